Background: an optimization exercise with open tools, aiming at small area, a short achievable clock period and few clock cycles. Do not read the settings as production practice. In this exercise RTL edits were held to simulation tests only and were not proved equivalent to the original. The runs stand in the order in which they began. Some may have run side by side, so a run need not build on the results above it, and the first need not be the original design. Not every run is shown, and edits may drop behaviour that the tests do not exercise.

`design/flow/design.v`:
```
module Registrador (
    input  wire        Clk,
    input  wire        Reset,
    input  wire        Load,
    input  wire [31:0] Entrada,
    output reg  [31:0] Saida
);
always @(posedge Clk) begin
    if (Reset)
        Saida <= 32'd0;
    else if (Load)
        Saida <= Entrada;
end
endmodule
module Instr_Reg (
    input  wire        Clk,
    input  wire        Reset,
    input  wire        Load_ir,
    input  wire [31:0] Entrada,
    output reg  [5:0]  Instr31_26,
    output reg  [4:0]  Instr25_21,
    output reg  [4:0]  Instr20_16,
    output reg  [15:0] Instr15_0
);
always @(posedge Clk) begin
    if (Reset) begin
        Instr31_26 <= 6'd0;
        Instr25_21 <= 5'd0;
        Instr20_16 <= 5'd0;
        Instr15_0  <= 16'd0;
    end
    else if (Load_ir) begin
        Instr31_26 <= Entrada[31:26];
        Instr25_21 <= Entrada[25:21];
        Instr20_16 <= Entrada[20:16];
        Instr15_0  <= Entrada[15:0];
    end
end
endmodule
module Banco_reg (
    input  wire        Clk,
    input  wire        Reset,
    input  wire        RegWrite,
    input  wire [4:0]  ReadReg1,
    input  wire [4:0]  ReadReg2,
    input  wire [4:0]  WriteReg,
    input  wire [31:0] WriteData,
    output wire [31:0] ReadData1,
    output wire [31:0] ReadData2
);
reg [31:0] Cluster [0:31];
integer i;
assign ReadData1 = Cluster[ReadReg1];
assign ReadData2 = Cluster[ReadReg2];
always @(posedge Clk) begin
    if (Reset) begin
        for (i = 0; i < 32; i = i + 1)
            Cluster[i] <= 32'd0;
    end
    else if (RegWrite)
        Cluster[WriteReg] <= WriteData;
end
endmodule
module RegDesloc (
    input  wire        Clk,
    input  wire        Reset,
    input  wire [2:0]  Shift,
    input  wire [4:0]  N,
    input  wire [31:0] Entrada,
    output wire [31:0] Saida
);
reg [31:0] temp;
reg [4:0]  n_shift;
assign Saida = temp;
always @(posedge Clk) begin
    if (Reset)
        temp <= 32'd0;
    else begin
        case (Shift)
            3'b001: begin
                temp    <= Entrada;
                n_shift <= N;
            end
            3'b010: temp <= temp << n_shift;
            3'b011: temp <= temp >> n_shift;
            3'b100: temp <= $signed(temp) >>> n_shift;
            3'b101: temp <= (temp >> n_shift) | (temp << (6'd32 - {1'b0, n_shift}));
            3'b110: temp <= (temp << n_shift) | (temp >> (6'd32 - {1'b0, n_shift}));
            default: temp <= temp;
        endcase
    end
end
endmodule
module Ula32 (
    input  wire [31:0] A,
    input  wire [31:0] B,
    input  wire [2:0]  Seletor,
    output wire [31:0] S,
    output wire        Overflow,
    output wire        Negativo,
    output wire        z,
    output wire        Igual,
    output wire        Maior,
    output wire        Menor
);
wire [31:0] novo_B;
wire [31:0] carry_temp;
wire [31:0] soma_temp;
reg  [31:0] s_temp;
wire        overflow_temp;
wire        igual_temp;
assign novo_B = (Seletor == 3'b001) ? B :
                (Seletor == 3'b100) ? 32'd1 :
                                      ~B;
assign soma_temp[0]  = A[0] ^ novo_B[0] ^ Seletor[1];
assign carry_temp[0] = (Seletor[1] & (A[0] | novo_B[0])) | (A[0] & novo_B[0]);
genvar k;
generate
    for (k = 1; k < 32; k = k + 1) begin : g_carry
        assign soma_temp[k]  = A[k] ^ novo_B[k] ^ carry_temp[k-1];
        assign carry_temp[k] = (carry_temp[k-1] & (A[k] | novo_B[k])) | (A[k] & novo_B[k]);
    end
endgenerate
always @(*) begin
    case (Seletor)
        3'b000:  s_temp = A;
        3'b001:  s_temp = soma_temp;
        3'b010:  s_temp = soma_temp;
        3'b011:  s_temp = A & B;
        3'b110:  s_temp = A ^ B;
        3'b101:  s_temp = ~A;
        3'b100:  s_temp = soma_temp;
        default: s_temp = 32'd0;
    endcase
end
assign S             = s_temp;
assign Negativo      = s_temp[31];
assign z             = (s_temp == 32'd0);
assign overflow_temp = carry_temp[31] ^ carry_temp[30];
assign Overflow      = overflow_temp;
assign igual_temp    = (soma_temp == 32'd0) ? ~overflow_temp : 1'b0;
assign Igual         = igual_temp;
assign Maior         = ((~soma_temp[31] & ~overflow_temp) | (overflow_temp & ~A[31])) & ~igual_temp;
assign Menor         = (soma_temp[31] & ~overflow_temp) | (overflow_temp & A[31]);
endmodule
module Control_Unit (
    output reg        PCWrite,
    output reg  [2:0] PCSource,
    output reg        MemWrRd,
    output reg  [2:0] MemAdrsSrc,
    output reg  [1:0] WDControl,
    output reg        IRWrite,
    output reg        MDWrite,
    output reg  [1:0] MDControl,
    output reg  [1:0] WriteIn,
    output reg  [2:0] WriteDataSrc,
    output reg        RegWrite,
    output reg        ABWrite,
    output reg  [2:0] ALUControl,
    output reg  [1:0] ALUSrcA,
    output reg  [1:0] ALUSrcB,
    output reg        ALUOutWrite,
    output reg        EPCWrite,
    output reg  [2:0] ShiftControl,
    output reg        ShiftEntry,
    output reg        DivMultTempWrite,
    output reg        DivMultEntry,
    output reg  [1:0] Div,
    output reg  [1:0] Mult,
    output reg        DivorMult,
    output reg        WriteHi,
    output reg        WriteLo,
    input  wire       Clock,
    input  wire       Reset,
    input  wire       MulttoControl,
    input  wire [1:0] DivtoControl,
    input  wire [5:0] Funct,
    input  wire [5:0] Opcode,
    input  wire       Z,
    input  wire       N,
    input  wire       O,
    input  wire       ET,
    input  wire       GT,
    input  wire       LT
);
    parameter RESET1 = 7'd0;
    parameter RESET2 = 7'd1;
    parameter BUSCA1 = 7'd2;
    parameter BUSCA2 = 7'd3;
    parameter INSTRUCAOWRITE = 7'd4;
    parameter LEITURA1 = 7'd5;
    parameter LEITURA2 = 7'd6;
    parameter ESCREVE1 = 7'd7;
    parameter ESCREVE2 = 7'd8;
    parameter AND = 7'd9;
    parameter ADD = 7'd10;
    parameter SUB = 7'd11;
    parameter ADDIS = 7'd12;
    parameter JR = 7'd13;
    parameter J = 7'd14;
    parameter JAL1 = 7'd15;
    parameter JAL2 = 7'd16;
    parameter MFHI = 7'd17;
    parameter MFLO = 7'd18;
    parameter SLT = 7'd19;
    parameter BREAK = 7'd20;
    parameter RTE = 7'd21;
    parameter LUI = 7'd22;
    parameter SLTI = 7'd23;
    parameter BRANCHS = 7'd24;
    parameter DESVIO = 7'd25;
    parameter OFFSOMARS = 7'd26;
    parameter MEMTOMDR1 = 7'd27;
    parameter MEMTOMDR2 = 7'd28;
    parameter ADDM = 7'd29;
    parameter LB = 7'd30;
    parameter LH = 7'd31;
    parameter LW = 7'd32;
    parameter SB = 7'd33;
    parameter SH = 7'd34;
    parameter SW = 7'd35;
    parameter SHIFTSHAMT = 7'd36;
    parameter SHIFTREG = 7'd37;
    parameter SHIFTDIREITA = 7'd38;
    parameter SHIFTARITMETICO = 7'd39;
    parameter SHIFTESQUERDA = 7'd40;
    parameter SHIFTRESULT = 7'd41;
    parameter OVERFLOW = 7'd42;
    parameter OVERFLOW2 = 7'd43;
    parameter OVERFLOW3 = 7'd44;
    parameter OVERFLOW4 = 7'd45;
    parameter INEXISTENTE = 7'd46;
    parameter INEXISTENTE2 = 7'd47;
    parameter INEXISTENTE3 = 7'd48;
    parameter INEXISTENTE4 = 7'd49;
    parameter MULT1 = 7'd50;
    parameter MULT2 = 7'd51;
    parameter MULT3 = 7'd52;
    parameter DIV1 = 7'd53;
    parameter DIV2 = 7'd54;
    parameter DIV3 = 7'd55;
    parameter DIVM1 = 7'd56;
    parameter DIVM2 = 7'd57;
    parameter DIVM3 = 7'd58;
    parameter DIVM4 = 7'd59;
    parameter DIVM5 = 7'd60;
    parameter DIVZERO = 7'd61;
    parameter DIVZERO2 = 7'd62;
    parameter DIVZERO3 = 7'd63;
    parameter DIVZERO4 = 7'd64;
    reg [6:0] State;
    reg [1:0] Counter;
    always @(posedge Clock) begin
        if (Reset) begin
            State <= RESET1;
            Counter <= 2'b00;
            PCWrite <= 0;
            PCSource <= 3'b000;
            MemWrRd <= 0;
            MemAdrsSrc <= 3'b000;
            WDControl <= 2'b00;
            IRWrite <= 0;
            MDWrite <= 0;
            MDControl <= 2'b00;
            WriteIn <= 2'b00;
            WriteDataSrc <= 3'b000;
            RegWrite <= 0;
            ABWrite <= 0;
            ALUControl <= 3'b000;
            ALUSrcA <= 2'b00;
            ALUSrcB <= 2'b00;
            ALUOutWrite <= 0;
            EPCWrite <= 0;
            ShiftControl <= 3'b000;
            ShiftEntry <= 0;
            DivMultTempWrite <= 0;
            DivMultEntry <= 0;
            Div <= 2'b00;
            Mult <= 2'b00;
            DivorMult <= 0;
            WriteHi <= 0;
            WriteLo <= 0;
        end
        else if (State == RESET1) begin
            State <= RESET2;
            Counter <= 2'b00;
            PCWrite <= 0;
            PCSource <= 3'b000;
            MemWrRd <= 0;
            MemAdrsSrc <= 3'b000;
            WDControl <= 2'b00;
            IRWrite <= 0;
            MDWrite <= 0;
            MDControl <= 2'b00;
            WriteIn <= 2'b00;
            WriteDataSrc <= 3'b000;
            RegWrite <= 0;
            ABWrite <= 0;
            ALUControl <= 3'b000;
            ALUSrcA <= 2'b00;
            ALUSrcB <= 2'b00;
            ALUOutWrite <= 0;
            EPCWrite <= 0;
            ShiftControl <= 3'b000;
            ShiftEntry <= 0;
            DivMultTempWrite <= 0;
            DivMultEntry <= 0;
            Div <= 2'b00;
            Mult <= 2'b00;
            DivorMult <= 0;
            WriteHi <= 0;
            WriteLo <= 0;
        end
        else if (State == RESET2) begin
            WriteIn <= 2'b10;
            WriteDataSrc <= 3'b110;
            RegWrite <= 1;
            State <= BUSCA1;
        end
        else if (State == BUSCA1) begin
            PCWrite <= 1;
            PCSource <= 3'b001;
            MemWrRd <= 0;
            MemAdrsSrc <= 3'b000;
            WDControl <= 2'b00;
            IRWrite <= 0;
            MDWrite <= 0;
            MDControl <= 2'b00;
            WriteIn <= 2'b00;
            WriteDataSrc <= 3'b000;
            RegWrite <= 0;
            ABWrite <= 0;
            ALUControl <= 3'b001;
            ALUSrcA <= 2'b00;
            ALUSrcB <= 2'b01;
            ALUOutWrite <= 0;
            EPCWrite <= 0;
            ShiftControl <= 3'b000;
            ShiftEntry <= 0;
            DivMultTempWrite <= 0;
            DivMultEntry <= 0;
            Div <= 2'b00;
            Mult <= 2'b00;
            DivorMult <= 0;
            WriteHi <= 0;
            WriteLo <= 0;
            Counter <= 2'b00;
            State <= BUSCA2;
        end
        else if (State == BUSCA2) begin
            PCWrite <= 0;
            PCSource <= 3'b000;
            MemWrRd <= 0;
            MemAdrsSrc <= 3'b000;
            ALUControl <= 3'b000;
            ALUSrcA <= 2'b00;
            ALUSrcB <= 2'b00;
            State <= INSTRUCAOWRITE;
        end
        else if (State == INSTRUCAOWRITE) begin
            MemWrRd <= 0;
            MemAdrsSrc <= 3'b000;
            IRWrite <= 1;
            State <= LEITURA1;
        end
        else if (State == LEITURA1) begin
            IRWrite <= 0;
            ABWrite <= 1;
            ALUControl <= 3'b001;
            ALUSrcA <= 2'b00;
            ALUSrcB <= 2'b11;
            ALUOutWrite <= 1;
            State <= LEITURA2;
        end
        else if (State == LEITURA2) begin
            ABWrite <= 0;
            ALUControl <= 3'b000;
            ALUSrcA <= 2'b00;
            ALUSrcB <= 2'b00;
            ALUOutWrite <= 0;
            Counter <= 2'b00;
            if (Opcode == 6'h0) begin
                if (Funct == 6'h0 || Funct == 6'h2 ||
                    Funct == 6'h3)
                    State <= SHIFTSHAMT;
                else if (Funct == 6'h4 || Funct == 6'h7)
                    State <= SHIFTREG;
                else if (Funct == 6'h5)
                    State <= DIVM1;
                else if (Funct == 6'h8)
                    State <= JR;
                else if (Funct == 6'hd)
                    State <= BREAK;
                else if (Funct == 6'h10)
                    State <= MFHI;
                else if (Funct == 6'h12)
                    State <= MFLO;
                else if (Funct == 6'h13)
                    State <= RTE;
                else if (Funct == 6'h18)
                    State <= MULT1;
                else if (Funct == 6'h1a)
                    State <= DIV1; 
                else if (Funct == 6'h20)
                    State <= ADD;
                else if (Funct == 6'h22)
                    State <= SUB;
                else if (Funct == 6'h24)
                    State <= AND;
                else if (Funct == 6'h2a)
                    State <= SLT;
                else 
                    State <= INEXISTENTE;
            end
            else if (Opcode == 6'h2)
                State <= J;
            else if (Opcode == 6'h3)
                State <= JAL1;
            else if (Opcode == 6'h4 || Opcode == 6'h5 ||
                     Opcode == 6'h6 || Opcode == 6'h7)
                State <= BRANCHS;
            else if (Opcode == 6'h8 || Opcode == 6'h9)
                State <= ADDIS;
            else if (Opcode == 6'ha)
                State <= SLTI;
            else if (Opcode == 6'hf)
                    State <= LUI;
            else if (Opcode == 6'h1  || Opcode == 6'h20 ||
                     Opcode == 6'h21 || Opcode == 6'h23 ||
                     Opcode == 6'h28 || Opcode == 6'h29 ||
                     Opcode == 6'h2b)
                State <= OFFSOMARS;
            else
                State <= INEXISTENTE;
        end
        else if (State == ESCREVE1) begin
            WriteIn <= 2'b01;
            WriteDataSrc <= 3'b000;
            RegWrite <= 1;
            ALUControl <= 3'b000;
            ALUSrcA <= 2'b00;
            ALUSrcB <= 2'b00;
            ALUOutWrite <= 0;
            Counter <= 2'b00;
            State <= BUSCA1;
        end
        else if (State == ESCREVE2) begin
            WriteIn <= 2'b00;
            WriteDataSrc <= 3'b000;
            RegWrite <= 1;
            ALUControl <= 3'b000;
            ALUSrcA <= 2'b00;
            ALUSrcB <= 2'b00;
            ALUOutWrite <= 0;
            Counter <= 2'b00;
            State <= BUSCA1;
        end
        else if (State == AND) begin
            ALUControl <= 3'b011;
            ALUSrcA <= 2'b01;
            ALUSrcB <= 2'b00;
            ALUOutWrite <= 1;
            State <= ESCREVE1;
        end
        else if (State == ADD) begin
            ALUControl <= 3'b001;
            ALUSrcA <= 2'b01;
            ALUSrcB <= 2'b00;
            ALUOutWrite <= 1;
            if (Counter == 2'b01) begin 
                if (O == 1)
                    State <= OVERFLOW;
                else
                    State <= ESCREVE1;
            end
            else
                Counter <= Counter + 1;
        end
        else if (State == SUB) begin
            ALUControl <= 3'b010;
            ALUSrcA <= 2'b01;
            ALUSrcB <= 2'b00;
            ALUOutWrite <= 1;
            if (Counter == 2'b01) begin 
                if (O == 1)
                    State <= OVERFLOW;
                else
                    State <= ESCREVE1;
            end
            else
                Counter <= Counter + 1;
        end
        else if (State == ADDIS) begin
            ALUControl <= 3'b001;
            ALUSrcA <= 2'b01;
            ALUSrcB <= 2'b10;
            ALUOutWrite <= 1;
            if (Counter == 2'b01) begin 
                if (Opcode == 6'h8 && O == 1)
                    State <= OVERFLOW;
                else
                    State <= ESCREVE2;
            end
            else
                Counter <= Counter + 1;
        end
        else if (State == JR) begin
            PCWrite <= 1;
            PCSource <= 3'b001;
            ALUControl <= 3'b000;
            ALUSrcA <= 2'b01;
            State <= BUSCA1;
        end
        else if (State == J) begin
            PCWrite <= 1;
            PCSource <= 3'b000;
            State <= BUSCA1;
        end
        else if (State == JAL1) begin
            ALUControl <= 3'b000;
            ALUSrcA <= 2'b00;
            ALUOutWrite <= 1;
            State <= JAL2;
        end
        else if (State == JAL2) begin
            PCWrite <= 1;
            PCSource <= 3'b000;
            WriteIn <= 2'b11;
            WriteDataSrc <= 3'b000;
            RegWrite <= 1;
            ALUControl <= 3'b000;
            ALUSrcA <= 2'b00;
            ALUOutWrite <= 0;
            State <= BUSCA1;
        end
        else if (State == MFHI) begin
            WriteIn <= 2'b01;
            WriteDataSrc <= 3'b100;
            RegWrite <= 1;
            State <= BUSCA1;
        end
        else if (State == MFLO) begin
            WriteIn <= 2'b01;
            WriteDataSrc <= 3'b011;
            RegWrite <= 1;
            State <= BUSCA1;
        end
        else if (State == SLT) begin
            WriteIn <= 2'b01;
            WriteDataSrc <= 3'b111;
            RegWrite <= 1;
            ALUControl <= 3'b111;
            ALUSrcA <= 2'b01;
            ALUSrcB <= 2'b00;
            State <= BUSCA1;
        end
        else if (State == BREAK) begin
            PCWrite <= 1;
            PCSource <= 3'b001;
            ALUControl <= 3'b010;
            ALUSrcA <= 2'b00;
            ALUSrcB <= 2'b01;
            State <= BUSCA1;
        end
        else if (State == RTE) begin
            PCWrite <= 1;
            PCSource <= 3'b010;
            State <= BUSCA1;
        end
        else if (State == LUI) begin
            WriteIn <= 2'b00;
            WriteDataSrc <= 3'b010;
            RegWrite <= 1;
            State <= BUSCA1;
        end
        else if (State == SLTI) begin
            WriteIn <= 2'b00;
            WriteDataSrc <= 3'b111;
            RegWrite <= 1;
            ALUControl <= 3'b111; 
            ALUSrcA <= 2'b01;
            ALUSrcB <= 2'b10;
            State <= BUSCA1;
        end
        else if (State == BRANCHS) begin
            ALUControl <= 3'b111;
            ALUSrcA <= 2'b01;
            ALUSrcB <= 2'b00;
            if (Counter == 2'b01) begin 
                if ((Opcode == 6'h4 && ET == 0) ||
                    (Opcode == 6'h5 && ET == 1) ||
                    (Opcode == 6'h6 && GT == 1) ||
                    (Opcode == 6'h7 && GT == 0))
                    State <= BUSCA1;
                else if ((Opcode == 6'h4 && ET == 1) ||
                    (Opcode == 6'h5 && ET == 0) ||
                    (Opcode == 6'h6 && (ET == 1 || LT == 1)) ||
                    (Opcode == 6'h7 && GT == 1))
                    State <= DESVIO;
            end
            else
                Counter <= Counter + 1;
        end
        else if (State == DESVIO) begin
            PCWrite <= 1;
            PCSource <= 3'b011;
            ALUControl <= 3'b000;
            ALUSrcA <= 2'b00;
            ALUSrcB <= 2'b00;
            Counter <= 2'b00;
            State <= BUSCA1;
        end
        else if (State == OFFSOMARS) begin
            ALUControl <= 3'b001;
            ALUSrcA <= 2'b01;
            ALUSrcB <= 2'b10;
            ALUOutWrite <= 1;
            State <= MEMTOMDR1;
        end
        else if (State == MEMTOMDR1) begin
            MemWrRd <= 0;
            MemAdrsSrc <= 3'b001;
            ALUControl <= 3'b000;
            ALUSrcA <= 2'b00;
            ALUSrcB <= 2'b00;
            ALUOutWrite <= 0;
            if (Counter == 2'b00) begin
                Counter <= Counter + 1;
            end
            else if (Counter == 2'b01) begin
                Counter <= 2'b00;
                State <= MEMTOMDR2;
            end
        end
        else if (State == MEMTOMDR2) begin
            MemWrRd <= 0;
            MemAdrsSrc <= 3'b001;
            MDWrite <= 1;
            Counter <= 2'b00;
            if (Opcode == 6'h1)
                State <= ADDM;
            else if (Opcode == 6'h20)
                State <= LB;
            else if (Opcode == 6'h21)
                State <= LH;
            else if (Opcode == 6'h23)
                State <= LW;
            else if (Opcode == 6'h28)
                State <= SB;
            else if (Opcode == 6'h29)
                State <= SH;
            else if (Opcode == 6'h2b)
                State <= SW;
        end
        else if (State == ADDM) begin
            ALUControl <= 3'b001;
            ALUSrcA <= 2'b10;
            ALUSrcB <= 2'b00;
            ALUOutWrite <= 1;
            MemWrRd <= 0;
            MemAdrsSrc <= 3'b000;
            MDWrite <= 0;
            if (Counter == 2'b01) begin 
                if (O == 1)
                    State <= OVERFLOW;
                else
                    State <= ESCREVE2;
            end
            else
                Counter <= Counter + 1;
        end
        else if (State == LB) begin
            MDControl <= 2'b10;
            WriteIn <= 2'b00;
            WriteDataSrc <= 3'b001;
            RegWrite <= 1;
            MemWrRd <= 0;
            MemAdrsSrc <= 3'b000;
            MDWrite <= 0;
            State <= BUSCA1;
        end
        else if (State == LH) begin
            MDControl <= 2'b01;
            WriteIn <= 2'b00;
            WriteDataSrc <= 3'b001;
            RegWrite <= 1;
            MemWrRd <= 0;
            MemAdrsSrc <= 3'b000;
            MDWrite <= 0;
            State <= BUSCA1;
        end
        else if (State == LW) begin
            MDControl <= 2'b00;
            WriteIn <= 2'b00;
            WriteDataSrc <= 3'b001;
            RegWrite <= 1;
            MemWrRd <= 0;
            MemAdrsSrc <= 3'b000;
            MDWrite <= 0;
            State <= BUSCA1;
        end
        else if (State == SB) begin
            MemWrRd <= 1;
            MemAdrsSrc <= 3'b001;
            WDControl <= 2'b10;
            State <= BUSCA1;
        end
        else if (State == SH) begin
            MemWrRd <= 1;
            MemAdrsSrc <= 3'b001;
            WDControl <= 2'b01;
            State <= BUSCA1;
        end
        else if (State == SW) begin
            MemWrRd <= 1;
            MemAdrsSrc <= 3'b001;
            WDControl <= 2'b00;
            State <= BUSCA1;
        end
        else if (State == SHIFTSHAMT) begin
            ShiftControl <= 3'b001;
            ShiftEntry <= 0;
            if (Funct == 6'h2)
                State <= SHIFTDIREITA;
            else if (Funct == 6'h3)
                State <= SHIFTARITMETICO;
            else if (Funct == 6'h0)
                State <= SHIFTESQUERDA;
        end
        else if (State == SHIFTREG) begin
            ShiftControl <= 3'b001;
            ShiftEntry <= 1;
            if (Funct == 6'h4)
                State <= SHIFTESQUERDA;
            else if (Funct == 6'h7)
                State <= SHIFTARITMETICO;
        end
        else if (State == SHIFTDIREITA) begin
            ShiftControl <= 3'b011;
            ShiftEntry <= 0;
            State <= SHIFTRESULT;
        end
        else if (State == SHIFTARITMETICO) begin
            ShiftControl <= 3'b100;
            ShiftEntry <= 0;
            State <= SHIFTRESULT;
        end
        else if (State == SHIFTESQUERDA) begin
            ShiftControl <= 3'b010;
            ShiftEntry <= 0;
            State <= SHIFTRESULT;
        end
        else if (State == SHIFTRESULT) begin
            WriteIn <= 2'b01;
            WriteDataSrc <= 3'b101;
            RegWrite <= 1;
            ShiftControl <= 3'b000;
            State <= BUSCA1;
        end
        else if (State == OVERFLOW) begin
            ALUControl <= 3'b010;
            ALUSrcA <= 2'b00;
            ALUSrcB <= 2'b01;
            EPCWrite <= 1;
            MemWrRd <= 0;
            MemAdrsSrc <= 3'b011;
            ALUOutWrite <= 0;
            State <= OVERFLOW2;
        end
        else if (State == OVERFLOW2) begin
            MemWrRd <= 0;
            MemAdrsSrc <= 3'b011;
            ALUControl <= 3'b000;
            ALUSrcA <= 2'b00;
            ALUSrcB <= 2'b00;
            EPCWrite <= 0;
            State <= OVERFLOW3;
        end
        else if (State == OVERFLOW3) begin
            MemWrRd <= 0;
            MemAdrsSrc <= 3'b011;
            MDWrite <= 1;
            State <= OVERFLOW4;
        end
        else if (State == OVERFLOW4) begin
            PCWrite <= 1;
            PCSource <= 3'b100;
            MDControl <= 2'b10;
            MemWrRd <= 0;
            MemAdrsSrc <= 3'b000;
            MDWrite <= 0;
            State <= BUSCA1;
        end
        else if (State == INEXISTENTE) begin
            ALUControl <= 3'b010;
            ALUSrcA <= 2'b00;
            ALUSrcB <= 2'b01;
            EPCWrite <= 1;
            MemWrRd <= 0;
            MemAdrsSrc <= 3'b010;
            ALUOutWrite <= 0;
            State <= INEXISTENTE2;
        end
        else if (State == INEXISTENTE2) begin
            MemWrRd <= 0;
            MemAdrsSrc <= 3'b010;
            ALUControl <= 3'b000;
            ALUSrcA <= 2'b00;
            ALUSrcB <= 2'b00;
            EPCWrite <= 0;
            State <= INEXISTENTE3;
        end
        else if (State == INEXISTENTE3) begin
            MemWrRd <= 0;
            MemAdrsSrc <= 3'b010;
            MDWrite <= 1;
            State <= INEXISTENTE4;
        end
        else if (State == INEXISTENTE4) begin
            PCWrite <= 1;
            PCSource <= 3'b100;
            MDControl <= 2'b10;
            MemWrRd <= 0;
            MemAdrsSrc <= 3'b000;
            MDWrite <= 0;
            State <= BUSCA1;
        end
        else if (State == MULT1) begin
            DivMultEntry <= 0;
            Mult <= 2'b01;
            State <= MULT2;
        end
        else if (State == MULT2) begin
            Mult <= 2'b10;
            DivMultEntry <= 0;
            if (MulttoControl == 1)
                State <= MULT3;
        end
        else if (State == MULT3) begin
            DivorMult <= 1;
            WriteHi <= 1;
            WriteLo <= 1;
            Mult <= 2'b00;
            State <= BUSCA1;
        end
        else if (State == DIV1) begin
            DivMultEntry <= 0;
            Div <= 2'b01;
            State <= DIV2;
        end
        else if (State == DIV2) begin
            Div <= 2'b10;
            DivMultEntry <= 0;
            if (DivtoControl == 2'b01)
                State <= DIV3;
            else if (DivtoControl == 2'b10)
                State <= DIVZERO;
        end
        else if (State == DIV3) begin
            DivorMult <= 0;
            WriteHi <= 1;
            WriteLo <= 1;
            Div <= 2'b00;
            State <= BUSCA1;
        end
        else if (State == DIVM1) begin
            MemAdrsSrc <= 3'b110;
            MemWrRd <= 0;
            if (Counter == 2'b01) begin 
                State <= DIVM2;
            end
            else begin
                Counter <= Counter + 1;
            end
        end
        else if (State == DIVM2) begin
            MemAdrsSrc <= 3'b101;
            MemWrRd <= 0;
            MDWrite <= 1;
            Counter <= 2'b00;
            State <= DIVM3;
        end
        else if (State == DIVM3) begin
            MemAdrsSrc <= 3'b101;
            MemWrRd <= 0;
            DivMultTempWrite <= 1;
            MDWrite <= 0;
            State <= DIVM4;
        end
        else if (State == DIVM4) begin
            MemAdrsSrc <= 3'b101;
            MemWrRd <= 0;
            MDWrite <= 1;
            DivMultTempWrite <= 0;
            State <= DIVM5;
        end
        else if (State == DIVM5) begin
            DivMultEntry <= 1;
            Div <= 2'b01;
            MemAdrsSrc <= 3'b000;
            MemWrRd <= 0;
            MDWrite <= 0;
            State <= DIV2;
        end
        else if (State == DIVZERO) begin
            ALUControl <= 3'b010;
            ALUSrcA <= 2'b00;
            ALUSrcB <= 2'b01;
            EPCWrite <= 1;
            MemWrRd <= 0;
            MemAdrsSrc <= 3'b100;
            Div <= 2'b00;
            State <= DIVZERO2;  
        end
        else if (State == DIVZERO2) begin
            MemWrRd <= 0;
            MemAdrsSrc <= 3'b100;
            ALUControl <= 3'b000;
            ALUSrcA <= 2'b00;
            ALUSrcB <= 2'b00;
            EPCWrite <= 0;
            State <= DIVZERO3;  
        end
        else if (State == DIVZERO3) begin
            MemWrRd <= 0;
            MemAdrsSrc <= 3'b100;
            MDWrite <= 1;
            State <= DIVZERO4;  
        end
        else if (State == DIVZERO4) begin
            PCWrite <= 1;
            PCSource <= 3'b100;
            MDControl <= 2'b10;
            MemWrRd <= 0;
            MemAdrsSrc <= 3'b000;
            MDWrite <= 0;
            State <= BUSCA1;  
        end
    end
endmodule
module Div(
    output reg [31:0] Hi,
    output reg [31:0] Lo,
    output reg [1:0]  DivtoControl,
    input wire        Clock,
    input wire        Reset,
    input wire [1:0]  State,
    input wire [31:0] Dividend,
    input wire [31:0] Divider
);
reg [63:0] Resto;
reg [31:0] Divider_reg;
reg [5:0] Counter;
reg Dividend_Sinal;
reg Divider_Sinal;
reg [31:0] Temp;
reg [1:0]  c_DivtoControl;
reg [63:0] c_Resto;
reg [31:0] c_Divider_reg;
reg [5:0]  c_Counter;
reg        c_Dividend_Sinal;
reg        c_Divider_Sinal;
always @(posedge Clock) begin
    c_DivtoControl = DivtoControl;
    c_Resto = Resto;
    c_Divider_reg = Divider_reg;
    c_Counter = Counter;
    c_Dividend_Sinal = Dividend_Sinal;
    c_Divider_Sinal = Divider_Sinal;
    if (Reset) begin
        c_Resto = 64'd0;
        c_Divider_reg = 32'd0;
        c_Counter = 6'd0;
        c_DivtoControl = 2'b00;
        c_Dividend_Sinal = 0;
        c_Divider_Sinal = 0;
    end
    else if (State == 2'b00) begin
        c_Counter = 6'd0;
        c_DivtoControl = 2'b00;
        c_Dividend_Sinal = 0;
        c_Divider_Sinal = 0;
    end
    else if (State == 2'b01) begin
        if (Dividend[31] == 1) begin
            c_Resto = {32'd0, ((~Dividend) + 32'd1)};
            c_Dividend_Sinal = 1;
        end
        else begin
            c_Resto = {32'd0, Dividend};
            c_Dividend_Sinal = 0;
        end
        if (Divider[31] == 1) begin
            c_Divider_reg = (~Divider) + 1;
            c_Divider_Sinal = 1;
        end
        else begin
            c_Divider_reg = Divider;
            c_Divider_Sinal = 0;
        end
        if (c_Divider_reg == 0)
            c_DivtoControl = 2'b10;
    end
    else if (State == 2'b10) begin
        if (c_Counter <= 32) begin
            Temp = c_Resto[63:32] - c_Divider_reg;
            if (Temp[31] == 1) begin
                c_Resto[63:32] = c_Resto[63:32];
                c_Resto = {c_Resto[62:0], 1'b0};
            end
            else begin
                c_Resto[63:32] = Temp;
                c_Resto = {c_Resto[62:0], 1'b1};
            end
            c_Counter = c_Counter + 1;
        end
        if (c_Counter >= 33) begin
            if (c_DivtoControl != 2'b01) begin
                if (c_Dividend_Sinal == c_Divider_Sinal) begin
                    c_Resto[31:0] = c_Resto[31:0];
                end
                else begin
                    c_Resto[31:0] = (~c_Resto[31:0]) + 1;
                end
                if (c_Resto[63:32] != 0) begin
                    c_Resto[63:32] = {1'b0, c_Resto[63:33]};
                    if (c_Dividend_Sinal == 0)
                        c_Resto[63:32] = c_Resto[63:32];
                    else 
                        c_Resto[63:32] = (~c_Resto[63:32]) + 1;
                end
            end
            c_DivtoControl = 2'b01;
        end
    end
    DivtoControl <= c_DivtoControl;
    Resto <= c_Resto;
    Divider_reg <= c_Divider_reg;
    Counter <= c_Counter;
    Dividend_Sinal <= c_Dividend_Sinal;
    Divider_Sinal <= c_Divider_Sinal;
end
always @(*) begin
        Hi = Resto[63:32];
        Lo = Resto[31:0];
    end
endmodule
module Extend_1to32 (
    output wire [31:0] O,
    input  wire        I
);
assign O = {31'd0, I};
endmodule
module MD_Control (
    output wire [31:0] O,
    input  wire [31:0] I,
    input  wire [1:0]  Selector
);
    assign O = (Selector == 2'b00) ?                I:  
               (Selector == 2'b01) ? {16'd0, I[15:0]}:  
               (Selector == 2'b10) ?  {24'd0, I[7:0]}:  
                                                32'bx;
endmodule
module MUX_2to1 (
    output wire [31:0] O,
    input  wire [31:0] I0,
    input  wire [31:0] I1,
    input  wire        Select
);
assign O = (Select == 1'b0) ? I0: I1;
endmodule
module MUX_ALUSrcA (
    output wire [31:0] O,
    input  wire [31:0] I0,
    input  wire [31:0] I1,
    input  wire [31:0] I2,
    input  wire [1:0]  Select
);
assign O = (Select == 2'b00) ? I0:  
           (Select == 2'b01) ? I1:  
           (Select == 2'b10) ? I2:  
                            32'bx;
endmodule
module MUX_ALUSrcB (
    output wire [31:0] O,
    input  wire [31:0] I0,
    input  wire [31:0] I2,
    input  wire [31:0] I3,
    input  wire [1:0]  Select
);
assign O = (Select == 2'b00) ? I0:     
           (Select == 2'b01) ? 32'd4:  
           (Select == 2'b10) ? I2:     
                               I3;     
endmodule
module MUX_MemAdrsSrc (
    output wire [31:0] O,
    input  wire [31:0] I0,
    input  wire [31:0] I1,
    input  wire [31:0] I5,
    input  wire [31:0] I6,
    input  wire [2:0]  Select
);
assign O = (Select == 3'b000) ? I0:       
           (Select == 3'b001) ? I1:       
           (Select == 3'b010) ? 32'd253:  
           (Select == 3'b011) ? 32'd254:  
           (Select == 3'b100) ? 32'd255:  
           (Select == 3'b101) ? I5:       
           (Select == 3'b110) ? I6:       
                             32'bx;
endmodule
module MUX_PCSource (
    output wire [31:0] O,
    input  wire [31:0] I0,
    input  wire [31:0] I1,
    input  wire [31:0] I2,
    input  wire [31:0] I3,
    input  wire [31:0] I4,
    input  wire [2:0]  Select
);
assign O = (Select == 3'b000) ? I0:  
           (Select == 3'b001) ? I1:  
           (Select == 3'b010) ? I2:  
           (Select == 3'b011) ? I3:  
           (Select == 3'b100) ? I4:  
                             32'bx;
endmodule
module MUX_ShiftNumber (
    output wire [4:0] O,
    input  wire [4:0] I0,
    input  wire [4:0] I1,
    input  wire       Select
);
assign O = (Select == 1'b0) ? I0:  
                              I1;  
endmodule
module MUX_WriteDataSrc (
    output wire [31:0] O,
    input  wire [31:0] I0,
    input  wire [31:0] I1,
    input  wire [31:0] I2,
    input  wire [31:0] I3,
    input  wire [31:0] I4,
    input  wire [31:0] I5,
    input  wire [31:0] I7,
    input  wire [2:0]  Select
);
assign O = (Select == 3'b000) ? I0:        
           (Select == 3'b001) ? I1:       
           (Select == 3'b010) ? I2:       
           (Select == 3'b011) ? I3:       
           (Select == 3'b100) ? I4:       
           (Select == 3'b101) ? I5:       
           (Select == 3'b110) ? 32'd227:  
                                I7;       
endmodule
module MUX_WriteIn (
    output wire [4:0] O,
    input  wire [4:0] I0,
    input  wire [15:0] I1,
    input  wire [1:0] Select
);
assign O = (Select == 2'b00) ? I0:     
           (Select == 2'b01) ? I1[15:11]:     
           (Select == 2'b10) ? 5'd29:  
                               5'd31;  
endmodule
module Mult (
    output reg  [31:0] Hi,
    output reg  [31:0] Lo,
    output reg         MulttoControl,
    input  wire        Clock,
    input  wire        Reset,
    input  wire [1:0]  State,
    input  wire [31:0] Multiplying,
    input  wire [31:0] Multiplier
);
    reg [5:0]  Counter;
    reg [31:0] Multiplying_reg;
    reg [63:0] Product;
    reg        Operation;
    reg        Product_signal;
    reg        c_MulttoControl;
    reg [5:0]  c_Counter;
    reg [31:0] c_Multiplying_reg;
    reg [63:0] c_Product;
    reg        c_Operation;
    reg        c_Product_signal;
always @(posedge Clock) begin
    c_MulttoControl = MulttoControl;
    c_Counter = Counter;
    c_Multiplying_reg = Multiplying_reg;
    c_Product = Product;
    c_Operation = Operation;
    c_Product_signal = Product_signal;
    if (Reset) begin
        c_MulttoControl = 0;
        c_Counter = 6'd0;
        c_Multiplying_reg = 32'd0;
        c_Product = 64'd0;
    end
    else if (State == 2'b00) begin
        c_MulttoControl = 0;
        c_Counter = 6'd0;
    end
    else if (State == 2'b01) begin
        c_Multiplying_reg = Multiplying;
        c_MulttoControl = 0;
        c_Counter = 6'd0;
        if (Multiplying[31] == Multiplier[31])
            c_Product_signal = 0;
        else
            c_Product_signal = 1;
        if (Multiplier[31] == 0) begin
            c_Operation = 0;
            c_Product = {32'd0, Multiplier};
        end
        else begin 
            c_Operation = 1;
            c_Product = {32'd0, ((~Multiplier) + 32'd1)};
        end
    end
    else if (State == 2'b10) begin
        if (c_Counter <= 31) begin
            if (c_Product[0] == 1) begin
                if (c_Operation == 0)
                    c_Product[63:32] = c_Product[63:32] + c_Multiplying_reg;
                else 
                    c_Product[63:32] = c_Product[63:32] - c_Multiplying_reg;
            end
            if (c_Product[63:32] == 0)
                c_Product = {1'b0, c_Product[63:1]};
            else
                c_Product = {c_Product_signal, c_Product[63:1]};
            c_Counter = c_Counter + 1;
        end
        if (c_Counter >= 32) begin
            c_MulttoControl = 1;
        end
    end
    MulttoControl <= c_MulttoControl;
    Counter <= c_Counter;
    Multiplying_reg <= c_Multiplying_reg;
    Product <= c_Product;
    Operation <= c_Operation;
    Product_signal <= c_Product_signal;
end
always @(*) begin
    Hi = Product[63:32];
    Lo = Product[31:0];
end
endmodule
module ShiftLeft16 (
    output wire [31:0] O,
    input  wire [15:0] I
);
assign O = {I[15:0], 16'd0};
endmodule
module ShiftLeft2_32bits (
    output wire [31:0] O,
    input  wire [31:0] I
);
assign O = I << 2;
endmodule
module ShiftLeft_26to28 (
    output wire [27:0] O,
    input  wire [25:0] I
);
assign O = {I[25:0], 2'b00};
endmodule
module SignExtend_16to32 (
    output wire [31:0] O,
    input  wire [15:0] I
);
assign O = (I[15] == 1) ? {16'b1111111111111111, I[15:0]}:
                          {16'b0000000000000000, I[15:0]};
endmodule
module WD_Control (
    output wire [31:0] O,
    input  wire [31:0] I,
    input  wire [31:0] Data,
    input  wire [1:0]  Selector
);
    assign O = (Selector == 2'b00) ?                      I:  
               (Selector == 2'b01) ? {Data[31:16], I[15:0]}:  
               (Selector == 2'b10) ?   {Data[31:8], I[7:0]}:  
                                                      32'bx;
endmodule
module CPU (
    input  wire        clock,
    input  wire        reset,
    output wire [31:0] mem_addr,
    output wire        mem_wr,
    output wire [31:0] mem_wdata,
    input  wire [31:0] mem_rdata
);
    wire Z;
    wire N;
    wire O;
    wire ET;
    wire GT;
    wire LT;
    wire PCWrite;
    wire MemWrRd;
    wire IRWrite;
    wire RegWrite;
    wire ABWrite;
    wire MDWrite;
    wire ShiftEntry;
    wire DivMultTempWrite;
    wire DivMultEntry;
    wire DivorMult;
    wire WriteHi;
    wire WriteLo;
    wire [1:0] ALUSrcA;
    wire [1:0] ALUSrcB;
    wire [1:0] WriteIn;
    wire [1:0] MDControl;
    wire [1:0] WDControl;
    wire [1:0] Div;
    wire [1:0] Mult;
    wire [2:0] PCSource;
    wire [2:0] MemAdrsSrc;
    wire [2:0] ALUControl;
    wire [2:0] WriteDataSrc;
    wire [2:0] ShiftControl;
    wire MulttoControl;
    wire [1:0] DivtoControl;
    wire ALUOutWrite;
    wire EPCWrite;
    wire [31:0] M_PCSource_out;
    wire [31:0] JumpAdrs;
    wire [31:0] ALU;
    wire [31:0] EPC;
    wire [31:0] ALU_out;
    wire [31:0] MDControl_out;
    wire [31:0] MuxMem_out;
    wire [31:0] PC_out;
    wire [31:0] A;
    wire [31:0] B;
    wire [31:0] WDControl_out;
    wire [31:0] MemData_out;
    wire [31:0] MemDataReg_out;
    wire [5:0] Opcode;
    wire [4:0] Instr25_21;
    wire [4:0] Instr20_16;
    wire [15:0] Instr15_0;
    wire [4:0] M_WriteIn_out;
    wire [31:0] SL16_out;
    wire [31:0] Extd_1to32_out;
    wire [31:0] ShiftReg_out;
    wire [31:0] M_WriteData_out;
    wire [31:0] BReg_to_A;
    wire [31:0] BReg_to_B;
    wire [31:0] MuxA_out;
    wire [31:0] MuxB_out;
    wire [31:0] Extend_16to32_out;
    wire [31:0] SL2_out;
    wire [25:0] Instrucoes_25to0;
    wire [27:0] Shift_26to28_out;
    wire [4:0] MUX_Shift_N_out;
    wire [31:0] MUX_Shift_Entry_out;
    wire [31:0] DivMultTempReg_out;
    wire [31:0] MUX_DivMult_Entry1_out;
    wire [31:0] MUX_DivMult_Entry2_out;
    wire [31:0] Div_out_hi;
    wire [31:0] Div_out_lo;
    wire [31:0] Mult_out_hi;
    wire [31:0] Mult_out_lo;
    wire [31:0] MUX_DivMult_Out1_out;
    wire [31:0] MUX_DivMult_Out2_out;
    wire [31:0] Hi;
    wire [31:0] Lo;
    assign Instrucoes_25to0 = {Instr25_21, Instr20_16, Instr15_0};
    assign JumpAdrs = {PC_out[31:28], Shift_26to28_out};
    MUX_PCSource M_PCSource_(
        M_PCSource_out,
        JumpAdrs,
        ALU,
        EPC,
        ALU_out,
        MDControl_out,
        PCSource
    );
    Registrador PC_(
        clock,
        reset,
        PCWrite,
        M_PCSource_out,
        PC_out
    );
    MUX_MemAdrsSrc MuxMem_ (
        MuxMem_out,
        PC_out,
        ALU_out,
        A,
        B,
        MemAdrsSrc
    );
    assign mem_addr    = MuxMem_out;
    assign mem_wr      = MemWrRd;
    assign mem_wdata   = WDControl_out;
    assign MemData_out = mem_rdata;
    Instr_Reg IR_(
        clock,
        reset,
        IRWrite,
        MemData_out,
        Opcode,
        Instr25_21,
        Instr20_16,
        Instr15_0
    );
    MUX_WriteIn M_WriteIn_(
        M_WriteIn_out,
        Instr20_16,
        Instr15_0,
        WriteIn
    );
    ShiftLeft16 SL16_(
        SL16_out,
        Instr15_0
    );
    Extend_1to32 Extd_1to32_(
        Extd_1to32_out,
        LT
    );
    MUX_WriteDataSrc M_WriteData_(
        M_WriteData_out,
        ALU_out,
        MDControl_out,
        SL16_out,
        Lo,
        Hi,
        ShiftReg_out,
        Extd_1to32_out,
        WriteDataSrc
    );
    Banco_reg BReg_(
        clock,
        reset,
        RegWrite,
        Instr25_21,
        Instr20_16,
        M_WriteIn_out,
        M_WriteData_out,
        BReg_to_A,
        BReg_to_B
    );
    Registrador A_(
        clock,
        reset,
        ABWrite,
        BReg_to_A,
        A
    );
    Registrador B_(
        clock,
        reset,
        ABWrite,
        BReg_to_B,
        B
    );
    MUX_ALUSrcA MuxA_(
        MuxA_out,
        PC_out,
        A,
        MemDataReg_out,
        ALUSrcA
    );
    SignExtend_16to32 Extend_16to32_(
        Extend_16to32_out,
        Instr15_0
    );
    ShiftLeft2_32bits SL2_(
        SL2_out,
        Extend_16to32_out
    );
    MUX_ALUSrcB MuxB_(
        MuxB_out,
        B,
        Extend_16to32_out,
        SL2_out,
        ALUSrcB
    );
    Ula32 ALU_(
        MuxA_out,
        MuxB_out,
        ALUControl,
        ALU,
        O,
        N,
        Z,
        ET,
        GT,
        LT
    );
    Registrador EPC_(
        clock,
        reset,
        EPCWrite,
        ALU,
        EPC
    );
    Registrador ALU_out_(
        clock,
        reset,
        ALUOutWrite,
        ALU,
        ALU_out
    );
    ShiftLeft_26to28 Shift_26to28_(
        Shift_26to28_out,
        Instrucoes_25to0
    );
    Registrador MemDataReg_(
        clock,
        reset,
        MDWrite,
        MemData_out,
        MemDataReg_out
    );
    MD_Control MemDataControl_(
        MDControl_out,
        MemDataReg_out,
        MDControl
    );
    WD_Control WriteDataControl_(
        WDControl_out,
        B,
        MemDataReg_out,
        WDControl
    );
    MUX_ShiftNumber MUX_Shift_N_(
        MUX_Shift_N_out,
        Instr15_0[10:6],
        B[4:0],
        ShiftEntry
    );
    MUX_2to1 MUX_Shift_Entry_(
        MUX_Shift_Entry_out,
        B,
        A,
        ShiftEntry
    );
    RegDesloc ShiftReg_(
        clock,
        reset,
        ShiftControl,
        MUX_Shift_N_out,
        MUX_Shift_Entry_out,
        ShiftReg_out
    );
    Registrador DivMultTempReg_(
        clock,
        reset,
        DivMultTempWrite,
        MemDataReg_out,
        DivMultTempReg_out
    );
    MUX_2to1 MUX_DivMult_Entry1_(
        MUX_DivMult_Entry1_out,
        A,
        MemDataReg_out,
        DivMultEntry
    );
    MUX_2to1 MUX_DivMult_Entry2_(
        MUX_DivMult_Entry2_out,
        B,
        DivMultTempReg_out,
        DivMultEntry
    );
    Mult Mult_(
        Mult_out_hi,
        Mult_out_lo,
        MulttoControl,
        clock,
        reset,
        Mult,
        MUX_DivMult_Entry1_out,
        MUX_DivMult_Entry2_out
    );
    Div Div_(
        Div_out_hi,
        Div_out_lo,
        DivtoControl,
        clock,
        reset,
        Div,
        MUX_DivMult_Entry1_out,
        MUX_DivMult_Entry2_out
    );
    MUX_2to1 MUX_DivMult_Out1_(
        MUX_DivMult_Out1_out,
        Div_out_hi,
        Mult_out_hi,
        DivorMult
    );
    MUX_2to1 MUX_DivMult_Out2_(
        MUX_DivMult_Out2_out,
        Div_out_lo,
        Mult_out_lo,
        DivorMult
    );
    Registrador Hi_(
        clock,
        reset,
        WriteHi,
        MUX_DivMult_Out1_out,
        Hi
    );
    Registrador Lo_(
        clock,
        reset,
        WriteLo,
        MUX_DivMult_Out2_out,
        Lo
    );
    Control_Unit Control_(
        PCWrite,
        PCSource,
        MemWrRd,
        MemAdrsSrc,
        WDControl,
        IRWrite,
        MDWrite,
        MDControl,
        WriteIn,
        WriteDataSrc,
        RegWrite,
        ABWrite,
        ALUControl,
        ALUSrcA,
        ALUSrcB,
        ALUOutWrite,
        EPCWrite,
        ShiftControl,
        ShiftEntry,
        DivMultTempWrite,
        DivMultEntry,
        Div,
        Mult,
        DivorMult,
        WriteHi,
        WriteLo,
        clock,
        reset,
        MulttoControl,
        DivtoControl,
        Instr15_0[5:0],
        Opcode,
        Z,
        N,
        O,
        ET,
        GT,
        LT
    );
endmodule
```
`design/flow/run.sh`:
```
#!/bin/bash
# synth_recipe.tcl (not shown) runs the flow's synth.tcl, then flattens the netlist and writes it again
# the make line also repeats each setting of config.mk as NAME=value (left out here)
make -C /OpenROAD-flow-scripts/flow DESIGN_CONFIG=/design/flow/config.mk WORK_HOME=/design/flow/orfs CLKGATE_MAP_FILE= SYNTH_SCRIPT=/design/flow/synth_recipe.tcl finish
```
`design/flow/config.mk`:
```
export PLATFORM = sky130hd
export DESIGN_NAME = CPU
export DESIGN_NICKNAME = CPU
export VERILOG_FILES = /design/flow/design.v
export SDC_FILE = /design/flow/constraint.sdc
export NUM_CORES = 4
export LEC_CHECK = 0
export CAP_MARGIN = 20
export CORE_MARGIN = 2
export CORE_UTILIZATION = 30
export SLEW_MARGIN = 20
```
`design/flow/constraint.sdc`:
```
create_clock -name core_clock -period 17.0 [get_ports {clock}]
set_input_delay 3.4000 -clock core_clock [delete_from_list [all_inputs] [get_ports {clock}]]
set_output_delay 3.4000 -clock core_clock [all_outputs]
set_load 0.01 [all_outputs]
```
==> results of run 1 <==
## stage by stage
stage | area, µm² | util (%) | setup WS, ps | cells | hold WS [ps]
floorplan | 103000 | - | 1170 | 10200 | 441
global placement | 109000 | 31.9 | 937 | 14100 | 445
detailed placement | 109000 | 31.9 | 937 | 14100 | 450
CTS | 115000 | 33.6 | 912 | 14500 | 460
global route | 115000 | 33.6 | 112 | 14500 | 503
finish | 115000 | 33.6 | 754 | 14500 | 456
## final cells by class
class / count / area [µm²] / area share (%)
clock inverters: 87 / 881 / 0.767
repair buffers: 441 / 3710 / 3.23
clock buffers: 235 / 4920 / 4.28
inverters: 121 / 454 / 0.395
multi-input cells: 7382 / 55900 / 48.7
well taps: 4557 / 5700 / 4.96
diodes: 7 / 17.5 / 0.0152
flip-flops and latches: 1643 / 43300 / 37.7
## final timing paths
path,startpoint,end,slack [ps],depth (start not counted)
max,Control_.ALUControl[0],Control_.State[1],750,54
min,Control_.MemWrRd,Control_.MemWrRd,460,2
min reg2reg,Control_.MemWrRd,Control_.MemWrRd,460,2
max reg2reg,Control_.ALUControl[0],Control_.State[1],750,54
## cell usage after synthesis, drive strengths merged (117+ instances only)
cell       n
nand3    133
xnor2    120
edfxtp  1031
a211oi   361
nor2    2191
mux2i    619
a21oi    479
dfxtp    612
mux4     683
nand2    583
o21ai    473
clkbuf   840
nor3     168
a22oi    117
buf      173
## per-layer routing
layer	routed length [µm]	up-vias	part of all wire [%]
li1	-	37000	-
met1	164000	43100	38
met2	189000	5815	44
met3	50000	1101	12
met4	30400	8	7.0
met5	58	-	0.013
## kinds of logic after synthesis
group / count (synthesis) / share of synthesized area, %
compound gates: 2113 / 13.4
simple gates: 3518 / 14.5
xor+xnor: 188 / 1.61
buf+inv: 1134 / 4.23
mux: 1413 / 22.2
flops: 1643 / 42.0
fa+ha+maj: 150 / 2.08
## critical path: cells and delay by family, from the launching register on
kind            cells  cell delay [ps]
fa+ha+maj          32            12250
simple gates        9             1420
compound gates      4             1050
buf+inv             7              700
flops               1              330
xor+xnor            1              200
mux                 1              190
==> flow_summary.json, run 1 <==
{
  "fin_skew_ps": 104,
  "synthArstFlopShare_pct": 0,
  "hold_violations": 0,
  "cts_sinks": 1643,
  "tns_ps": 0,
  "status": "finished clean",
  "largest_reg_flops": 1024,
  "path_max_fanout": 17,
  "ys_types": 98,
  "largestRegisters": "BReg_.Cluster x1024, Div_.Resto x64, Mult_.Product x64",
  "syn_inst": 10200,
  "wl_per_cell_um": 29.9,
  "grt_pass1_vias": 80100,
  "yosys.area.top_type": "edfxtp_1",
  "port-buffer-count": 98,
  "place.gp.congestion": 1.02,
  "grt_pass1_wl_um": 610000,
  "n_fill_cell": 34500,
  "root_buffer": "clkbuf_16",
  "slowest_delay_ps": 510,
  "num_io_pins": 99,
  "period_share_pct": 95.6,
  "initial_core_util_pct": 30.1,
  "synth.avg_cell_area_um2": 10.1,
  "rsz0062_at_grt": "no",
  "grt_max_degree": 143,
  "worstMarginPinSlew_ps": 1320,
  "antenna_found_initial": 18,
  "period_needed_ps": 16250,
  "ys_seq_area_share_pct": 42.0,
  "drtIter0Drc": 13000,
  "cts-resized-gates": 0,
  "grt_use_met2_pct": 36.3,
  "syn_area_um2": 103000,
  "overflow": 0,
  "vias": 87000,
  "setup_viol": 0,
  "path_class": "register to register",
  "drc": 0,
  "grt-busiest-layer": "met2",
  "globalRouteMet1Util_pct": 31.8,
  "cts_tree": "done",
  "cts_setup_buffers": 0,
  "slew_headroom_pct": 11.2,
  "core_um2": 342000,
  "dp_hpwl_um": 292000,
  "clock_latency_ps": 910,
  "final_cell_mix": "nor2_1, edfxtp_1, mux4_2",
  "grt.total_usage_pct": 24.1,
  "fmax_ghz": 0.0616,
  "firstDrtPassIters": 6,
  "cts_hold_buf": 0,
  "start_kind": "register",
  "area_growth_pct": 11.6,
  "wirelength_um": 433000,
  "h-tree-depth": 4,
  "max_cap_violations": 0,
  "numCtsBuffers": 182,
  "cp-end-kind": "register",
  "synth_top_cell_area_share_pct": 30.1,
  "ys_seq_elements": 1643,
  "regMostFlops": "BReg_.Cluster",
  "mostFrequentLayoutCell": "nor2_1",
  "ys.flop_type": "edfxtp_1",
  "die_x_um": 590,
  "grt_use_met3_pct": 5.25,
  "dieArea_um2": 348000,
  "die_h_um": 590,
  "num_rows": 215,
  "synth_warnings": 8,
  "fin_nets": 9955,
  "clk_path_buf_depth": 4,
  "synth_nets": 10300,
  "path_common_cell": "fa_1",
  "worstPathArrival_ps": 17040,
  "drv_slew": 0,
  "hold_class": "register to register",
  "viasPerCell": 6.01,
  "ant_nets": 0,
  "critPathSlowestCell": "fa_1",
  "layout-drive-gt1-share_pct": 16.2,
  "synth_edf_count": 1031,
  "synth_area_leaders": "edfxtp_1, mux4_2, dfxtp_1",
  "critPathRequiredTime_ps": 17800,
  "path_clk_slew_ps": 70
}
Testbench counts, summed over its fixed seeds: cycles 153,464.
Power of run 1 is not shown: the default activity estimate is doubtful for this run.
==> run 2, diff against run 1 <==
==> design/flow/design.v (replaced) <==
module CPU (
    input  wire        clock,
    input  wire        reset,
    output wire [31:0] mem_addr,
    output wire        mem_wr,
    output wire [31:0] mem_wdata,
    input  wire [31:0] mem_rdata
);
    localparam K_NONE = 2'd0, K_FETCH = 2'd1, K_DATA = 2'd2;
    reg [31:0] ba, bwd;
    reg        bw;
    reg [1:0]  k0, k1, k2;      
    assign mem_addr  = ba;
    assign mem_wr    = bw;
    assign mem_wdata = bwd;
    wire arr_fetch = (k2 == K_FETCH);
    wire arr_data  = (k2 == K_DATA);
    reg [31:0] fpc;             
    reg [31:0] ir, bufr;
    reg        irv, bufv;
    reg [31:0] pc;              
    localparam S_RUN  = 3'd0, S_MEM = 3'd1, S_ADDM = 3'd2, S_DM1 = 3'd3,
               S_DM2  = 3'd4, S_DM3 = 3'd5, S_MD   = 3'd6, S_TRAP = 3'd7;
    reg [2:0]  est;
    reg [3:0]  cnt;
    reg        is_div, fix, sq, sr, prev;
    reg [31:0] hi, lo, md, epc;
    reg [1:0]  hx;              
    wire [5:0]  op  = ir[31:26];
    wire [4:0]  rs  = ir[25:21];
    wire [4:0]  rt  = ir[20:16];
    wire [4:0]  rd  = ir[15:11];
    wire [4:0]  sha = ir[10:6];
    wire [5:0]  fn  = ir[5:0];
    wire [15:0] imm = ir[15:0];
    wire [31:0] simm = {{16{imm[15]}}, imm};
    wire isR     = (op == 6'h00);
    wire i_sll   = isR & (fn == 6'h00);
    wire i_srl   = isR & (fn == 6'h02);
    wire i_sra   = isR & (fn == 6'h03);
    wire i_sllv  = isR & (fn == 6'h04);
    wire i_divm  = isR & (fn == 6'h05);
    wire i_srav  = isR & (fn == 6'h07);
    wire i_jr    = isR & (fn == 6'h08);
    wire i_brk   = isR & (fn == 6'h0d);
    wire i_mfhi  = isR & (fn == 6'h10);
    wire i_mflo  = isR & (fn == 6'h12);
    wire i_rte   = isR & (fn == 6'h13);
    wire i_mult  = isR & (fn == 6'h18);
    wire i_div   = isR & (fn == 6'h1a);
    wire i_add   = isR & (fn == 6'h20);
    wire i_sub   = isR & (fn == 6'h22);
    wire i_and   = isR & (fn == 6'h24);
    wire i_slt   = isR & (fn == 6'h2a);
    wire i_addm  = (op == 6'h01);
    wire i_j     = (op == 6'h02);
    wire i_jal   = (op == 6'h03);
    wire i_beq   = (op == 6'h04);
    wire i_bne   = (op == 6'h05);
    wire i_ble   = (op == 6'h06);
    wire i_bgt   = (op == 6'h07);
    wire i_addi  = (op == 6'h08);
    wire i_addiu = (op == 6'h09);
    wire i_slti  = (op == 6'h0a);
    wire i_lui   = (op == 6'h0f);
    wire i_lb    = (op == 6'h20);
    wire i_lh    = (op == 6'h21);
    wire i_lw    = (op == 6'h23);
    wire i_sb    = (op == 6'h28);
    wire i_sh    = (op == 6'h29);
    wire i_sw    = (op == 6'h2b);
    wire i_shift  = i_sll | i_srl | i_sra | i_sllv | i_srav;
    wire i_branch = i_beq | i_bne | i_ble | i_bgt;
    wire i_load   = i_lb | i_lh | i_lw;
    wire i_rmw    = i_sb | i_sh;
    wire r_valid  = i_shift | i_divm | i_jr | i_brk | i_mfhi | i_mflo | i_rte |
                    i_mult | i_div | i_add | i_sub | i_and | i_slt;
    wire i_undef  = ~(r_valid | i_addm | i_j | i_jal | i_branch | i_addi |
                      i_addiu | i_slti | i_lui | i_load | i_rmw | i_sw);
    wire [31:0] rf [0:31];
    reg         wen;
    reg  [4:0]  wa;
    reg  [31:0] wd;
    genvar gi;
    generate
        for (gi = 0; gi < 32; gi = gi + 1) begin : g_rf
            reg [31:0] q;
            wire we_i = reset | (wen & (wa == gi));
            wire [31:0] d_i = reset ? ((gi == 29) ? 32'd227 : 32'd0) : wd;
            always @(posedge clock)
                if (we_i) q <= d_i;
            assign rf[gi] = q;
        end
    endgenerate
    wire [31:0] rsv = rf[rs];
    wire [31:0] rtv = rf[rt];
    wire        in_addm = (est == S_ADDM);
    wire [31:0] opa  = in_addm ? md : rsv;
    wire [31:0] opb  = (isR | i_branch | in_addm) ? rtv : simm;
    wire        dosub = i_sub | i_slt | i_slti | i_branch;
    wire [31:0] bb   = dosub ? ~opb : opb;
    wire [31:0] sum  = opa + bb + {31'd0, dosub};
    wire        ovf  = (opa[31] == bb[31]) & (sum[31] != opa[31]);
    wire        lt   = (opa[31] ^ opb[31]) ? opa[31] : sum[31];
    wire        eq   = (rsv == rtv);
    function [31:0] rev32(input [31:0] x);
        integer k;
        begin
            for (k = 0; k < 32; k = k + 1) rev32[k] = x[31 - k];
        end
    endfunction
    wire        sh_var  = i_sllv | i_srav;
    wire        sh_left = i_sll | i_sllv;
    wire        sh_ar   = i_sra | i_srav;
    wire [31:0] sh_in   = sh_var ? rsv : rtv;
    wire [4:0]  sh_amt  = sh_var ? rtv[4:0] : sha;
    wire [31:0] sh_x    = sh_left ? rev32(sh_in) : sh_in;
    wire [32:0] sh_y    = $signed({sh_ar & sh_x[31], sh_x}) >>> sh_amt;
    wire [31:0] shres   = sh_left ? rev32(sh_y[31:0]) : sh_y[31:0];
    wire [31:0] pc4  = pc + 32'd4;
    wire [31:0] btgt = pc4 + {simm[29:0], 2'b00};
    wire        taken = (i_beq & eq) | (i_bne & ~eq) | (i_ble & (lt | eq)) |
                        (i_bgt & ~(lt | eq));
    wire [31:0] ldata = i_lb ? {24'd0, mem_rdata[7:0]} :
                        i_lh ? {16'd0, mem_rdata[15:0]} : mem_rdata;
    wire [11:0] smc_d   = sum[11:0] - pc4[11:0];
    wire        smc_hit = (smc_d < 12'd16) | (smc_d > 12'd4092);
    wire [2:0]  bd = {lo[1:0], prev};
    wire [33:0] mde = {{2{md[31]}}, md};
    reg  [33:0] badd;
    always @(*) begin
        case (bd)
            3'b001, 3'b010: badd = mde;
            3'b011:         badd = mde << 1;
            3'b100:         badd = ~(mde << 1);
            3'b101, 3'b110: badd = ~mde;
            default:        badd = 34'd0;
        endcase
    end
    wire        bneg = bd[2] & ~(bd[1] & bd[0]);
    wire [33:0] macc = {hx, hi} + badd + {33'd0, bneg};
    wire [31:0] t1  = {hi[30:0], lo[31]};
    wire [32:0] d1  = {1'b0, t1} - {1'b0, md};
    wire        q1  = ~d1[32];
    wire [31:0] r1  = q1 ? d1[31:0] : t1;
    wire [31:0] t2  = {r1[30:0], lo[30]};
    wire [32:0] d2  = {1'b0, t2} - {1'b0, md};
    wire        q2  = ~d2[32];
    wire [31:0] r2  = q2 ? d2[31:0] : t2;
    wire [31:0] dv_a = (est == S_DM3) ? md : rsv;
    wire [31:0] dv_b = (est == S_DM3) ? mem_rdata : rtv;
    wire [31:0] abs_a = dv_a[31] ? (~dv_a + 32'd1) : dv_a;
    wire [31:0] abs_b = dv_b[31] ? (~dv_b + 32'd1) : dv_b;
    wire        b_zero = (dv_b == 32'd0);
    reg         pop;            
    reg         redir;          
    reg  [31:0] rtgt;
    reg         ereq;           
    reg         ereq_wr;
    reg  [31:0] ereq_a, ereq_d;
    reg  [2:0]  est_n;
    reg         trap;
    reg  [31:0] tvec;
    reg         md_start, dv_start, md_step, md_fix, md_cap;
    reg         epc_we;
    always @(*) begin
        pop = 1'b0; redir = 1'b0; rtgt = pc4;
        ereq = 1'b0; ereq_wr = 1'b0; ereq_a = sum; ereq_d = rtv;
        est_n = est; trap = 1'b0; tvec = 32'd253;
        wen = 1'b0; wa = isR ? rd : rt; wd = sum;
        md_start = 1'b0; dv_start = 1'b0; md_step = 1'b0; md_fix = 1'b0;
        md_cap = 1'b0; epc_we = 1'b0;
        if (irv) begin
            case (est)
            S_RUN: begin
                if (i_undef) begin
                    trap = 1'b1; tvec = 32'd253;
                end else if (i_add | i_sub | i_addi) begin
                    if (ovf) begin trap = 1'b1; tvec = 32'd254; end
                    else begin wen = 1'b1; pop = 1'b1; end
                end else if (i_addiu) begin
                    wen = 1'b1; pop = 1'b1;
                end else if (i_and) begin
                    wd = rsv & rtv; wen = 1'b1; pop = 1'b1;
                end else if (i_slt | i_slti) begin
                    wd = {31'd0, lt}; wen = 1'b1; pop = 1'b1;
                end else if (i_shift) begin
                    wd = shres; wen = 1'b1; pop = 1'b1;
                end else if (i_lui) begin
                    wd = {imm, 16'd0}; wen = 1'b1; pop = 1'b1;
                end else if (i_mfhi) begin
                    wd = hi; wen = 1'b1; pop = 1'b1;
                end else if (i_mflo) begin
                    wd = lo; wen = 1'b1; pop = 1'b1;
                end else if (i_j) begin
                    redir = 1'b1; rtgt = {pc4[31:28], ir[25:0], 2'b00};
                end else if (i_jal) begin
                    redir = 1'b1; rtgt = {pc4[31:28], ir[25:0], 2'b00};
                    wd = pc4; wa = 5'd31; wen = 1'b1;
                end else if (i_jr) begin
                    redir = 1'b1; rtgt = rsv;
                end else if (i_rte) begin
                    redir = 1'b1; rtgt = epc;
                end else if (i_brk) begin
                    redir = 1'b1; rtgt = pc;
                end else if (i_branch) begin
                    if (taken) begin redir = 1'b1; rtgt = btgt; end
                    else pop = 1'b1;
                end else if (i_sw) begin
                    ereq = 1'b1; ereq_wr = 1'b1; ereq_a = sum; ereq_d = rtv;
                    if (smc_hit) redir = 1'b1; else pop = 1'b1;
                end else if (i_load | i_rmw | i_addm) begin
                    ereq = 1'b1; ereq_a = sum; est_n = S_MEM;
                end else if (i_divm) begin
                    ereq = 1'b1; ereq_a = rsv; est_n = S_DM1;
                end else if (i_mult) begin
                    md_start = 1'b1; est_n = S_MD;
                end else if (i_div) begin
                    if (b_zero) begin trap = 1'b1; tvec = 32'd255; end
                    else begin dv_start = 1'b1; est_n = S_MD; end
                end
            end
            S_MEM: begin
                if (arr_data) begin
                    if (i_load) begin
                        wd = ldata; wen = 1'b1; pop = 1'b1; est_n = S_RUN;
                    end else if (i_addm) begin
                        md_cap = 1'b1; est_n = S_ADDM;
                    end else begin
                        ereq = 1'b1; ereq_wr = 1'b1; ereq_a = sum;
                        ereq_d = i_sb ? {mem_rdata[31:8], rtv[7:0]}
                                      : {mem_rdata[31:16], rtv[15:0]};
                        if (smc_hit) redir = 1'b1; else pop = 1'b1;
                        est_n = S_RUN;
                    end
                end
            end
            S_ADDM: begin
                if (ovf) begin trap = 1'b1; tvec = 32'd254; end
                else begin wa = rt; wen = 1'b1; pop = 1'b1; est_n = S_RUN; end
            end
            S_DM1: begin
                ereq = 1'b1; ereq_a = rtv; est_n = S_DM2;
            end
            S_DM2: begin
                if (arr_data) begin md_cap = 1'b1; est_n = S_DM3; end
            end
            S_DM3: begin
                if (arr_data) begin
                    if (b_zero) begin trap = 1'b1; tvec = 32'd255; end
                    else begin dv_start = 1'b1; est_n = S_MD; end
                end
            end
            S_MD: begin
                if (fix) begin
                    md_fix = 1'b1; pop = 1'b1; est_n = S_RUN;
                end else begin
                    md_step = 1'b1;
                    if (cnt == 4'd15 && !is_div) begin pop = 1'b1; est_n = S_RUN; end
                end
            end
            S_TRAP: begin
                if (arr_data) begin
                    redir = 1'b1; rtgt = {24'd0, mem_rdata[7:0]}; est_n = S_RUN;
                end
            end
            endcase
        end
        if (trap) begin
            ereq = 1'b1; ereq_a = tvec; epc_we = 1'b1; est_n = S_TRAP;
            wen = 1'b0; pop = 1'b0;
        end
        if (redir) pop = 1'b0;
    end
    wire        drop     = arr_fetch & irv & bufv & ~pop & ~redir;
    wire        accept   = arr_fetch & ~redir & ~drop;
    wire        flushf   = redir | drop;         
    wire [31:0] fnext    = redir ? rtgt : (drop ? pc + 32'd8 : fpc);
    always @(posedge clock) begin
        if (reset) begin
            ba <= 32'd0; bw <= 1'b0; bwd <= 32'd0;
            k0 <= K_FETCH; k1 <= K_NONE; k2 <= K_NONE;
            fpc <= 32'd4;
            irv <= 1'b0; bufv <= 1'b0; pc <= 32'd0;
            est <= S_RUN; cnt <= 4'd0;
            is_div <= 1'b0; fix <= 1'b0; sq <= 1'b0; sr <= 1'b0; prev <= 1'b0;
            hi <= 32'd0; lo <= 32'd0; hx <= 2'd0; md <= 32'd0; epc <= 32'd0;
        end else begin
            k2 <= (flushf && k1 == K_FETCH) ? K_NONE : k1;
            k1 <= (flushf && k0 == K_FETCH) ? K_NONE : k0;
            if (ereq) begin
                ba <= ereq_a; bw <= ereq_wr; bwd <= ereq_d;
                k0 <= ereq_wr ? K_NONE : K_DATA;
                fpc <= fnext;
            end else begin
                ba <= fnext; bw <= 1'b0;
                k0 <= K_FETCH;
                fpc <= fnext + 32'd4;
            end
            if (redir) begin
                irv <= 1'b0; bufv <= 1'b0; pc <= rtgt;
            end else begin
                if (pop) pc <= pc4;
                if (pop | ~irv) begin
                    if (bufv) begin
                        ir <= bufr;
                        if (accept) bufr <= mem_rdata;
                        else bufv <= 1'b0;
                    end else begin
                        irv <= accept;
                        if (accept) ir <= mem_rdata;
                    end
                end else if (accept) begin
                    bufr <= mem_rdata; bufv <= 1'b1;
                end
            end
            est <= est_n;
            if (epc_we) epc <= pc;
            if (md_cap) md <= mem_rdata;
            if (md_start) begin
                hi <= 32'd0; hx <= 2'd0; lo <= rtv; md <= rsv; prev <= 1'b0;
                cnt <= 4'd0; is_div <= 1'b0; fix <= 1'b0;
            end
            if (dv_start) begin
                hi <= 32'd0; lo <= abs_a; md <= abs_b;
                sq <= dv_a[31] ^ dv_b[31]; sr <= dv_a[31];
                cnt <= 4'd0; is_div <= 1'b1; fix <= 1'b0;
            end
            if (md_step) begin
                cnt <= cnt + 4'd1;
                if (is_div) begin
                    hi <= r2; lo <= {lo[29:0], q1, q2};
                    if (cnt == 4'd15) fix <= 1'b1;
                end else begin
                    {hx, hi} <= {macc[33], macc[33], macc[33:2]};
                    lo <= {macc[1:0], lo[31:2]};
                    prev <= lo[1];
                end
            end
            if (md_fix) begin
                fix <= 1'b0;
                if (sr) hi <= ~hi + 32'd1;
                if (sq) lo <= ~lo + 32'd1;
            end
        end
    end
endmodule
==> run 2 against run 1 <==
Still clean; register-to-register slack improved by 3900 ps; count of clock-buffer cells in the layout decreased by 38; worst hold slack improved by 0.86 ps; critical endpoint is now fpc[30]; highest routed layer unchanged.
==> flow_summary.json, run 2 <==
{
  "status": "finished clean",
  "ys_seq_area_share_pct": 45.6,
  "cts_tree": "done",
  "path_common_cell": "o21ai_0",
  "root_buffer": "clkbuf_16",
  "cts_hold_buf": 0,
  "antenna_found_initial": 73,
  "fin_skew_ps": 109,
  "fmax_ghz": 0.0808,
  "wirelength_um": 542000,
  "port-buffer-count": 98,
  "critPathSlowestCell": "edfxtp_1",
  "firstDrtPassIters": 11,
  "period_share_pct": 72.8,
  "clk_path_buf_depth": 4,
  "cts-resized-gates": 0,
  "drtIter0Drc": 18300,
  "period_needed_ps": 12380,
  "numCtsBuffers": 164,
  "synth_top_cell_area_share_pct": 38.9,
  "worstPathArrival_ps": 13080,
  "yosys.area.top_type": "edfxtp_1",
  "synth_most_common_cell": "edfxtp_1",
  "layout-drive-gt1-share_pct": 11.6,
  "initial_core_util_pct": 30.1,
  "synth_nets": 8910,
  "path_class": "register to register",
  "syn_area_um2": 83900,
  "h-tree-depth": 4,
  "grt_max_degree": 74,
  "viasPerCell": 6.98,
  "path_clk_slew_ps": 60,
  "num_io_pins": 99,
  "wl_per_cell_um": 43.0,
  "synthArstFlopShare_pct": 0,
  "setup_viol": 0,
  "mostFrequentLayoutCell": "edfxtp_1",
  "cp-end-kind": "register",
  "core_um2": 279000,
  "yosys-top-cells-count": "edfxtp_1, nor2_1, nand2_1",
  "start_kind": "register",
  "worstMarginPinSlew_ps": 1290,
  "ys_seq_elements": 1367,
  "largest_reg_flops": 1024,
  "ys.flop_type": "edfxtp_1",
  "cts_sinks": 1367,
  "tns_ps": 0,
  "num_rows": 194,
  "ys_types": 108,
  "synth_area_leaders": "edfxtp_1, dfxtp_1, a22oi_1",
  "final_cell_mix": "edfxtp_1, nand2_1, nor2_1",
  "dieArea_um2": 284000,
  "hold_class": "register to register",
  "fin_nets": 8950,
  "die_x_um": 533,
  "crit_family": "simple AND/OR/NAND/NOR gates",
  "drv_slew": 0,
  "synth_warnings": 1,
  "reg2reg_slack_ps": 4620,
  "rsz0062_at_grt": "no",
  "synth.avg_cell_area_um2": 9.69,
  "grt_pass1_wl_um": 712000,
  "path_buf_inv": 4,
  "drc": 0,
  "path_max_fanout": 23,
  "clock_latency_ps": 910,
  "syn_inst": 8658,
  "hold_violations": 0,
  "max_cap_violations": 0,
  "grt.total_usage_pct": 36.4,
  "cts_setup_buffers": 0,
  "slowest_delay_ps": 770,
  "die_h_um": 533,
  "regMostFlops": "g_rf.q",
  "grt_pass1_vias": 78900,
  "vias": 88200,
  "overflow": 0,
  "place.gp.congestion": 1.07,
  "dp_hpwl_um": 361000,
  "area_growth_pct": 15.2,
  "critPathRequiredTime_ps": 17700,
  "slew_headroom_pct": 14.2,
  "ant_nets": 0,
  "synth_edf_count": 1088
}
## run 2: final cells by class
class                           instances  area, µm²
Clock buffer                          197       4270
Multi-Input combinational cell       6472      43500
Sequential cell                      1367      38300
Tap cell                             3724       4660
Timing Repair Buffer                  535       4270
Inverter                              158        593
Antenna cell                           83        208
Clock inverter                         87        907
Fill cell                           27900     182000
## run 2: path summary, 6_finish.rpt
| kind | end | start | depth (start not counted) |
|---|---|---|---|
| max | fpc[30] | ir[23] | 37 |
| min | k2[0] | k1[0] | 1 |
| max reg2reg | fpc[30] | ir[23] | 37 |
| min reg2reg | k2[0] | k1[0] | 1 |
## run 2: per-stage QoR
| step | std cells | area [µm²] | setup WS (ps) | utilization, % | hold WS (ps) |
|---|---|---|---|---|---|
| global route | 12600 | 96500 | 4470 | 34.6 | 474 |
| CTS | 12500 | 96300 | 5130 | 34.5 | 460 |
| floorplan | 8658 | 83900 | 7370 | - | 439 |
| detailed placement | 12300 | 91200 | 5250 | 32.7 | 446 |
| global placement | 12300 | 91100 | 5130 | 32.7 | 446 |
| finish | 12600 | 96600 | 4620 | 34.7 | 457 |
## run 2: logic make-up (layout without fill, tap and decap cells)
family / after synthesis / in the layout / share of synthesized area (%)
other: 0 / 83 / 0
flip-flops: 1367 / 1367 / 45.6
AND/OR/NAND/NOR: 2707 / 2707 / 15.2
adder cells (fa/ha/maj): 223 / 223 / 3.37
AO/OA/AOI/OAI: 2785 / 2785 / 23.4
XOR/XNOR: 365 / 365 / 3.81
multiplexers: 392 / 392 / 4.80
buffers and inverters: 819 / 977 / 3.82
## run 2: routing by layer
| layer | track usage [%] | share of wire, % | up-vias |
|---|---|---|---|
| li1 | - | - | 33700 |
| met1 | 45.8 | 36 | 42800 |
| met2 | 49.4 | 39 | 9190 |
| met3 | 15.2 | 16 | 2434 |
| met4 | 26.2 | 8.9 | 42 |
| met5 | 0.472 | 0.088 | - |
Testbench counts for the RTL of run 2, summed over its fixed seeds: cycles 41,782.
Power of run 2 is not shown: the default activity estimate is doubtful for this run.
==> run 3, diff against run 2 <==
--- a/design/flow/design.v
+++ b/design/flow/design.v
@@ -16,6 +16,8 @@
     wire arr_fetch = (k2 == K_FETCH);
     wire arr_data  = (k2 == K_DATA);
-    reg [31:0] fpc;             
+    reg [31:0] fa;              
+    reg        fa_inc;
     reg [31:0] ir, bufr;
+    reg [31:0] rs_oh, rt_oh;    
     reg        irv, bufv;
     reg [31:0] pc;              
@@ -23,6 +25,9 @@
                S_DM2  = 3'd4, S_DM3 = 3'd5, S_MD   = 3'd6, S_TRAP = 3'd7;
     reg [2:0]  est;
-    reg [3:0]  cnt;
+    reg [4:0]  cnt;
     reg        is_div, fix, sq, sr, prev;
+    reg        ldp;             
+    reg [4:0]  ld_rt;
+    reg [1:0]  ld_k;            
     reg [31:0] hi, lo, md, epc;
     reg [1:0]  hx;              
@@ -93,6 +98,13 @@
         end
     endgenerate
-    wire [31:0] rsv = rf[rs];
-    wire [31:0] rtv = rf[rt];
+    reg [31:0] rsv, rtv;
+    integer ri;
+    always @(*) begin
+        rsv = 32'd0; rtv = 32'd0;
+        for (ri = 0; ri < 32; ri = ri + 1) begin
+            rsv = rsv | ({32{rs_oh[ri]}} & rf[ri]);
+            rtv = rtv | ({32{rt_oh[ri]}} & rf[ri]);
+        end
+    end
     wire        in_addm = (est == S_ADDM);
     wire [31:0] opa  = in_addm ? md : rsv;
@@ -119,10 +131,16 @@
     wire [31:0] shres   = sh_left ? rev32(sh_y[31:0]) : sh_y[31:0];
     wire [31:0] pc4  = pc + 32'd4;
+    wire [31:0] pc8  = pc + 32'd8;
     wire [31:0] btgt = pc4 + {simm[29:0], 2'b00};
     wire        taken = (i_beq & eq) | (i_bne & ~eq) | (i_ble & (lt | eq)) |
                         (i_bgt & ~(lt | eq));
-    wire [31:0] ldata = i_lb ? {24'd0, mem_rdata[7:0]} :
-                        i_lh ? {16'd0, mem_rdata[15:0]} : mem_rdata;
-    wire [11:0] smc_d   = sum[11:0] - pc4[11:0];
+    wire [31:0] ldata = ld_k[1] ? {24'd0, mem_rdata[7:0]} :
+                        ld_k[0] ? {16'd0, mem_rdata[15:0]} : mem_rdata;
+    wire        ld_arr = arr_data & ldp;
+    wire        ld_hz  = ldp & ((rs == ld_rt) | (rt == ld_rt) | (rd == ld_rt) |
+                                i_load | (i_jal & (ld_rt == 5'd31)));
+    wire        egate  = irv & ~ld_arr & ~ld_hz;
+    wire [11:0] smc_k   = simm[11:0] - pc4[11:0];
+    wire [11:0] smc_d   = rsv[11:0] + smc_k;
     wire        smc_hit = (smc_d < 12'd16) | (smc_d > 12'd4092);
     wire [2:0]  bd = {lo[1:0], prev};
@@ -140,4 +158,10 @@
     wire        bneg = bd[2] & ~(bd[1] & bd[0]);
     wire [33:0] macc = {hx, hi} + badd + {33'd0, bneg};
+    wire        m_skip = (cnt <= 5'd12) & (prev ? (lo[7:0] == 8'hff) : (lo[7:0] == 8'h00));
+    wire        hi_z   = (hi == 32'd0);
+    wire        d_sk16 = hi_z & (lo[31:16] == 16'd0) & (cnt <= 5'd8);
+    wire        d_sk8  = hi_z & (lo[31:24] == 8'd0) & (cnt <= 5'd12);
+    wire [4:0]  cnt_n  = cnt + (is_div ? (d_sk16 ? 5'd8 : d_sk8 ? 5'd4 : 5'd1)
+                                       : (m_skip ? 5'd4 : 5'd1));
     wire [31:0] t1  = {hi[30:0], lo[31]};
     wire [32:0] d1  = {1'b0, t1} - {1'b0, md};
@@ -153,5 +177,17 @@
     wire [31:0] abs_b = dv_b[31] ? (~dv_b + 32'd1) : dv_b;
     wire        b_zero = (dv_b == 32'd0);
-    reg         pop;            
+    reg         adv;
+    always @(*) begin
+        adv = 1'b0;
+        if (egate) begin
+            case (est)
+            S_RUN:  adv = ~(i_rmw | i_addm | i_divm | i_mult | i_div);
+            S_MEM:  adv = arr_data & ~i_addm;
+            S_ADDM: adv = 1'b1;
+            S_MD:   adv = fix | (~is_div & (cnt_n == 5'd16));
+            default: adv = 1'b0;
+            endcase
+        end
+    end
     reg         redir;          
     reg  [31:0] rtgt;
@@ -163,13 +199,15 @@
     reg  [31:0] tvec;
     reg         md_start, dv_start, md_step, md_fix, md_cap;
-    reg         epc_we;
     always @(*) begin
-        pop = 1'b0; redir = 1'b0; rtgt = pc4;
+        redir = 1'b0; rtgt = pc4;
         ereq = 1'b0; ereq_wr = 1'b0; ereq_a = sum; ereq_d = rtv;
         est_n = est; trap = 1'b0; tvec = 32'd253;
         wen = 1'b0; wa = isR ? rd : rt; wd = sum;
         md_start = 1'b0; dv_start = 1'b0; md_step = 1'b0; md_fix = 1'b0;
-        md_cap = 1'b0; epc_we = 1'b0;
-        if (irv) begin
+        md_cap = 1'b0;
+        if (ld_arr) begin
+            wa = ld_rt; wd = ldata; wen = 1'b1;
+        end
+        if (egate) begin
             case (est)
             S_RUN: begin
@@ -178,19 +216,19 @@
                 end else if (i_add | i_sub | i_addi) begin
                     if (ovf) begin trap = 1'b1; tvec = 32'd254; end
-                    else begin wen = 1'b1; pop = 1'b1; end
+                    else wen = 1'b1;
                 end else if (i_addiu) begin
-                    wen = 1'b1; pop = 1'b1;
+                    wen = 1'b1;
                 end else if (i_and) begin
-                    wd = rsv & rtv; wen = 1'b1; pop = 1'b1;
+                    wd = rsv & rtv; wen = 1'b1;
                 end else if (i_slt | i_slti) begin
-                    wd = {31'd0, lt}; wen = 1'b1; pop = 1'b1;
+                    wd = {31'd0, lt}; wen = 1'b1;
                 end else if (i_shift) begin
-                    wd = shres; wen = 1'b1; pop = 1'b1;
+                    wd = shres; wen = 1'b1;
                 end else if (i_lui) begin
-                    wd = {imm, 16'd0}; wen = 1'b1; pop = 1'b1;
+                    wd = {imm, 16'd0}; wen = 1'b1;
                 end else if (i_mfhi) begin
-                    wd = hi; wen = 1'b1; pop = 1'b1;
+                    wd = hi; wen = 1'b1;
                 end else if (i_mflo) begin
-                    wd = lo; wen = 1'b1; pop = 1'b1;
+                    wd = lo; wen = 1'b1;
                 end else if (i_j) begin
                     redir = 1'b1; rtgt = {pc4[31:28], ir[25:0], 2'b00};
@@ -206,9 +244,10 @@
                 end else if (i_branch) begin
                     if (taken) begin redir = 1'b1; rtgt = btgt; end
-                    else pop = 1'b1;
                 end else if (i_sw) begin
                     ereq = 1'b1; ereq_wr = 1'b1; ereq_a = sum; ereq_d = rtv;
-                    if (smc_hit) redir = 1'b1; else pop = 1'b1;
-                end else if (i_load | i_rmw | i_addm) begin
+                    if (smc_hit) redir = 1'b1;
+                end else if (i_load) begin
+                    ereq = 1'b1; ereq_a = sum;
+                end else if (i_rmw | i_addm) begin
                     ereq = 1'b1; ereq_a = sum; est_n = S_MEM;
                 end else if (i_divm) begin
@@ -223,7 +262,5 @@
             S_MEM: begin
                 if (arr_data) begin
-                    if (i_load) begin
-                        wd = ldata; wen = 1'b1; pop = 1'b1; est_n = S_RUN;
-                    end else if (i_addm) begin
+                    if (i_addm) begin
                         md_cap = 1'b1; est_n = S_ADDM;
                     end else begin
@@ -231,5 +268,5 @@
                         ereq_d = i_sb ? {mem_rdata[31:8], rtv[7:0]}
                                       : {mem_rdata[31:16], rtv[15:0]};
-                        if (smc_hit) redir = 1'b1; else pop = 1'b1;
+                        if (smc_hit) redir = 1'b1;
                         est_n = S_RUN;
                     end
@@ -238,5 +275,5 @@
             S_ADDM: begin
                 if (ovf) begin trap = 1'b1; tvec = 32'd254; end
-                else begin wa = rt; wen = 1'b1; pop = 1'b1; est_n = S_RUN; end
+                else begin wa = rt; wen = 1'b1; est_n = S_RUN; end
             end
             S_DM1: begin
@@ -254,34 +291,40 @@
             S_MD: begin
                 if (fix) begin
-                    md_fix = 1'b1; pop = 1'b1; est_n = S_RUN;
+                    md_fix = 1'b1; est_n = S_RUN;
                 end else begin
                     md_step = 1'b1;
-                    if (cnt == 4'd15 && !is_div) begin pop = 1'b1; est_n = S_RUN; end
-                end
-            end
-            S_TRAP: begin
-                if (arr_data) begin
-                    redir = 1'b1; rtgt = {24'd0, mem_rdata[7:0]}; est_n = S_RUN;
+                    if (cnt_n == 5'd16 && !is_div) est_n = S_RUN;
                 end
             end
+            default: ;
             endcase
         end
         if (trap) begin
-            ereq = 1'b1; ereq_a = tvec; epc_we = 1'b1; est_n = S_TRAP;
-            wen = 1'b0; pop = 1'b0;
+            ereq = 1'b1; ereq_a = tvec; est_n = S_TRAP;
+            wen = 1'b0;
+        end
+        if (est == S_TRAP && arr_data && !ldp) begin
+            redir = 1'b1; rtgt = {24'd0, mem_rdata[7:0]}; est_n = S_RUN;
         end
-        if (redir) pop = 1'b0;
     end
-    wire        drop     = arr_fetch & irv & bufv & ~pop & ~redir;
+    wire        drop     = arr_fetch & irv & bufv & ~adv;
     wire        accept   = arr_fetch & ~redir & ~drop;
     wire        flushf   = redir | drop;         
-    wire [31:0] fnext    = redir ? rtgt : (drop ? pc + 32'd8 : fpc);
+    wire [31:0] fseq     = fa_inc ? fa + 32'd4 : fa;
+    wire [31:0] fnext    = redir ? rtgt : (drop ? pc8 : fseq);
+    function [31:0] oh5(input [4:0] x);
+        begin
+            oh5 = 32'd1 << x;
+        end
+    endfunction
+    wire        ld_ir  = adv | ~irv;
+    wire [31:0] ir_src = bufv ? bufr : mem_rdata;
     always @(posedge clock) begin
         if (reset) begin
             ba <= 32'd0; bw <= 1'b0; bwd <= 32'd0;
             k0 <= K_FETCH; k1 <= K_NONE; k2 <= K_NONE;
-            fpc <= 32'd4;
+            fa <= 32'd0; fa_inc <= 1'b1;
             irv <= 1'b0; bufv <= 1'b0; pc <= 32'd0;
-            est <= S_RUN; cnt <= 4'd0;
+            est <= S_RUN; cnt <= 5'd0; ldp <= 1'b0;
             is_div <= 1'b0; fix <= 1'b0; sq <= 1'b0; sr <= 1'b0; prev <= 1'b0;
             hi <= 32'd0; lo <= 32'd0; hx <= 2'd0; md <= 32'd0; epc <= 32'd0;
@@ -292,22 +335,25 @@
                 ba <= ereq_a; bw <= ereq_wr; bwd <= ereq_d;
                 k0 <= ereq_wr ? K_NONE : K_DATA;
-                fpc <= fnext;
+                fa <= fnext; fa_inc <= 1'b0;
             end else begin
                 ba <= fnext; bw <= 1'b0;
                 k0 <= K_FETCH;
-                fpc <= fnext + 32'd4;
+                fa <= fnext; fa_inc <= 1'b1;
             end
             if (redir) begin
                 irv <= 1'b0; bufv <= 1'b0; pc <= rtgt;
             end else begin
-                if (pop) pc <= pc4;
-                if (pop | ~irv) begin
+                if (adv) pc <= pc4;
+                if (ld_ir) begin
+                    if (bufv | accept) begin
+                        ir <= ir_src;
+                        rs_oh <= oh5(ir_src[25:21]);
+                        rt_oh <= oh5(ir_src[20:16]);
+                    end
                     if (bufv) begin
-                        ir <= bufr;
                         if (accept) bufr <= mem_rdata;
                         else bufv <= 1'b0;
                     end else begin
                         irv <= accept;
-                        if (accept) ir <= mem_rdata;
                     end
                 end else if (accept) begin
@@ -316,20 +362,30 @@
             end
             est <= est_n;
-            if (epc_we) epc <= pc;
+            if (trap) epc <= pc;
+            if (ld_arr) ldp <= 1'b0;
+            else if (egate && est == S_RUN && i_load) begin
+                ldp <= 1'b1; ld_rt <= rt; ld_k <= {i_lb, i_lh};
+            end
             if (md_cap) md <= mem_rdata;
             if (md_start) begin
                 hi <= 32'd0; hx <= 2'd0; lo <= rtv; md <= rsv; prev <= 1'b0;
-                cnt <= 4'd0; is_div <= 1'b0; fix <= 1'b0;
+                cnt <= 5'd0; is_div <= 1'b0; fix <= 1'b0;
             end
             if (dv_start) begin
                 hi <= 32'd0; lo <= abs_a; md <= abs_b;
                 sq <= dv_a[31] ^ dv_b[31]; sr <= dv_a[31];
-                cnt <= 4'd0; is_div <= 1'b1; fix <= 1'b0;
+                cnt <= 5'd0; is_div <= 1'b1; fix <= 1'b0;
             end
             if (md_step) begin
-                cnt <= cnt + 4'd1;
+                cnt <= cnt_n;
                 if (is_div) begin
-                    hi <= r2; lo <= {lo[29:0], q1, q2};
-                    if (cnt == 4'd15) fix <= 1'b1;
+                    if (d_sk16) lo <= {lo[15:0], 16'd0};
+                    else if (d_sk8) lo <= {lo[23:0], 8'd0};
+                    else begin hi <= r2; lo <= {lo[29:0], q1, q2}; end
+                    if (cnt_n == 5'd16) fix <= 1'b1;
+                end else if (m_skip) begin
+                    {hx, hi} <= {{8{hx[1]}}, hx, hi[31:8]};
+                    lo <= {hi[7:0], lo[31:8]};
+                    prev <= lo[7];
                 end else begin
                     {hx, hi} <= {macc[33], macc[33], macc[33:2]};
==> run 3 against run 2 <==
Fmax rose by 28%; die area increased by 2.2%; worst hold slack better by 2.4 ps; worst setup slack better by 2700 ps; still clean; wire length down 11%; synthesized area increased by 2.2%; global-route usage shrank 4.6 points; core utilization down 0.15 points; final cell count barely moved; non-clock buffer count up 2; critical path depth shrank 15; synthesized cell count rose by 0.23%.
==> flow_summary.json, run 3 <==
{
  "status": "finished clean",
  "ys.flop_type": "edfxtp_1",
  "viasPerCell": 6.84,
  "synth.avg_cell_area_um2": 9.88,
  "yosys.area.top_type": "edfxtp_1",
  "regMostFlops": "g_rf.q",
  "dieArea_um2": 290000,
  "drv_slew": 0,
  "h-tree-depth": 4,
  "path_max_fanout": 32,
  "cts_hold_buf": 0,
  "startpoint": "ir[29]",
  "tns_ps": 0,
  "wirelength_um": 484000,
  "final_cell_mix": "edfxtp_1, a22oi_1, nand2_1",
  "dp_hpwl_um": 316000,
  "grt.total_usage_pct": 31.8,
  "fmax_ghz": 0.103,
  "slowest_delay_ps": 1000,
  "synthArstFlopShare_pct": 0,
  "yosys-top-cells-count": "edfxtp_1, a22oi_1, nand2_1",
  "num_io_pins": 99,
  "min_from": "k1[0]",
  "dp_slack_ps": 7730,
  "setup_viol": 0,
  "ys_types": 105,
  "crit_family": "compound AO/OA/AOI/OAI gates",
  "cts_sinks": 1441,
  "wl_per_cell_um": 38.4,
  "hold_class": "register to register",
  "synth_warnings": 1,
  "clock_latency_ps": 890,
  "root_buffer": "clkbuf_16",
  "drtIter0Drc": 17300,
  "n_fill_cell": 28400,
  "core_um2": 285000,
  "numCtsBuffers": 154,
  "path_buf_inv": 3,
  "slew_headroom_pct": 7.75,
  "syn_area_um2": 85700,
  "mostFrequentLayoutCell": "edfxtp_1",
  "layout_setup_ws_ps": 7330,
  "critPathRequiredTime_ps": 17430,
  "path_cells": "or4_1 > or3_4 > o31ai_4 > inv_2 > buf_4 > xnor2_1 > ha_1 > a21o_1 > a21oi_1 > nor2_1 > nor2_1 > o21ai_0 > a221o_1 > a221oi_1 > a211oi_2 > or2_2 > nor2_1 > a31oi_1 > o21ai_0 > nand3_1 > o21bai_4 > buf_4",
  "area_growth_pct": 14.6,
  "initial_core_util_pct": 30.1,
  "critPathSlowestCell": "o21ai_0",
  "antenna_found_initial": 45,
  "ys_seq_elements": 1441,
  "max_cap_violations": 0,
  "place.gp.congestion": 1.06,
  "hold_ws_ps": 459,
  "path_class": "register to register",
  "num_rows": 196,
  "layout-drive-gt1-share_pct": 10.8,
  "synth_nets": 8942,
  "ys_seq_area_share_pct": 47.2,
  "path_clk_slew_ps": 70,
  "worstPathArrival_ps": 10100,
  "grt_pass1_wl_um": 652000,
  "worstReg2RegStart": "ir[29]",
  "grt_pass1_vias": 79200,
  "firstDrtPassIters": 10,
  "cts_tree": "done",
  "vias": 86400,
  "synth_most_common_cell": "edfxtp_1",
  "die_x_um": 539,
  "largest_reg_flops": 1024,
  "fin_skew_ps": 85.3,
  "hold_violations": 0,
  "ant_nets": 0,
  "overflow": 0,
  "worstMarginPinSlew_ps": 1380,
  "drc": 0,
  "synth_area_leaders": "edfxtp_1, a22oi_1, dfxtp_1",
  "fin_nets": 8951,
  "synth_top_cell_area_share_pct": 40.6,
  "synth_edf_count": 1159,
  "die_h_um": 539,
  "syn_inst": 8678,
  "port-buffer-count": 98,
  "grt_max_degree": 86,
  "clk_path_buf_depth": 3,
  "cts_setup_buffers": 0,
  "cts-resized-gates": 0,
  "rsz0062_at_grt": "no",
  "period_needed_ps": 9670,
  "period_share_pct": 56.9,
  "path_common_cell": "nor2_1",
  "cp-end-kind": "register",
  "start_kind": "register"
}
-- run 3: changes by cell type after synthesis, sizes merged, moves of 71 or more --
cell | previous run | this run
nand4 | 168 | 309
edfxtp | 1088 | 1159
mux2i | 319 | 193
nand3 | 390 | 152
a221oi | 239 | 86
nor2 | 757 | 658
a22o | 193 | 12
a22oi | 498 | 1077
a21oi | 616 | 520
o21ai | 390 | 485
-- run 3: kinds of logic after synthesis --
kind of cell	after synthesis	share of synthesized area (%)
AO/OA/AOI/OAI	3090	24.6
XOR/XNOR	407	4.16
adder cells (fa/ha/maj)	230	3.51
buffers and inverters	897	4.27
flip-flops	1441	47.2
multiplexers	246	3.00
AND/OR/NAND/NOR	2367	13.3
-- run 3: worst reg2reg max path: stages, from the launching register on --
cell	delay, ps
edfxtp_1	590
or4_1	750
or3_4	460
o31ai_4	490
inv_2	390
buf_4	330
xnor2_1	160
ha_1	360
a21o_1	240
a21oi_1	210
nor2_1	70
nor2_1	270
o21ai_0	150
a221o_1	410
a221oi_1	610
a211oi_2	270
or2_2	440
nor2_1	120
a31oi_1	80
o21ai_0	1000
nand3_1	610
o21bai_4	260
buf_4	830
-- run 3: per-layer routing --
metal | GRT usage (%) | vias to the layer above | wire length [µm]
met1 | 38.8 | 41700 | 171000
met3 | 13.7 | 2355 | 76300
met5 | 0 | - | 307
li1 | - | 33800 | -
met4 | 22.8 | 30 | 44000
met2 | 44.5 | 8506 | 192000
-- run 3: final cells by class --
| class | instances | area (µm²) | area share [%] |
|---|---|---|---|
| Clock buffer | 184 | 4080 | 4.15 |
| Sequential cell | 1441 | 40500 | 41.2 |
| Timing Repair Buffer | 537 | 4340 | 4.42 |
| Tap cell | 3762 | 4710 | 4.79 |
| Antenna cell | 54 | 135 | 0.138 |
| Clock inverter | 89 | 1130 | 1.15 |
| Inverter | 213 | 800 | 0.814 |
| Multi-Input combinational cell | 6340 | 42600 | 43.4 |
-- run 3: per-stage QoR --
step | util [%] | cells | area [µm²]
final | 34.5 | 12600 | 98200
after global routing | 34.5 | 12600 | 98100
after CTS | 34.4 | 12600 | 98000
after detailed placement | 32.6 | 12300 | 92800
after global placement | 32.6 | 12300 | 92700
after floorplan | - | 8678 | 85700
-- run 3: worst paths after layout --
kind / end / slack [ps] / depth (start not counted)
setup reg to reg: g_rf[25].q[9] / 7330 / 22
hold / removal: k2[0] / 460 / 1
setup / recovery: g_rf[25].q[9] / 7330 / 22
hold reg to reg: k2[0] / 460 / 1
Testbench counts for the RTL of run 3, summed over its fixed seeds: cycles 35,587.
Power of run 3 is not shown: the default activity estimate is doubtful for this run.
==> run 4, diff against run 3 <==
==> design/flow/design.v (replaced) <==
module CPU (
    input  wire        clock,
    input  wire        reset,
    output wire [31:0] mem_addr,
    output wire        mem_wr,
    output wire [31:0] mem_wdata,
    input  wire [31:0] mem_rdata
);
    localparam K_NONE = 2'd0, K_FETCH = 2'd1, K_DATA = 2'd2;
    reg [31:0] ba, bwd;
    reg        bw;
    reg [1:0]  k0, k1, k2;      
    wire        fast;           
    wire [31:0] ftgt;
    assign mem_addr  = fast ? ftgt : ba;
    assign mem_wr    = bw;
    assign mem_wdata = bwd;
    wire arr_fetch = (k2 == K_FETCH);
    wire arr_data  = (k2 == K_DATA);
    reg [31:0] fa;              
    reg        fa_inc;
    reg [31:0] ir, bufr;
    reg [31:0] rs_oh, rt_oh;    
    reg        irv, bufv;
    reg [31:0] pc;              
    localparam S_RUN  = 4'd0, S_MEM = 4'd1, S_ADDM = 4'd2, S_DM1 = 4'd3,
               S_DM2  = 4'd4, S_DM3 = 4'd5, S_MD   = 4'd6, S_TRAP = 4'd7,
               S_TRAPQ = 4'd8, S_DM4 = 4'd9;
    reg [3:0]  est;
    reg [1:0]  tv;              
    reg [33:0] d3;              
    reg        dload;           
    reg        fwd_s, fwd_t;    
    reg [4:0]  cnt;
    reg        is_div, fix, sq, sr, prev;
    reg        ldp, ldp1;       
    reg [4:0]  ld_rt, ld_rt1;
    reg [1:0]  ld_k, ld_k1;     
    reg [31:0] hi, lo, md, epc;
    reg [1:0]  hx;              
    wire [5:0]  op  = ir[31:26];
    wire [4:0]  rs  = ir[25:21];
    wire [4:0]  rt  = ir[20:16];
    wire [4:0]  rd  = ir[15:11];
    wire [4:0]  sha = ir[10:6];
    wire [5:0]  fn  = ir[5:0];
    wire [15:0] imm = ir[15:0];
    wire [31:0] simm = {{16{imm[15]}}, imm};
    localparam ND = 42;
    function [ND-1:0] dec(input [31:0] x);
        reg R, sll, srl, sra, sllv, divm, srav, jr, brk, mfhi, mflo, rte, mult, div, add, sub, an, slt;
        reg addm, j, jal, beq, bne, ble, bgt, addi, addiu, slti, lui, lb, lh, lw, sb, sh, sw;
        reg shift, branch, load, rmw, undef, ujmp, opbrt, dosub, vfn, vop;
        begin
            R = (x[31:26] == 6'h00);
            sll = R & (x[5:0] == 6'h00);
            srl = R & (x[5:0] == 6'h02);
            sra = R & (x[5:0] == 6'h03);
            sllv = R & (x[5:0] == 6'h04);
            divm = R & (x[5:0] == 6'h05);
            srav = R & (x[5:0] == 6'h07);
            jr = R & (x[5:0] == 6'h08);
            brk = R & (x[5:0] == 6'h0d);
            mfhi = R & (x[5:0] == 6'h10);
            mflo = R & (x[5:0] == 6'h12);
            rte = R & (x[5:0] == 6'h13);
            mult = R & (x[5:0] == 6'h18);
            div = R & (x[5:0] == 6'h1a);
            add = R & (x[5:0] == 6'h20);
            sub = R & (x[5:0] == 6'h22);
            an = R & (x[5:0] == 6'h24);
            slt = R & (x[5:0] == 6'h2a);
            addm = (x[31:26] == 6'h01);
            j = (x[31:26] == 6'h02);
            jal = (x[31:26] == 6'h03);
            beq = (x[31:26] == 6'h04);
            bne = (x[31:26] == 6'h05);
            ble = (x[31:26] == 6'h06);
            bgt = (x[31:26] == 6'h07);
            addi = (x[31:26] == 6'h08);
            addiu = (x[31:26] == 6'h09);
            slti = (x[31:26] == 6'h0a);
            lui = (x[31:26] == 6'h0f);
            lb = (x[31:26] == 6'h20);
            lh = (x[31:26] == 6'h21);
            lw = (x[31:26] == 6'h23);
            sb = (x[31:26] == 6'h28);
            sh = (x[31:26] == 6'h29);
            sw = (x[31:26] == 6'h2b);
            shift  = sll | srl | sra | sllv | srav;
            branch = beq | bne | ble | bgt;
            load   = lb | lh | lw;
            rmw    = sb | sh;
            case (x[5:0])
                6'h00, 6'h02, 6'h03, 6'h04, 6'h05, 6'h07, 6'h08, 6'h0d, 6'h10,
                6'h12, 6'h13, 6'h18, 6'h1a, 6'h20, 6'h22, 6'h24, 6'h2a: vfn = 1'b1;
                default: vfn = 1'b0;
            endcase
            case (x[31:26])
                6'h01, 6'h02, 6'h03, 6'h04, 6'h05, 6'h06, 6'h07, 6'h08, 6'h09,
                6'h0a, 6'h0f, 6'h20, 6'h21, 6'h23, 6'h28, 6'h29, 6'h2b: vop = 1'b1;
                default: vop = 1'b0;
            endcase
            undef  = ~((R & vfn) | vop);
            ujmp   = j | jal | jr | rte | brk;
            opbrt  = R | branch;
            dosub  = sub | slt | slti | branch;
            dec = {dosub, opbrt, ujmp, undef, rmw, load, branch, shift, sw, sh, sb, lw, lh, lb, lui, slti, addiu, addi, bgt, ble, bne, beq, jal, j, addm, slt, an, sub, add, div, mult, rte, mflo, mfhi, brk, jr, srav, divm, sllv, sra, srl, sll};
        end
    endfunction
    reg [ND-1:0] ic;
    wire isR = (op == 6'h00);
    wire i_sll = ic[0];
    wire i_srl = ic[1];
    wire i_sra = ic[2];
    wire i_sllv = ic[3];
    wire i_divm = ic[4];
    wire i_srav = ic[5];
    wire i_jr = ic[6];
    wire i_brk = ic[7];
    wire i_mfhi = ic[8];
    wire i_mflo = ic[9];
    wire i_rte = ic[10];
    wire i_mult = ic[11];
    wire i_div = ic[12];
    wire i_add = ic[13];
    wire i_sub = ic[14];
    wire i_an = ic[15];
    wire i_slt = ic[16];
    wire i_addm = ic[17];
    wire i_j = ic[18];
    wire i_jal = ic[19];
    wire i_beq = ic[20];
    wire i_bne = ic[21];
    wire i_ble = ic[22];
    wire i_bgt = ic[23];
    wire i_addi = ic[24];
    wire i_addiu = ic[25];
    wire i_slti = ic[26];
    wire i_lui = ic[27];
    wire i_lb = ic[28];
    wire i_lh = ic[29];
    wire i_lw = ic[30];
    wire i_sb = ic[31];
    wire i_sh = ic[32];
    wire i_sw = ic[33];
    wire i_shift = ic[34];
    wire i_branch = ic[35];
    wire i_load = ic[36];
    wire i_rmw = ic[37];
    wire i_undef = ic[38];
    wire i_ujmp = ic[39];
    wire i_opbrt = ic[40];
    wire i_dosub = ic[41];
    wire [31:0] rf [0:31];
    reg         wen;
    reg  [4:0]  wa;
    reg  [31:0] wd;
    reg         wb_v;
    reg  [4:0]  wb_a;
    reg  [31:0] wb_d;
    genvar gi;
    generate
        for (gi = 0; gi < 32; gi = gi + 1) begin : g_rf
            reg [31:0] q;
            wire we_i = reset | (wb_v & (wb_a == gi));
            wire [31:0] d_i = reset ? ((gi == 29) ? 32'd227 : 32'd0) : wb_d;
            always @(posedge clock)
                if (we_i) q <= d_i;
            assign rf[gi] = q;
        end
    endgenerate
    reg [31:0] rsf, rtf;
    integer ri;
    always @(*) begin
        rsf = 32'd0; rtf = 32'd0;
        for (ri = 0; ri < 32; ri = ri + 1) begin
            rsf = rsf | ({32{rs_oh[ri]}} & rf[ri]);
            rtf = rtf | ({32{rt_oh[ri]}} & rf[ri]);
        end
    end
    wire [31:0] rsv = fwd_s ? wb_d : rsf;
    wire [31:0] rtv = fwd_t ? wb_d : rtf;
    function [35:0] ksadd(input [34:0] a, input [34:0] b, input ci);
        reg [34:0] g, p, gg, pp, gn, pn;
        integer i, d;
        begin
            g = a & b; p = a ^ b;
            gg = g; gg[0] = g[0] | (p[0] & ci); pp = p;
            for (d = 1; d < 35; d = d * 2) begin
                gn = gg; pn = pp;
                for (i = d; i < 35; i = i + 1) begin
                    gn[i] = gg[i] | (pp[i] & gg[i - d]);
                    pn[i] = pp[i] & pp[i - d];
                end
                gg = gn; pp = pn;
            end
            ksadd = {gg[34], p ^ {gg[33:0], ci}};
        end
    endfunction
    reg         in_addm;        
    wire [31:0] opa  = in_addm ? md : rsv;
    wire [31:0] opb  = (i_opbrt | in_addm) ? rtv : simm;
    wire        dosub = i_dosub;
    wire [31:0] bb   = dosub ? ~opb : opb;
    wire [35:0] sum_k = ksadd({3'b0, opa}, {3'b0, bb}, dosub);
    wire [31:0] sum  = sum_k[31:0];
    wire        ovf  = (opa[31] == bb[31]) & (sum[31] != opa[31]);
    wire        lt   = (opa[31] ^ opb[31]) ? opa[31] : sum[31];
    wire        eq   = (rsv == rtv);
    function slt32(input [31:0] a, input [31:0] b);
        reg [31:0] g, e, gn, en;
        integer i, w;
        begin
            g = ~a & b; e = ~(a ^ b);
            g[31] = a[31] & ~b[31]; e[31] = ~(a[31] ^ b[31]);
            for (w = 1; w < 32; w = w * 2) begin
                gn = g; en = e;
                for (i = 0; i + w < 32; i = i + 2 * w) begin
                    gn[i] = g[i + w] | (e[i + w] & g[i]);
                    en[i] = e[i + w] & e[i];
                end
                g = gn; e = en;
            end
            slt32 = g[0];
        end
    endfunction
    wire        blt  = slt32(rsv, rtv);
    function [31:0] rev32(input [31:0] x);
        integer k;
        begin
            for (k = 0; k < 32; k = k + 1) rev32[k] = x[31 - k];
        end
    endfunction
    wire        sh_var  = i_sllv | i_srav;
    wire        sh_left = i_sll | i_sllv;
    wire        sh_ar   = i_sra | i_srav;
    wire [31:0] sh_in   = sh_var ? rsv : rtv;
    wire [4:0]  sh_amt  = sh_var ? rtv[4:0] : sha;
    wire [31:0] sh_x    = sh_left ? rev32(sh_in) : sh_in;
    wire [32:0] sh_y    = $signed({sh_ar & sh_x[31], sh_x}) >>> sh_amt;
    wire [31:0] shres   = sh_left ? rev32(sh_y[31:0]) : sh_y[31:0];
    wire [31:0] pc4  = pc + 32'd4;
    wire [3:0]  jhi  = pc[31:28] + {3'd0, &pc[27:2]};    
    wire [31:0] pc8  = pc + 32'd8;
    wire [31:0] btgt = pc4 + {simm[29:0], 2'b00};
    wire        taken = (i_beq & eq) | (i_bne & ~eq) | (i_ble & (blt | eq)) |
                        (i_bgt & ~(blt | eq));
    wire [31:0] ldata = ld_k[1] ? {24'd0, mem_rdata[7:0]} :
                        ld_k[0] ? {16'd0, mem_rdata[15:0]} : mem_rdata;
    wire        ld_arr = arr_data & ldp;
    wire        ld_hz  = (ldp & ((rs == ld_rt) | (rt == ld_rt) | (isR & (rd == ld_rt)) |
                                 (i_jal & (ld_rt == 5'd31)))) |
                         (ldp1 & ((rs == ld_rt1) | (rt == ld_rt1) | (isR & (rd == ld_rt1)) |
                                  i_load | (i_jal & (ld_rt1 == 5'd31))));
    wire        egate  = irv & ~ld_arr & ~ld_hz;
    wire [11:0] smc_k   = simm[11:0] - pc4[11:0];
    wire [11:0] smc_d   = rsv[11:0] + smc_k;
    wire        smc_hit = (smc_d < 12'd16) | (smc_d > 12'd4092);
    wire [2:0]  bd = {lo[1:0], prev};
    wire [33:0] mde = {{2{md[31]}}, md};
    reg  [33:0] badd;
    always @(*) begin
        case (bd)
            3'b001, 3'b010: badd = mde;
            3'b011:         badd = mde << 1;
            3'b100:         badd = ~(mde << 1);
            3'b101, 3'b110: badd = ~mde;
            default:        badd = 34'd0;
        endcase
    end
    wire        bneg = bd[2] & ~(bd[1] & bd[0]);
    wire [33:0] macc = {hx, hi} + badd + {33'd0, bneg};
    wire        m_skip = (cnt <= 5'd12) & (prev ? (lo[7:0] == 8'hff) : (lo[7:0] == 8'h00));
    wire        hi_z   = (hi == 32'd0);
    wire        d_sk16 = hi_z & (lo[31:16] == 16'd0) & (cnt <= 5'd8);
    wire        d_sk8  = hi_z & (lo[31:24] == 8'd0) & (cnt <= 5'd12);
    wire [4:0]  cnt_n  = cnt + (is_div ? (d_sk16 ? 5'd8 : d_sk8 ? 5'd4 : 5'd1)
                                       : (m_skip ? 5'd4 : 5'd1));
    wire [33:0] t4  = {hi, lo[31:30]};
    wire [35:0] s1k = ksadd({1'b0, t4}, ~{3'b0, md}, 1'b1);
    wire [35:0] s2k = ksadd({1'b0, t4}, ~{2'b0, md, 1'b0}, 1'b1);
    wire [35:0] s3k = ksadd({1'b0, t4}, ~{1'b0, d3}, 1'b1);
    wire        ge1 = ~s1k[34], ge2 = ~s2k[34], ge3 = ~s3k[34];
    wire [1:0]  qd  = ge3 ? 2'd3 : ge2 ? 2'd2 : ge1 ? 2'd1 : 2'd0;
    wire [31:0] r4  = ge3 ? s3k[31:0] : ge2 ? s2k[31:0] : ge1 ? s1k[31:0] : t4[31:0];
    wire        m_done = ~is_div & (m_skip ? (cnt == 5'd12) : (cnt == 5'd15));
    wire [31:0] dv_a = (est == S_DM4) ? md : rsv;
    wire [31:0] dv_b = (est == S_DM4) ? d3[31:0] : rtv;
    wire [31:0] abs_a = dv_a[31] ? (~dv_a + 32'd1) : dv_a;
    wire [31:0] abs_b = dv_b[31] ? (~dv_b + 32'd1) : dv_b;
    wire        md_zero = (md == 32'd0);
    reg         adv;
    always @(*) begin
        adv = 1'b0;
        if (egate) begin
            case (est)
            S_RUN:  adv = ~(i_rmw | i_addm | i_divm | i_mult | i_div);
            S_MEM:  adv = arr_data & ~i_addm;
            S_ADDM: adv = 1'b1;
            S_MD:   adv = fix | m_done;
            default: adv = 1'b0;
            endcase
        end
    end
    reg         redir;          
    reg  [31:0] rtgt;
    reg         ereq;           
    reg         ereq_wr;
    reg  [31:0] ereq_a, ereq_d;
    reg  [3:0]  est_n;
    reg         trap;
    reg  [31:0] tvec;
    reg         md_start, dv_start, md_step, md_fix, md_cap, md_cap2;
    always @(*) begin
        redir = 1'b0; rtgt = pc4;
        ereq = 1'b0; ereq_wr = 1'b0; ereq_a = sum; ereq_d = rtv;
        est_n = est; trap = 1'b0; tvec = 32'd253;
        wen = 1'b0; wa = isR ? rd : rt; wd = sum;
        md_start = 1'b0; dv_start = 1'b0; md_step = 1'b0; md_fix = 1'b0;
        md_cap = 1'b0; md_cap2 = 1'b0;
        if (egate) begin
            case (est)
            S_RUN: begin
                if (i_undef) begin
                    trap = 1'b1; tvec = 32'd253;
                end else if (i_add | i_sub | i_addi) begin
                    if (ovf) begin trap = 1'b1; tvec = 32'd254; end
                    else wen = 1'b1;
                end else if (i_addiu) begin
                    wen = 1'b1;
                end else if (i_an) begin
                    wd = rsv & rtv; wen = 1'b1;
                end else if (i_slt | i_slti) begin
                    wd = {31'd0, lt}; wen = 1'b1;
                end else if (i_shift) begin
                    wd = shres; wen = 1'b1;
                end else if (i_lui) begin
                    wd = {imm, 16'd0}; wen = 1'b1;
                end else if (i_mfhi) begin
                    wd = hi; wen = 1'b1;
                end else if (i_mflo) begin
                    wd = lo; wen = 1'b1;
                end else if (i_j) begin
                    redir = 1'b1; rtgt = {jhi, ir[25:0], 2'b00};
                end else if (i_jal) begin
                    redir = 1'b1; rtgt = {jhi, ir[25:0], 2'b00};
                    wd = pc4; wa = 5'd31; wen = 1'b1;
                end else if (i_jr) begin
                    redir = 1'b1; rtgt = rsv;
                end else if (i_rte) begin
                    redir = 1'b1; rtgt = epc;
                end else if (i_brk) begin
                    redir = 1'b1; rtgt = pc;
                end else if (i_branch) begin
                    if (taken) begin redir = 1'b1; rtgt = btgt; end
                end else if (i_sw) begin
                    ereq = 1'b1; ereq_wr = 1'b1; ereq_a = sum; ereq_d = rtv;
                    if (smc_hit) redir = 1'b1;
                end else if (i_load) begin
                    ereq = 1'b1; ereq_a = sum;
                end else if (i_rmw | i_addm) begin
                    ereq = 1'b1; ereq_a = sum; est_n = S_MEM;
                end else if (i_divm) begin
                    ereq = 1'b1; ereq_a = rsv; est_n = S_DM1;
                end else if (i_mult) begin
                    md_start = 1'b1; est_n = S_MD;
                end else if (i_div) begin
                    dv_start = 1'b1; est_n = S_MD;
                end
            end
            S_MEM: begin
                if (arr_data) begin
                    if (i_addm) begin
                        md_cap = 1'b1; est_n = S_ADDM;
                    end else begin
                        ereq = 1'b1; ereq_wr = 1'b1; ereq_a = sum;
                        ereq_d = i_sb ? {mem_rdata[31:8], rtv[7:0]}
                                      : {mem_rdata[31:16], rtv[15:0]};
                        if (smc_hit) redir = 1'b1;
                        est_n = S_RUN;
                    end
                end
            end
            S_ADDM: begin
                if (ovf) begin trap = 1'b1; tvec = 32'd254; end
                else begin wa = rt; wen = 1'b1; est_n = S_RUN; end
            end
            S_DM1: begin
                ereq = 1'b1; ereq_a = rtv; est_n = S_DM2;
            end
            S_DM2: begin
                if (arr_data) begin md_cap = 1'b1; est_n = S_DM3; end
            end
            S_DM3: begin
                if (arr_data) begin md_cap2 = 1'b1; est_n = S_DM4; end
            end
            S_DM4: begin
                dv_start = 1'b1; est_n = S_MD;
            end
            S_MD: begin
                if (is_div & dload & md_zero) begin
                    trap = 1'b1; tvec = 32'd255;
                end else if (fix) begin
                    md_fix = 1'b1; est_n = S_RUN;
                end else begin
                    md_step = 1'b1;
                    if (m_done) est_n = S_RUN;
                end
            end
            default: ;
            endcase
        end
        if (trap) begin
            est_n = S_TRAPQ;
            wen = 1'b0;
        end
        if (est == S_TRAPQ) begin
            ereq = 1'b1; ereq_a = {24'd0, 6'h3f, tv}; est_n = S_TRAP;
        end
        if (est == S_TRAP && arr_data && !ldp) begin
            redir = 1'b1; rtgt = {24'd0, mem_rdata[7:0]}; est_n = S_RUN;
        end
    end
    assign fast = irv & ~ldp & ~ldp1 & (est == S_RUN) & i_ujmp & (k0 == K_FETCH);
    assign ftgt = (i_j | i_jal) ? {jhi, ir[25:0], 2'b00} :
                  i_jr ? rsv : i_rte ? epc : pc;
    wire [31:0] ftgt4 = ftgt + 32'd4;
    wire        drop     = arr_fetch & irv & bufv & ~adv;
    wire        accept   = arr_fetch & ~redir & ~drop;
    wire        flushf   = redir | drop;         
    wire [31:0] fseq     = fa_inc ? fa + 32'd4 : fa;
    wire [31:0] fnext    = fast ? ftgt4 : redir ? rtgt : (drop ? pc8 : fseq);
    function [31:0] oh5(input [4:0] x);
        begin
            oh5 = 32'd1 << x;
        end
    endfunction
    wire        ld_ir  = adv | ~irv;
    wire [31:0] ir_src = bufv ? bufr : mem_rdata;
    always @(posedge clock) begin
        if (reset) begin
            ba <= 32'd0; bw <= 1'b0; bwd <= 32'd0;
            k0 <= K_FETCH; k1 <= K_NONE; k2 <= K_NONE;
            fa <= 32'd0; fa_inc <= 1'b1;
            irv <= 1'b0; bufv <= 1'b0; pc <= 32'd0;
            est <= S_RUN; cnt <= 5'd0; ldp <= 1'b0; ldp1 <= 1'b0; wb_v <= 1'b0; dload <= 1'b0;
            in_addm <= 1'b0;
            fwd_s <= 1'b0; fwd_t <= 1'b0;
            is_div <= 1'b0; fix <= 1'b0; sq <= 1'b0; sr <= 1'b0; prev <= 1'b0;
            hi <= 32'd0; lo <= 32'd0; hx <= 2'd0; md <= 32'd0; epc <= 32'd0;
        end else begin
            k2 <= (flushf && k1 == K_FETCH) ? K_NONE : k1;
            k1 <= (flushf && !fast && k0 == K_FETCH) ? K_NONE : k0;
            if (ereq) begin
                ba <= ereq_a; bw <= ereq_wr; bwd <= ereq_d;
                k0 <= ereq_wr ? K_NONE : K_DATA;
                fa <= fnext; fa_inc <= 1'b0;
            end else begin
                ba <= fnext; bw <= 1'b0;
                k0 <= K_FETCH;
                fa <= fnext; fa_inc <= 1'b1;
            end
            if (ld_ir & (bufv | arr_fetch)) begin
                ir <= ir_src;
                ic <= dec(ir_src);
                rs_oh <= oh5(ir_src[25:21]);
                rt_oh <= oh5(ir_src[20:16]);
            end
            if (arr_fetch & (ld_ir ? bufv : ~bufv))
                bufr <= mem_rdata;
            if (redir) begin
                irv <= 1'b0; bufv <= 1'b0; pc <= rtgt;
            end else begin
                if (adv) pc <= pc4;
                if (ld_ir) begin
                    if (bufv) begin
                        if (!accept) bufv <= 1'b0;
                    end else begin
                        irv <= accept;
                    end
                end else if (accept) begin
                    bufv <= 1'b1;
                end
            end
            est <= est_n;
            in_addm <= (est_n == S_ADDM);
            wb_v <= wen | ld_arr;
            wb_a <= ld_arr ? ld_rt : wa;
            wb_d <= ld_arr ? ldata : wd;
            if (trap) begin epc <= pc; tv <= tvec[1:0]; end
            fwd_s <= (ld_arr | wen) & ((ld_arr ? ld_rt : wa) == ((ld_ir & (bufv | arr_fetch)) ? ir_src[25:21] : rs));
            fwd_t <= (ld_arr | wen) & ((ld_arr ? ld_rt : wa) == ((ld_ir & (bufv | arr_fetch)) ? ir_src[20:16] : rt));
            if (md_cap2) d3 <= {2'b0, mem_rdata};
            else if (dv_start) d3 <= {2'b0, abs_a};
            else if (md_step) d3 <= {1'b0, md, 1'b0} + {2'b0, md};
            if (ld_arr) begin
                ldp <= ldp1; ld_rt <= ld_rt1; ld_k <= ld_k1; ldp1 <= 1'b0;
            end else if (egate && est == S_RUN && i_load) begin
                if (ldp) begin
                    ldp1 <= 1'b1; ld_rt1 <= rt; ld_k1 <= {i_lb, i_lh};
                end else begin
                    ldp <= 1'b1; ld_rt <= rt; ld_k <= {i_lb, i_lh};
                end
            end
            if (md_cap) md <= mem_rdata;
            if (md_start) begin
                hi <= 32'd0; hx <= 2'd0; lo <= rtv; md <= rsv; prev <= 1'b0;
                cnt <= 5'd0; is_div <= 1'b0; fix <= 1'b0;
            end
            if (dv_start) begin
                md <= abs_b;
                sq <= dv_a[31] ^ dv_b[31]; sr <= dv_a[31];
                cnt <= 5'd0; is_div <= 1'b1; fix <= 1'b0; dload <= 1'b1;
            end
            if (md_step) begin
                if (is_div & dload) begin
                    hi <= 32'd0; lo <= d3[31:0]; dload <= 1'b0;
                end else if (is_div) begin
                    cnt <= cnt_n;
                    if (d_sk16) lo <= {lo[15:0], 16'd0};
                    else if (d_sk8) lo <= {lo[23:0], 8'd0};
                    else begin hi <= r4; lo <= {lo[29:0], qd}; end
                    if (cnt_n == 5'd16) fix <= 1'b1;
                end else begin
                    cnt <= cnt_n;
                    if (m_skip) begin
                        {hx, hi} <= {{8{hx[1]}}, hx, hi[31:8]};
                        lo <= {hi[7:0], lo[31:8]};
                        prev <= lo[7];
                    end else begin
                        {hx, hi} <= {macc[33], macc[33], macc[33:2]};
                        lo <= {macc[1:0], lo[31:2]};
                        prev <= lo[1];
                    end
                end
            end
            if (md_fix) begin
                fix <= 1'b0;
                if (sr) hi <= ~hi + 32'd1;
                if (sq) lo <= ~lo + 32'd1;
            end
        end
    end
endmodule
==> run 4 against run 3 <==
Worst hold slack lost 22 ps; via count grew 12%; final area grew 13%; wire length grew 13%; register-to-register slack gained 1000 ps; largest cell class unchanged.
==> flow_summary.json, run 4 <==
{
  "status": "finished clean",
  "clk_path_buf_depth": 4,
  "largest_reg_flops": 1024,
  "path_max_fanout": 18,
  "die_h_um": 574,
  "ant_nets": 0,
  "multi_input_area_um2": 50000,
  "register_area_um2": 44200,
  "dp_cells": 14200,
  "ys.flop_type": "edfxtp_1",
  "syn_area_um2": 97500,
  "drtIter0Drc": 20100,
  "grt_max_degree": 83,
  "place.gp.congestion": 1.06,
  "drv_slew": 0,
  "h-tree-depth": 4,
  "max_cap_violations": 0,
  "synth_most_common_cell": "edfxtp_1",
  "grt_pass1_vias": 88000,
  "tns_ps": 0,
  "period_needed_ps": 9360,
  "slowest_delay_ps": 1250,
  "largestRegisters": "g_rf.q x1024, ic x39, d3 x34",
  "synthArstFlopShare_pct": 0,
  "worstReg2RegStart": "rs_oh[25]",
  "worstPathArrival_ps": 5960,
  "regMostFlops": "g_rf.q",
  "port-buffer-count": 98,
  "final_cells": 14600,
  "hold_class": "register to register",
  "synth_nets": 10500,
  "firstDrtPassIters": 14,
  "cts_hold_buf": 0,
  "holdPathStages": 2,
  "synth_warnings": 1,
  "viasPerCell": 6.63,
  "path_class": "register to output port",
  "cts_setup_buffers": 0,
  "num_io_pins": 99,
  "mostFrequentLayoutCell": "edfxtp_1",
  "crit_family": "compound AO/OA/AOI/OAI gates",
  "overflow": 0,
  "yosys-top-cells-count": "edfxtp_1, nand2_1, a22oi_1",
  "hold_violations": 0,
  "fmax_ghz": 0.107,
  "ys_types": 99,
  "dp_hpwl_um": 370000,
  "wl_per_cell_um": 37.7,
  "grt_pass1_wl_um": 738000,
  "clock_latency_ps": 930,
  "numCtsBuffers": 179,
  "startpoint": "rs_oh[25]",
  "core_um2": 324000,
  "fin_nets": 10500,
  "worstMarginPinSlew_ps": 1340,
  "cts_sinks": 1567,
  "num_rows": 209,
  "n_fill_cell": 33100,
  "setup_viol": 0,
  "yosys.area.top_type": "edfxtp_1",
  "vias": 96700,
  "fin_skew_ps": 107,
  "syn_inst": 10100,
  "critPathRequiredTime_ps": 13600,
  "path_clk_slew_ps": 60,
  "start_kind": "register",
  "hold_end": "k1[0]",
  "cts-resized-gates": 0,
  "drc": 0,
  "ys_seq_area_share_pct": 45.3,
  "grt.total_usage_pct": 31.8,
  "dieArea_um2": 329000,
  "synth_top_cell_area_share_pct": 39.4,
  "reg2reg_slack_ps": 8370,
  "slew_headroom_pct": 10.4,
  "rsz0062_at_grt": "no",
  "synth_area_leaders": "edfxtp_1, a22oi_1, dfxtp_1",
  "r2r_cells": 20,
  "cts_tree": "done",
  "synth.avg_cell_area_um2": 9.64,
  "final_cell_mix": "edfxtp_1, nand2_1, a22oi_1",
  "synth_edf_count": 1278,
  "layout-drive-gt1-share_pct": 9.67,
  "cp-end-kind": "output port",
  "ys_seq_elements": 1567,
  "initial_core_util_pct": 30.1,
  "wirelength_um": 549000,
  "critPathSlowestCell": "edfxtp_1",
  "period_share_pct": 55.1,
  "min_from": "k0[0]",
  "path_cells": "buf_4 > a22oi_1 > nand4_1 > nor3_1 > a32oi_2 > buf_4 > o21ai_0 > nor2_1 > a21oi_1 > o21ai_0 > clkdlybuf4s50_1",
  "path_buf_inv": 3,
  "root_buffer": "clkbuf_16",
  "antenna_found_initial": 33,
  "area_growth_pct": 14.1,
  "r2r_end": "ba[12]",
  "die_x_um": 574
}
run 4: worst max path at each step:
stage | end | slack (ps) | cells past startpoint
5_1_grt | mem_addr[20] | 7810 | 11
2_1_floorplan | ic[0] | 9420 | 4
4_1_cts | mem_addr[20] | 7970 | 11
3_5_place_dp | mem_addr[20] | 8930 | 11
3_3_place_gp | mem_addr[20] | 8950 | 11
6_report | mem_addr[24] | 7640 | 11
run 4: per-stage QoR:
stage          utilization [%]  area [µm²]  hold WS, ps  setup WS [ps]
6_report                  34.3      111000          437           7640
2_1_floorplan                -       97500          415           9420
3_5_place_dp              32.4      105000          428           8930
3_3_place_gp              32.4      105000          426           8950
4_1_cts                   34.3      111000          436           7970
5_1_grt                   34.3      111000          468           7810
run 4: logic make-up after synthesis:
logic type | Yosys count | share of synthesized area (%)
AO/OA/AOI/OAI | 3308 | 23.1
XOR/XNOR | 484 | 4.35
adder cells (fa/ha/maj) | 349 | 4.62
buffers and inverters | 1046 | 4.21
flip-flops | 1567 | 45.3
multiplexers | 387 | 4.48
AND/OR/NAND/NOR | 2965 | 13.9
run 4: layout make-up:
type,count,area share [%]
Antenna cell,28,0.0630
Clock buffer,212,4.23
Clock inverter,104,1.21
Inverter,311,1.05
Multi-Input combinational cell,7493,45.0
Sequential cell,1567,39.7
Tap cell,4325,4.87
Timing Repair Buffer,539,3.89
run 4: worst reg2reg max path, stage by stage (launching register included):
cell and delay [ps]:
edfxtp_1 1250, buf_4 590, a22oi_1 190, nand4_1 130, nor3_1 70, a32oi_2 520, buf_4 330, ha_1 270
nor4_1 700, nand2_1 170, nor3_1 500, and2_1 220, mux2_2 390, a211oi_2 640, o31ai_1 400, a22oi_1 570
nand2_1 510, buf_4 400, a211oi_1 220, nor3_1 100, o32ai_1 310
run 4: routing by layer:
metal | wire length [µm] | GRT usage (%) | vias up | part of all wire, %
met5 | 284 | 0 | - | 0.052
met4 | 52300 | 23.8 | 34 | 9.5
met3 | 86700 | 12.7 | 2516 | 16
met2 | 213000 | 43.3 | 9182 | 39
met1 | 197000 | 40.0 | 46300 | 36
li1 | - | - | 38700 | -
Testbench counts for the RTL of run 4, summed over its fixed seeds: cycles 34,861.
Power of run 4 is not shown: the default activity estimate is doubtful for this run.

-- separate check: timing with driven ports --
Ports are ideal in the flow. The routed layouts listed here were re-timed in OpenROAD.
Step 1 assumes that a clkbuf_16 drives the clock port and a buf_2 every other input.
Step 2 times the ports against the registers' clock, not the clock port: input delays grow and output delays shrink by t, the midpoint of the rising clock arrivals with the driver on.
a / b / c = ideal ports / drivers / drivers and shift; a / b = the first two.
run | t (ns) | setup slack, ns | hold slack, ns | worst setup path after step 2 | worst register clock-pin slew, ns
run 1 | 0.975 | 0.754 / 0.754 / 0.754 | 0.456 / 0.456 / 0.456 | register to register | 0.07 / 0.07
run 2 | 0.956 | 4.619 / 4.619 / 4.619 | 0.457 / 0.457 / 0.457 | register to register | 0.08 / 0.08
run 3 | 0.957 | 7.328 / 7.328 / 7.328 | 0.459 / 0.459 / 0.459 | register to register | 0.07 / 0.07
run 4 | 0.996 | 7.638 / 7.523 / 8.367 | 0.437 / 0.437 / 0.437 | register to register | 0.07 / 0.07
After both steps setup and hold are still met in every run listed.
